From an optimization exercise on the open Yosys and OpenROAD flow, aimed at small area; shortcuts taken in it are not production practice. RTL that was checked went through simulation tests only; none was proved equivalent to the original. Runs are listed by start time; runs that overlapped did not see each other's results, and the first one shown may already differ from the original design. The series may have gaps, and a smaller design here may also do less where the tests do not look. Function not checked in runs 1 to 6: the RTL went through the layout flow alone. No driver is modelled on the clock port, so clock power and skew are understated where the tree is cut down; a real chip needs a root buffer or a tree. No activity file was given, so power comes from the tool's default toggle rates.

`design/flow/design.v`:
```
`timescale 1ns/1ps
module axi_master (
    input  wire        ACLK,
    input  wire        ARESETN,
    input  wire        start_i,
    output wire [2:0]  awaddr,
    output reg         awvalid,
    input  wire        AWREADY,
    output wire [3:0]  wdata,
    output wire        wlast,
    output reg         wvalid,
    input  wire        WREADY,
    input  wire        BRESP1,
    input  wire        BVALID,
    output wire        bready,
    output reg  [2:0]  araddr,
    output reg         arvalid,
    input  wire        ARREADY,
    input  wire [31:0] RDATA,
    input  wire        RRESP1,
    input  wire        RLAST,
    input  wire        RVALID,
    output reg         error_reg
);
   wire rs = ARESETN & start_i;
   reg aresetn_r, aresetn_rr, aresetn_rrr;
   always @(posedge ACLK) begin
      aresetn_r   <= rs;
      aresetn_rr  <= aresetn_r;
      aresetn_rrr <= aresetn_rr;
   end
   assign bready = aresetn_r;
   reg [2:0] awaddr_r;
   reg [6:0] wcount;       
   reg [2:0] unread;
   reg [3:0] data_gen;
   reg       read_mismatch;
   assign awaddr = awaddr_r;
   assign wdata  = wcount[3:0];
   assign wlast  = &wcount[3:0];
   wire aw_hs = awvalid & AWREADY;
   wire wnext = wvalid & WREADY;
   wire b_hs  = aresetn_r & BVALID;
   wire ar_hs = arvalid & ARREADY;
   wire r_hs  = aresetn_r & RVALID;
   wire [2:0] aw_dist = awaddr_r - araddr;
   wire [2:0] w_dist  = wcount[6:4] - araddr;
   wire aw_throttle = aw_dist < unread;
   wire w_throttle  = w_dist < unread;
   wire ar_throttle = unread == 3'd0;
   always @(posedge ACLK) begin
      if (!aresetn_rrr)
        awvalid <= 1'b0;
      else if (!awvalid)
        awvalid <= !aw_throttle;
      else if (AWREADY && aw_throttle)
        awvalid <= 1'b0;
      if (!aresetn_rrr)
        wvalid <= 1'b0;
      else if (!wvalid)
        wvalid <= !w_throttle;
      else if (WREADY && wlast && w_throttle)
        wvalid <= 1'b0;
   end
   always @(posedge ACLK) begin
      if (!rs) begin
         awaddr_r      <= 3'd0;
         wcount        <= 7'd0;
         araddr        <= 3'd0;
         arvalid       <= 1'b0;
         unread        <= 3'd0;
         data_gen      <= 4'd0;
         read_mismatch <= 1'b0;
         error_reg     <= 1'b0;
      end else begin
         if (aw_hs)
           awaddr_r <= awaddr_r + 3'd1;
         if (wnext)
           wcount <= wcount + 7'd1;
         if (ar_hs) begin
            arvalid <= 1'b0;
            araddr  <= araddr + 3'd1;
         end else if (!ar_throttle)
           arvalid <= 1'b1;
         if (b_hs && !ar_hs)
           unread <= unread + 3'd1;
         else if (ar_hs && !b_hs)
           unread <= unread - 3'd1;
         if (r_hs)
           data_gen <= RLAST ? 4'd0 : data_gen + 4'd1;
         read_mismatch <= r_hs && (RDATA != {28'd0, data_gen});
         if (read_mismatch || (b_hs && BRESP1) || (r_hs && RRESP1))
           error_reg <= 1'b1;
      end
   end
endmodule
`timescale 1ns/1ps
module axi_master_top (
    input  wire        ACLK,
    input  wire        ARESETN,
    input  wire        start_i,
    output wire [8:0]  M_AXI_AWADDR,
    output wire        M_AXI_AWVALID,
    input  wire        M_AXI_AWREADY,
    output wire [31:0] M_AXI_WDATA,
    output wire        M_AXI_WLAST,
    output wire        M_AXI_WVALID,
    input  wire        M_AXI_WREADY,
    input  wire [1:0]  M_AXI_BRESP,
    input  wire        M_AXI_BVALID,
    output wire        M_AXI_BREADY,
    output wire [8:0]  M_AXI_ARADDR,
    output wire        M_AXI_ARVALID,
    input  wire        M_AXI_ARREADY,
    input  wire [31:0] M_AXI_RDATA,
    input  wire [1:0]  M_AXI_RRESP,
    input  wire        M_AXI_RLAST,
    input  wire        M_AXI_RVALID,
    output wire        M_AXI_RREADY,
    output wire        ERROR
);
   wire [2:0] awaddr, araddr;
   wire [3:0] wdata;
   wire       ready;
   assign M_AXI_AWADDR  = {awaddr, 6'd0};
   assign M_AXI_ARADDR  = {araddr, 6'd0};
   assign M_AXI_WDATA   = {28'd0, wdata};
   assign M_AXI_BREADY  = ready;
   assign M_AXI_RREADY  = ready;
   axi_master u_master (
      .ACLK(ACLK),
      .ARESETN(ARESETN),
      .start_i(start_i),
      .awaddr(awaddr),
      .awvalid(M_AXI_AWVALID),
      .AWREADY(M_AXI_AWREADY),
      .wdata(wdata),
      .wlast(M_AXI_WLAST),
      .wvalid(M_AXI_WVALID),
      .WREADY(M_AXI_WREADY),
      .BRESP1(M_AXI_BRESP[1]),
      .BVALID(M_AXI_BVALID),
      .bready(ready),
      .araddr(araddr),
      .arvalid(M_AXI_ARVALID),
      .ARREADY(M_AXI_ARREADY),
      .RDATA(M_AXI_RDATA),
      .RRESP1(M_AXI_RRESP[1]),
      .RLAST(M_AXI_RLAST),
      .RVALID(M_AXI_RVALID),
      .error_reg(ERROR)
   );
endmodule
```
`design/flow/flow/run.sh`:
```
#!/bin/bash
# The standard layout (standard.sh: standard synthesis, floorplan, place,
# CTS, route) with three changes to how the layout is made:
#  - constant outputs share the single tie cell synthesis gives them instead of
#    one tie cell per port (each with an unused second output);
#  - the port buffers are the smallest buffer, sky130_fd_sc_hd__buf_1 (repair
#    may still resize them);
#  - optional CTS arguments from flow/cts_args.txt.
set -euo pipefail
export SKIP_REPAIR_TIE_FANOUT=1
export BUFFER_PORTS_ARGS="-buffer_cell sky130_fd_sc_hd__buf_1"
if [[ -s flow/cts_args.txt ]]; then
  export CTS_ARGS="$(cat flow/cts_args.txt)"
fi
bash standard.sh finish > standard_flow.log 2>&1
```
`design/flow/standard.sh`:
```
#!/bin/bash
# synth_recipe.tcl (not shown) runs the flow's synth.tcl, then flattens the netlist and writes it again
# the make line also repeats each setting of config.mk as NAME=value (left out here)
make -C /OpenROAD-flow-scripts/flow DESIGN_CONFIG=/design/flow/config.mk WORK_HOME=/design/flow/orfs CLKGATE_MAP_FILE= SYNTH_SCRIPT=/design/flow/synth_recipe.tcl "${@:-finish}"
```
`design/flow/config.mk`:
```
export PLATFORM = sky130hd
export DESIGN_NAME = axi_master_top
export DESIGN_NICKNAME = axi_master_top
export VERILOG_FILES = /design/flow/design.v
export SDC_FILE = /design/flow/constraint.sdc
export NUM_CORES = 4
export LEC_CHECK = 0
export CAP_MARGIN = 20
export CORE_MARGIN = 2
export CORE_UTILIZATION = 40
export PLACE_DENSITY = 0.6
export SLEW_MARGIN = 20
```
`design/flow/constraint.sdc`:
```
create_clock -name core_clock -period 5.0 [get_ports {ACLK}]
set_input_delay 1.0000 -clock core_clock [delete_from_list [all_inputs] [get_ports {ACLK}]]
set_output_delay 1.0000 -clock core_clock [all_outputs]
set_load 0.01 [all_outputs]
```
==> summary.txt, run 1 <==
Synth
  – Async SR Flop Fraction: 0%
  – Commonest register cell after synthesis: dfxtp_1
  – #FFs+latches synth: 28
  – Synthesized cell area: between 0.0015 and 0.002 mm^2
  – Syn. warnings: 1
  – Mean Syn Cell Area: 8.593 um^2
  – Post-Synthesis Net Count: about 260
  – EDFF count, synth: 0
  – Yosys cell types: 26
  – Mapped Cells: around 200
  – Sequential area share after synthesis: about a third

Floorplanning
  – Die area: between 0.004 and 0.005 mm^2
  – Num rows: 24
  – CORE AREA: around 0.0043 mm^2
  – Die Wd: around 70 um
  – Die H: 70.20 um
  – # IOs: a little over 100
  – Initial core utilization: between 40% and 50%

Cells and area
  – Biggest register: u_master.wcount
  – Most frequent cells in the layout: 59 x buf_1, 28 x dfxtp_1, 13 x nor2_1, 13 x a21oi_1
  – Final instance area: 0.001765 mm^2
  – P&R area growth vs syn: 0.7136%
  – Largest register FFs: 7
  – Final net count: 280
  – Commonest non-fill, non-tap cell in the layout: buf_1
  – Diodes inserted: 0
  – Largest registers: u_master.wcount (7), u_master.data_gen (4)
  – Layout cell share with drive strength beyond 1: about 2.7%
  – Fin util: 41.11%

Timing
  – Maximum clock frequency: about 440 MHz
  – Final setup viols: 0
  – Worst slew margin: 41.40%
  – Sum of negative setup slack: 0 ps
  – Clock Skew: 5.484 ps
  – Tmin final: 2297 ps
  – Final Hold Viols: 0
  – RSZ-0062 raised after global routing: false
  – Tcrit/Tclk final: 45.95%
  – Measured slew at the worst slew-check pin: a little under 900 ps
  – Final setup margin: 2703 ps
  – Max Transition Viols Final: 0

Routing
  – Drt total wl: roughly 3000 um
  – Via count: between 1,000 and 1,500
  – Wirelength per Cell: roughly 11 um
  – DR iter-0 viols: 26
  – DR vias/cell: roughly 4.8
  – Final ANT Viol Nets: 0
  – Detailed-router iteration count before antenna repair: 4
  – Number of remaining DRC errors: 0

Setup path
  – Crit path required time: about 4000 ps
  – CP arrival: between 1000 and 1500 ps
  – Crit Path Class: flop to output pin
  – Crit path capture type: output pin
  – Crit start category: flop
  – Largest fanout on the critical path: 4

Placement
  – Worst slack, placed: 2451 ps
  – RePlAce Congestion: 0.7481
  – # port buffers: 59
  – Post-DP HPWL: approximately 2300 um
  – Dpl cell area: 0.001694 mm^2

GRT
  – Overall routing resource usage: 12.13%
  – First-pass GRT wire length: approximately 5000 um
  – Vias in the first global route: approximately 1,200
  – Largest net degree at the start of global routing: 41
  – Antenna violations before repair: 0
  – Total grt overflow: 0

Clocking
  – Clk sinks: 28
  – Max clock buf depth: 2
  – Reg clk slew, reported paths: approximately 100 ps
  – Cts hold-fix bufs: 0
  – Worst skew pair latency: roughly 280 ps
  – Post-CTS setup buffers: 0
  – CTS Root Cell: clkbuf_8
  – Cts bufs inserted: 3
  – CTS tree: yes
  – H-tree levels: 1
  – Post-cts resize count: 0

Power and ir drop
  – Pwr dens: 262.3 mW/mm^2
  – P_leak: ~0.61 nW
  – Worst VDD drop: 104.0 uV
  – Pwr Total: roughly 0.46 mW

Run status
  – Status: complete, no violations

Run
  – Max_cap viols: 0

Min path
  – Min-delay worst type: flop to flop
==> final timing paths <==
kind                                        start                            to  slack, ps  depth (start not counted)
setup / recovery  u_master.wcount[0]$_SDFFE_PN0P_                   M_AXI_WLAST       2700                          4
hold / removal        u_master.aresetn_rr$_DFF_P_  u_master.aresetn_rrr$_DFF_P_        340                          0
setup reg to reg  u_master.araddr[0]$_SDFFE_PN0P_   u_master.awvalid$_SDFF_PN0_       3070                          8
hold reg to reg       u_master.aresetn_rr$_DFF_P_  u_master.aresetn_rrr$_DFF_P_        340                          0
==> report_power, final <==
part           total [mW]  internal, mW  switching, mW  leakage [nW]
logic              0.0516        0.0179         0.0337         0.351
clock network       0.179         0.107         0.0721        0.0357
registers           0.232         0.227        0.00474         0.227
==> routing by layer <==
metal  routed length, um  GRT usage [%]  vias to the layer above
met5                   0              0                        -
met4                  27          3.205                        0
met3                 167          2.020                        4
met2                1412          20.74                       29
met1                1324          15.85                      588
li1                    -              -                      675
==> through the flow <==
stage / instances / hold WS, ps
2_1_floorplan: 204 / 309.6
3_3_place_gp: 268 / 313.3
3_5_place_dp: 268 / 312.1
4_1_cts: 272 / 336.9
5_1_grt: 272 / 344.9
6_report: 272 / 335.5
==> synth_stat cells, types with 2 or more instances <==
cell      count  share of area, %
a21boi_0      4               1.7
xor2_1        9               4.5
nand3_1      10               2.9
fa_1          3               3.4
xnor2_1       9               4.5
clkbuf_1      2              0.43
nor2_1       13               2.8
nor4_1        8               2.9
o21ai_0       7               2.0
nor3b_1       2              0.86
inv_1        11               2.4
ha_1         11               7.9
or3_1         3               1.1
nor3_1        6               1.7
nand2_1      10               2.1
a21oi_1      13               3.7
nand4_1       3               1.1
buf_4        45                19
dfxtp_1      28                32
==> layout make-up <==
| cell class | instances | area, um^2 |
|---|---|---|
| Clock buffer | 3 | 41.29 |
| Inverter | 11 | 41.29 |
| Fill cell | 443 | 2529 |
| Multi-Input combinational cell | 118 | 805.8 |
| Clock inverter | 1 | 30.03 |
| Tap cell | 52 | 65.06 |
| Timing Repair Buffer | 59 | 221.5 |
| Sequential cell | 28 | 560.5 |
==> worst max-delay path, cell delays in order, from the launching register on <==
cell and delay (ps):
dfxtp_1 410, ha_1 190, nand3_1 140, inv_1 110
buf_1 160
==> logic make-up (layout without fill, tap and decap cells) <==
family	Yosys count	in the layout	synth area share [%]
and+or+nand+nor	58	58	16.70
AOI/OAI and AO/OA	26	26	8.209
DFF	28	28	31.98
xor gates and xnor gates	18	18	8.994
adders and majority gates	14	14	11.28
other	1	1	0.2139
muxes	1	1	0.5710
buffers and inverters	58	74	22.06
==> run 2: changes to the inputs <==
--- a/design/flow/config.mk
+++ b/design/flow/config.mk
@@ -5,6 +5,7 @@
 export SDC_FILE = /design/flow/constraint.sdc
 export NUM_CORES = 4
 export LEC_CHECK = 0
+export ABC_AREA = 1
 export CAP_MARGIN = 20
 export CORE_MARGIN = 2
 export CORE_UTILIZATION = 40
==> summary.txt, run 2 <==
Floorplanning
  – # IOs: 102 (unchanged)
  – Num rows: 24 (unchanged)
  – Initial core utilization: 42.15% (+1.3 points)
  – CORE AREA: 0.004444 mm^2 (+3.5%)
  – Die Wd: 72.43 um (+3.2%)
  – Die area: 0.005246 mm^2 (+6.5%)
  – Die H: 72.43 um (+3.2%)

Power and ir drop
  – Pwr dens: 250.5 mW/mm^2 (-4.5%)
  – Worst VDD drop: 104.6 uV (+0.63%)
  – P_leak: 0.7568 nW (+23%)

Routing
  – DR vias/cell: 4.442 (-6.8%)
  – Final ANT Viol Nets: 0 (unchanged)
  – Wirelength per Cell: 9.589 um (-11%)
  – Number of remaining DRC errors: 0 (unchanged)
  – Drt total wl: 3059 um (+4.4%)
  – DR iter-0 viols: 26 (unchanged)
  – Via count: 1,417 (+9.3%)
  – Detailed-router iteration count before antenna repair: 4 (unchanged)

Placement
  – # port buffers: 59 (unchanged)
  – RePlAce Congestion: 0.7332 (-2.0%)
  – Post-DP HPWL: 2457 um (+7.8%)
  – Dpl cell area: 0.001810 mm^2 (+6.9%)

Synth
  – Mean Syn Cell Area: 7.492 um^2 (-13%)
  – Async SR Flop Fraction: 0% (unchanged)
  – Synth top cells by count: 45 x buf_4, 37 x nand2_1, 37 x nor2_1, 28 x dfxtp_1, 26 x inv_1
  – Post-Synthesis Net Count: 309 (+17%)
  – Commonest register cell after synthesis: dfxtp_1
  – Synthesized cell area: 0.001873 mm^2 (+6.9%)
  – Most frequent cell after synthesis: buf_4
  – Syn. warnings: 1 (unchanged)
  – Dominant cells by area after synthesis: dfxtp_1 30%, buf_4 18%, nand2_1 7.4%
  – Mapped Cells: 250 (+23%)
  – Sequential area share after synthesis: 29.93% (-2.1 points)
  – Synth area leader: dfxtp_1
  – EDFF count, synth: 0 (unchanged)
  – #FFs+latches synth: 28 (unchanged)
  – Synth top area share: 29.93% (-2.1 points)
  – Yosys cell types: 26 (unchanged)

Setup path
  – Crit path required time: 4000 ps (about the same)
  – Crit start category: flop
  – CP arrival: 1270 ps (-30 ps)
  – Crit path buf inv count: 2 (unchanged)
  – CP max stage cell: dfxtp_1
  – Crit-path leading delay family: flip-flops
  – Crit Path Class: flop to output pin
  – Sequence of cells on the critical path: ha_1 -> nand3_2 -> inv_1 -> buf_1
  – Crit path capture type: output pin
  – CP peak stage delay: 410 ps (about the same)
  – Largest fanout on the critical path: 4 (unchanged)

GRT
  – Overall routing resource usage: 12.56% (+0.43 points)
  – Total grt overflow: 0 (unchanged)
  – First-pass GRT wire length: 5319 um (+6.0%)
  – Antenna violations before repair: 0 (unchanged)
  – Largest net degree at the start of global routing: 41 (unchanged)
  – Vias in the first global route: 1,288 (+10%)

Cells and area
  – Most frequent cells in the layout: 59 x buf_1, 37 x nand2_1, 37 x nor2_1
  – Diodes inserted: 0 (unchanged)
  – P&R area growth vs syn: 0.4674%
  – Biggest register: u_master.wcount
  – Final net count: 327 (+17%)
  – Fin util: 42.34% (+1.2 points)
  – Final instance area: 0.001882 mm^2 (+6.6%)
  – Layout fillers: 481 (+8.6%)
  – Largest register FFs: 7 (unchanged)
  – Commonest non-fill, non-tap cell in the layout: buf_1
  – Layout cell share with drive strength beyond 1: 4.869% (+2.1 points)
  – Largest registers: u_master.wcount (7), u_master.data_gen (4)

Clocking
  – CTS tree: yes
  – Cts hold-fix bufs: 0 (unchanged)
  – Post-CTS setup buffers: 0 (unchanged)
  – Reg clk slew, reported paths: 100 ps (about the same)
  – Max clock buf depth: 2 (unchanged)
  – Worst skew pair latency: 280 ps (about the same)
  – Post-cts resize count: 0 (unchanged)
  – H-tree levels: 1 (unchanged)
  – CTS Root Cell: clkbuf_8
  – Clk sinks: 28 (unchanged)
  – Cts bufs inserted: 3 (unchanged)

Run status
  – Status: complete, no violations

Min path
  – Min-delay worst type: flop to flop

Timing
  – Sum of negative setup slack: 0 ps (unchanged)
  – Clock Skew: 1.804 ps (-3.680 ps)
  – Tmin final: 2274 ps (-23.14 ps)
  – Final setup viols: 0 (unchanged)
  – RSZ-0062 raised after global routing: false
  – Min Hold Slack: 336.5 ps (+1.006 ps)
  – Maximum clock frequency: 439.7 MHz (+1.0%)
  – Max Transition Viols Final: 0 (unchanged)
  – Final Hold Viols: 0 (unchanged)
  – Tcrit/Tclk final: 45.49% (-0.46 points)

Run
  – Max_cap viols: 0 (unchanged)
[run 2: cell count changes in the layout (fill, tap and decap cells not counted), sizes merged, moves of 3 or more]
cell	before	now
nand2	11	40
nor2	13	39
inv	11	27
nor4	8	0
o21ai	7	13
xnor2	9	4
nor3	6	2
a21boi	4	1
nand3	10	7
or3	3	0
[run 2: metal layers]
layer	wire length, um	GRT usage (%)	share of wire [%]
met1	1481	16.23	48
met5	0	0	0
met4	39	4.527	1.3
met3	192	2.639	6.3
met2	1345	20.69	44
[run 2: layout make-up]
cell class / count / area (um^2) / area share [%]
multi-input combinational: 149 / 862.1 / 45.81
sequential: 28 / 560.5 / 29.79
timing repair buffer: 59 / 221.5 / 11.77
inverter: 27 / 101.3 / 5.386
tap: 52 / 65.06 / 3.457
clock buffer: 3 / 41.29 / 2.194
clock inverter: 1 / 30.03 / 1.596
[run 2: through the flow]
| step | std cells | total power, mW | setup slack (ps) |
|---|---|---|---|
| after floorplan | 250 | 0.3008 | 2810 |
| after global placement | 315 | 0.2955 | 2598 |
| after detailed placement | 315 | 0.2963 | 2592 |
| after CTS | 319 | 0.4768 | 2716 |
| after global routing | 319 | 0.4979 | 2572 |
| final | 319 | 0.4714 | 2726 |
[run 2: cell families (layout without fill, tap and decap cells)]
| logic type | Yosys count | after routing | synth area share [%] |
|---|---|---|---|
| simple gates | 90 | 90 | 20.44 |
| buf+inv | 73 | 90 | 24.05 |
| compound gates | 32 | 32 | 9.219 |
| flops | 28 | 28 | 29.93 |
| fa+ha+maj | 14 | 14 | 10.55 |
| xor+xnor | 12 | 12 | 5.611 |
| other cells | 1 | 1 | 0.2002 |
[run 2: worst paths after layout]
kind | cells after the start | to | slack [ps] | from
setup / recovery | 4 | M_AXI_WLAST | 2730 | u_master.wcount[1]$_SDFFE_PN0P_
hold reg to reg | 0 | u_master.aresetn_rrr$_DFF_P_ | 340 | u_master.aresetn_rr$_DFF_P_
hold / removal | 0 | u_master.aresetn_rrr$_DFF_P_ | 340 | u_master.aresetn_rr$_DFF_P_
setup reg to reg | 8 | u_master.wvalid$_SDFF_PN0_ | 3100 | u_master.araddr[0]$_SDFFE_PN0P_
[run 2: power by group]
group	internal [mW]	leakage [nW]	switching, mW
clock network	0.107	0.0357	0.0734
logic	0.0200	0.494	0.0387
registers	0.228	0.227	0.00404
[run 2: worst reg2reg max path, delay by kind of cell, from the launching register on]
family                     cells  cell delay (ps)
adders and majority gates      3              790
DFF                            1              450
xor gates and xnor gates       2              360
AOI/OAI and AO/OA              2              160
buffers and inverters          1               50
==> run 3: changes to the inputs <==
==> design/flow/flow/cts_args.txt (new file) <==
-repair_clock_nets -buf_list sky130_fd_sc_hd__clkbuf_8 -root_buf sky130_fd_sc_hd__clkbuf_8 -dont_use_dummy_load -sink_clustering_enable -sink_clustering_size 40 -sink_clustering_max_diameter 200
--- a/design/flow/config.mk
+++ b/design/flow/config.mk
@@ -5,7 +5,6 @@
 export SDC_FILE = /design/flow/constraint.sdc
 export NUM_CORES = 4
 export LEC_CHECK = 0
-export ABC_AREA = 1
 export CAP_MARGIN = 20
 export CORE_MARGIN = 2
 export CORE_UTILIZATION = 40
==> summary.txt, run 3 <==
Run status
  – Status: complete, no violations

GRT
  – Total grt overflow: 0 (unchanged)
  – Overall routing resource usage: 12.32% (-0.25 points)
  – Vias in the first global route: 1,181 (-8.3%)
  – Largest net degree at the start of global routing: 41 (unchanged)
  – Antenna violations before repair: 0 (unchanged)
  – First-pass GRT wire length: 5037 um (-5.3%)

Synth
  – Synthesized cell area: 0.001753 mm^2 (-6.4%)
  – Mean Syn Cell Area: 8.593 um^2 (+15%)
  – Commonest register cell after synthesis: dfxtp_1
  – Synth Area in Compound Gates: 8.208% (-1.0 points)
  – Most frequent cell after synthesis: buf_4
  – Async SR Flop Fraction: 0% (unchanged)
  – Post-synthesis mux area share: 0.5710% (+0.57 points)
  – Synth top cells by count: 45 x buf_4, 28 x dfxtp_1, 13 x a21oi_1, 13 x nor2_1
  – Yosys cell types: 26 (unchanged)
  – Largest family of logic cells by synthesized area: buffers and inverters
  – Post-Synthesis Net Count: 263 (-15%)
  – Sequential area share after synthesis: 31.98% (+2.1 points)
  – Synth Area in Simple Gates: 16.70% (-3.7 points)
  – Synth top area share: 31.98% (+2.1 points)
  – Post-Synth XOR/XNOR Area: 8.994% (+3.4 points)
  – Dominant cells by area after synthesis: dfxtp_1 32%, buf_4 19%, ha_1 7.9%
  – Synth area leader: dfxtp_1
  – Syn. warnings: 1 (unchanged)
  – Mapped Cells: 204 (-18%)
  – #FFs+latches synth: 28 (unchanged)
  – EDFF count, synth: 0 (unchanged)
  – Synthesized-area fraction occupied by adder cells: 11.28% (+0.72 points)

Clocking
  – Worst skew pair latency: 270 ps (about the same)
  – CTS Root Cell: clkbuf_8
  – Cts bufs inserted: 3 (unchanged)
  – CTS tree: yes
  – Clk sinks: 28 (unchanged)
  – Max clock buf depth: 2 (unchanged)
  – Cts hold-fix bufs: 0 (unchanged)
  – Reg clk slew, reported paths: 100 ps (about the same)
  – Post-CTS setup buffers: 0 (unchanged)
  – Post-cts resize count: 0 (unchanged)
  – H-tree levels: 1 (unchanged)

Placement
  – # port buffers: 59 (unchanged)
  – Placed insts: 268 (-15%)
  – Post-DP HPWL: 2280 um (-7.2%)
  – RePlAce Congestion: 0.7481 (+2.0%)
  – Dpl cell area: 0.001694 mm^2 (-6.4%)

Floorplanning
  – # IOs: 102 (unchanged)
  – Initial core utilization: 40.82% (-1.3 points)
  – Die Wd: 70.20 um (-3.1%)
  – Die area: 0.004928 mm^2 (-6.1%)
  – Num rows: 24 (unchanged)
  – Die H: 70.20 um (-3.1%)
  – CORE AREA: 0.004294 mm^2 (-3.4%)

Timing
  – Measured slew at the worst slew-check pin: 859.2 ps
  – Clock Skew: 14.92 ps (+13.11 ps)
  – Tmin final: 2295 ps (+20.68 ps)
  – Maximum clock frequency: 435.7 MHz (-0.90%)
  – Final Hold Viols: 0 (unchanged)
  – Worst slew margin: 42.58%
  – Tcrit/Tclk final: 45.90% (+0.41 points)
  – Max Transition Viols Final: 0 (unchanged)
  – Final setup viols: 0 (unchanged)
  – Sum of negative setup slack: 0 ps (unchanged)
  – RSZ-0062 raised after global routing: false

Routing
  – Number of remaining DRC errors: 0 (unchanged)
  – DR iter-0 viols: 24 (-7.7%)
  – Drt total wl: 2912 um (-4.8%)
  – Wirelength per Cell: 10.75 um (+12%)
  – Detailed-router iteration count before antenna repair: 3 (-1)
  – Via count: 1,285 (-9.3%)
  – DR vias/cell: 4.742 (+6.7%)
  – Final ANT Viol Nets: 0 (unchanged)

Power and ir drop
  – Worst VDD drop: 102.6 uV (-2.0%)
  – Pwr Total: 0.4038 mW (-14%)
  – Pwr dens: 232.7 mW/mm^2 (-7.1%)
  – P_leak: 0.6003 nW (-21%)

Cells and area
  – Most frequent cells in the layout: 59 x buf_1, 28 x dfxtp_1, 13 x nor2_1, 13 x a21oi_1
  – Largest registers: u_master.wcount (7), u_master.data_gen (4)
  – Layout fillers: 447 (-7.1%)
  – Final instance area: 0.001735 mm^2 (-7.8%)
  – Fin util: 40.41% (-1.9 points)
  – P&R area growth vs syn: -0.9995%
  – Final net count: 280 (-14%)
  – Biggest register: u_master.wcount
  – Non-Filler Instances: 271 (-15%)
  – Largest register FFs: 7 (unchanged)
  – Layout cell share with drive strength beyond 1: 2.283% (-2.6 points)
  – Diodes inserted: 0 (unchanged)
  – Commonest non-fill, non-tap cell in the layout: buf_1

Setup path
  – Register-to-Register Path Depth: 8 (unchanged)
  – Crit start category: flop
  – Crit path required time: 4000 ps (about the same)
  – Largest fanout on the critical path: 4 (unchanged)
  – Crit path capture type: output pin
  – CP arrival: 1290 ps (+20 ps)
  – Crit Path Class: flop to output pin

Run
  – Max_cap viols: 0 (unchanged)

Min path
  – Min-delay worst type: flop to flop
  – Worst hold path depth: 0 (unchanged)
## run 3: worst paths after layout
kind	startpoint	end	slack (ps)
max reg2reg	u_master.araddr[0]$_SDFFE_PN0P_	u_master.awvalid$_SDFF_PN0_	3110
max	u_master.wcount[0]$_SDFFE_PN0P_	M_AXI_WLAST	2710
min reg2reg	u_master.aresetn_rr$_DFF_P_	u_master.aresetn_rrr$_DFF_P_	340
min	u_master.aresetn_rr$_DFF_P_	u_master.aresetn_rrr$_DFF_P_	340
## run 3: cells by family (layout without fill, tap and decap cells)
logic type / after synthesis / in the layout
adders and majority gates: 14 / 14
buffers and inverters: 58 / 73
other: 1 / 1
and+or+nand+nor: 58 / 58
AOI/OAI and AO/OA: 26 / 26
DFF: 28 / 28
xor gates and xnor gates: 18 / 18
muxes: 1 / 1
## run 3: worst max-delay path: stages (launching register included)
cell and delay [ps]:
dfxtp_1 410, ha_1 190, nand3_1 140, inv_1 110
buf_1 160
## run 3: metrics by stage
stage                     worst slack (ps)  hold slack [ps]
after floorplan                       2661            309.6
after global placement                2463            313.3
after detailed placement              2451            312.1
after CTS                             2693            336.9
after global routing                  2566            344.9
final                                 2705            335.4
## run 3: final cells by class
cell class                 count  area, um^2  area share, %
inverter                      11       41.29          2.379
sequential                    28       560.5          32.30
timing repair buffer          59       221.5          12.76
multi-input combinational    118       805.8          46.43
tap                           52       65.06          3.749
clock buffer                   3       41.29          2.379
## run 3: power breakdown
part	leakage, nW	switching, mW	internal (mW)	total, mW
logic	0.351	0.0337	0.0179	0.0516
clock network	0.0216	0.0662	0.0540	0.120
registers	0.227	0.00472	0.227	0.232
total	0.600	0.105	0.299	0.404
## run 3: layer usage
layer,wire (um),up-vias,global-route usage (%)
met5,0,-,0
met4,27,0,4.487
met3,166,2,2.453
met2,1410,24,20.53
met1,1307,584,15.76
li1,-,675,-
==> run 4: changes to the inputs <==
==> design/flow/flow/cts_args.txt (replaced) <==
-repair_clock_nets -buf_list sky130_fd_sc_hd__clkbuf_8 -dont_use_dummy_load -sink_buffer_max_cap_derate 1.0 -sink_clustering_enable -sink_clustering_size 30
==> summary.txt, run 4 <==
Synth
  – Async SR Flop Fraction: 0% (unchanged)
  – Most frequent cell after synthesis: buf_4
  – EDFF count, synth: 0 (unchanged)
  – Syn. warnings: 1 (unchanged)
  – Synth top area share: 31.98% (unchanged)
  – Post-Synthesis Net Count: 263 (unchanged)
  – Mean Syn Cell Area: 8.593 um^2 (unchanged)
  – Synthesized cell area: 0.001753 mm^2 (unchanged)
  – Synth area leader: dfxtp_1
  – Commonest register cell after synthesis: dfxtp_1
  – Synth top cells by count: 45 x buf_4, 28 x dfxtp_1, 13 x a21oi_1, 13 x nor2_1
  – Mapped Cells: 204 (unchanged)
  – #FFs+latches synth: 28 (unchanged)
  – Dominant cells by area after synthesis: dfxtp_1 32%, buf_4 19%, ha_1 7.9%
  – Sequential area share after synthesis: 31.98% (unchanged)
  – Yosys cell types: 26 (unchanged)

Routing
  – Drt total wl: 2912 um (unchanged)
  – Final ANT Viol Nets: 0 (unchanged)
  – DR vias/cell: 4.742 (unchanged)
  – DR iter-0 viols: 24 (unchanged)
  – Detailed-router iteration count before antenna repair: 3 (unchanged)
  – M1 wire length: 1307 um (unchanged)
  – Highest routed layer: met4
  – Number of remaining DRC errors: 0 (unchanged)
  – Via count: 1,285 (unchanged)
  – Wirelength per Cell: 10.75 um (unchanged)
  – WL met2: 1410 um (unchanged)
  – Detail Route met3 WL: 166 um (unchanged)

Setup path
  – Largest fanout on the critical path: 4 (unchanged)
  – Crit start category: flop
  – Worst reg2reg setup slack: 3110 ps (about the same)
  – Crit path required time: 4000 ps (about the same)
  – Crit path capture type: output pin
  – CP arrival: 1290 ps (about the same)
  – Crit Path Class: flop to output pin
  – R2r endpoint: u_master.awvalid$_SDFF_PN0_
  – Register-to-Register Path Depth: 8 (unchanged)
  – Crit path capture: M_AXI_WLAST
  – Crit path from: u_master.wcount[0]$_SDFFE_PN0P_
  – Reg2reg start: u_master.araddr[0]$_SDFFE_PN0P_

Cells and area
  – Fin util: 40.41% (unchanged)
  – Diodes inserted: 0 (unchanged)
  – Layout cell share with drive strength beyond 1: 2.283% (unchanged)
  – Biggest register: u_master.wcount
  – Layout fillers: 447 (unchanged)
  – Largest register FFs: 7 (unchanged)
  – P&R area growth vs syn: -0.9995% (unchanged)
  – Final instance area: 0.001735 mm^2 (unchanged)
  – Final net count: 280 (unchanged)
  – Largest registers: u_master.wcount (7), u_master.data_gen (4)
  – Most frequent cells in the layout: 59 x buf_1, 28 x dfxtp_1, 13 x nor2_1, 13 x a21oi_1
  – Commonest non-fill, non-tap cell in the layout: buf_1

Timing
  – RSZ-0062 raised after global routing: false
  – Measured slew at the worst slew-check pin: 859.2 ps (unchanged)
  – Maximum clock frequency: 435.7 MHz (unchanged)
  – Final setup viols: 0 (unchanged)
  – Worst slew margin: 42.58% (unchanged)
  – Final Hold Viols: 0 (unchanged)
  – Tcrit/Tclk final: 45.90% (unchanged)
  – Sum of negative setup slack: 0 ps (unchanged)
  – Max Transition Viols Final: 0 (unchanged)
  – Min Hold Slack: 335.4 ps (unchanged)
  – Clock Skew: 14.92 ps (unchanged)
  – Tmin final: 2295 ps (unchanged)

Power and ir drop
  – Pwr Total: 0.4038 mW (unchanged)
  – Worst VDD drop: 102.6 uV (unchanged)
  – Pwr dens: 232.7 mW/mm^2 (unchanged)
  – P_leak: 0.6003 nW (unchanged)

Clocking
  – Reg clk slew, reported paths: 100 ps (about the same)
  – Post-cts resize count: 0 (unchanged)
  – CTS tree: yes
  – Worst skew pair latency: 270 ps (about the same)
  – Max clock buf depth: 2 (unchanged)
  – Post-CTS setup buffers: 0 (unchanged)
  – Cts bufs inserted: 3 (unchanged)
  – Cts hold-fix bufs: 0 (unchanged)
  – CTS Root Cell: clkbuf_8
  – H-tree levels: 1 (unchanged)
  – Clk sinks: 28 (unchanged)

GRT
  – Largest net degree at the start of global routing: 41 (unchanged)
  – Overall routing resource usage: 12.32% (unchanged)
  – Antenna violations before repair: 0 (unchanged)
  – Vias in the first global route: 1,181 (unchanged)
  – First-pass GRT wire length: 5037 um (unchanged)
  – Total grt overflow: 0 (unchanged)

Floorplanning
  – Die Wd: 70.20 um (unchanged)
  – CORE AREA: 0.004294 mm^2 (unchanged)
  – Num rows: 24 (unchanged)
  – # IOs: 102 (unchanged)
  – Initial core utilization: 40.82% (unchanged)
  – Die H: 70.20 um (unchanged)
  – Die area: 0.004928 mm^2 (unchanged)

Run
  – Max_cap viols: 0 (unchanged)

Placement
  – # port buffers: 59 (unchanged)
  – RePlAce Congestion: 0.7481 (unchanged)
  – Post-DP HPWL: 2280 um (unchanged)
  – Dpl cell area: 0.001694 mm^2 (unchanged)

Min path
  – Min-delay worst type: flop to flop

Run status
  – Status: complete, no violations
-- run 4: cell counts in the layout (fill, tap and decap cells not counted) --
No cell type changed its count.
-- run 4: critical path, stage by stage (launching register included) --
cell and delay [ps]:
dfxtp_1 410, ha_1 190, nand3_1 140, inv_1 110, buf_1 160
-- run 4: cell type report --
type / instances / area, um^2 / share of cell area [%]
inverters: 11 / 41.29 / 2.379
flip-flops and latches: 28 / 560.5 / 32.30
repair buffers: 59 / 221.5 / 12.76
multi-input cells: 118 / 805.8 / 46.43
well taps: 52 / 65.06 / 3.749
clock buffers: 3 / 41.29 / 2.379
-- run 4: metrics by stage --
stage                     cells  setup WS, ps
after CTS                   271          2693
after global routing        271          2566
final                       271          2705
after detailed placement    268          2451
after global placement      268          2463
after floorplan             204          2661
-- run 4: power by group --
part	internal, mW	switching (mW)	leakage [nW]
clock network	0.0540	0.0662	0.0216
logic	0.0179	0.0337	0.351
registers	0.227	0.00472	0.227
total	0.299	0.105	0.600
-- run 4: cells by family after synthesis --
family / Yosys count / share of synthesized area [%]
compound gates: 26 / 8.209
xor+xnor: 18 / 8.994
fa+ha+maj: 14 / 11.28
buf+inv: 58 / 22.06
flops: 28 / 31.98
mux: 1 / 0.5710
other cells: 1 / 0.2139
simple gates: 58 / 16.70
-- run 4: worst min-delay path by stage --
stage,startpoint,to,slack (ps),cells after the start
final,u_master.aresetn_rr$_DFF_P_,u_master.aresetn_rrr$_DFF_P_,340,0
after global routing,u_master.aresetn_rr$_DFF_P_,u_master.aresetn_rrr$_DFF_P_,340,0
after CTS,u_master.aresetn_rr$_DFF_P_,u_master.aresetn_rrr$_DFF_P_,340,0
after detailed placement,u_master.aresetn_rr$_DFF_P_,u_master.aresetn_rrr$_DFF_P_,310,0
after global placement,u_master.aresetn_rr$_DFF_P_,u_master.aresetn_rrr$_DFF_P_,310,0
after floorplan,u_master.aresetn_rr$_DFF_P_,u_master.aresetn_rrr$_DFF_P_,310,0
-- run 4: routing by layer --
metal	track usage [%]	vias up
li1	-	675
met1	15.76	584
met2	20.53	24
met3	2.453	2
met4	4.487	0
met5	0	-
==> run 5: changes to the inputs <==
==> design/flow/flow/cts_args.txt (replaced) <==
-repair_clock_nets -buf_list sky130_fd_sc_hd__clkbuf_16 -dont_use_dummy_load
==> summary.txt, run 5 <==
Synth
  – Synth top cells by count: 45 x buf_4, 28 x dfxtp_1, 13 x a21oi_1, 13 x nor2_1
  – Async SR Flop Fraction: 0% (unchanged)
  – EDFF count, synth: 0 (unchanged)
  – Post-Synthesis Net Count: 263 (unchanged)
  – Mean Syn Cell Area: 8.593 um^2 (unchanged)
  – Mapped Cells: 204 (unchanged)
  – Most frequent cell after synthesis: buf_4
  – Syn. warnings: 1 (unchanged)
  – Yosys cell types: 26 (unchanged)
  – Commonest register cell after synthesis: dfxtp_1
  – Dominant cells by area after synthesis: dfxtp_1 32%, buf_4 19%, ha_1 7.9%
  – #FFs+latches synth: 28 (unchanged)
  – Sequential area share after synthesis: 31.98% (unchanged)
  – Synth top area share: 31.98% (unchanged)
  – Synthesized cell area: 0.001753 mm^2 (unchanged)
  – Synth area leader: dfxtp_1

Floorplanning
  – Initial core utilization: 40.82% (unchanged)
  – Die H: 70.20 um (unchanged)
  – Die Wd: 70.20 um (unchanged)
  – Num rows: 24 (unchanged)
  – CORE AREA: 0.004294 mm^2 (unchanged)
  – Die area: 0.004928 mm^2 (unchanged)
  – # IOs: 102 (unchanged)

Clocking
  – CTS Root Cell: clkbuf_16
  – CTS tree: yes
  – Worst skew pair latency: 260 ps (about the same)
  – H-tree levels: 1 (unchanged)
  – Clk sinks: 28 (unchanged)
  – Post-cts resize count: 0 (unchanged)
  – Post-CTS setup buffers: 0 (unchanged)
  – Max clock buf depth: 2 (unchanged)
  – Cts hold-fix bufs: 0 (unchanged)
  – Cts bufs inserted: 3 (unchanged)
  – Reg clk slew, reported paths: 70 ps (-30 ps)

Run
  – Max_cap viols: 0 (unchanged)

Routing
  – DR iter-0 viols: 31 (+29%)
  – Wirelength per Cell: 10.87 um (+1.2%)
  – Number of remaining DRC errors: 0 (unchanged)
  – Final ANT Viol Nets: 0 (unchanged)
  – Detailed-router iteration count before antenna repair: 3 (unchanged)
  – DR vias/cell: 4.793 (+1.1%)
  – Via count: 1,299 (+1.1%)
  – Drt total wl: 2947 um (+1.2%)

GRT
  – Vias in the first global route: 1,198 (+1.4%)
  – Largest net degree at the start of global routing: 41 (unchanged)
  – Total grt overflow: 0 (unchanged)
  – Overall routing resource usage: 12.56% (+0.24 points)
  – First-pass GRT wire length: 5140 um (+2.0%)
  – Antenna violations before repair: 0 (unchanged)

Timing
  – Tmin final: 2275 ps (-19.81 ps)
  – Final Hold Viols: 0 (unchanged)
  – Sum of negative setup slack: 0 ps (unchanged)
  – Worst slew margin: 41.84% (-0.74 points)
  – Max Transition Viols Final: 0 (unchanged)
  – Clock Skew: 9.870 ps (-5.048 ps)
  – Final setup margin: 2725 ps (+19.81 ps)
  – Tcrit/Tclk final: 45.50% (-0.40 points)
  – Measured slew at the worst slew-check pin: 870.3 ps (+11.12 ps)
  – RSZ-0062 raised after global routing: false
  – Final setup viols: 0 (unchanged)
  – Maximum clock frequency: 439.5 MHz (+0.87%)

Placement
  – RePlAce Congestion: 0.7481 (unchanged)
  – # port buffers: 59 (unchanged)
  – Post-DP HPWL: 2280 um (unchanged)
  – Dpl cell area: 0.001694 mm^2 (unchanged)
  – Worst slack, placed: 2451 ps (unchanged)

Setup path
  – CP arrival: 2450 ps (+1160 ps)
  – Largest fanout on the critical path: 4 (unchanged)
  – CP peak stage delay: 370 ps (-40 ps)
  – CP max stage cell: fa_1
  – Crit start category: primary input
  – Crit path capture type: flop
  – Crit Path Class: primary input to flop
  – Crit-path leading delay family: adder cells
  – Crit path required time: 5170 ps (+1170 ps)
  – Crit path buf inv count: 2 (unchanged)
  – Sequence of cells on the critical path: buf_1 -> nand2_1 -> ha_1 -> inv_1 -> fa_1 -> xor2_1 -> or3_1 -> a21oi_1

Cells and area
  – Final net count: 280 (unchanged)
  – Largest registers: u_master.wcount (7), u_master.data_gen (4)
  – Layout fillers: 443 (-0.89%)
  – Biggest register: u_master.wcount
  – P&R area growth vs syn: 0.9281%
  – Most frequent cells in the layout: 59 x buf_1, 28 x dfxtp_1, 13 x nor2_1, 13 x a21oi_1
  – Largest register FFs: 7 (unchanged)
  – Diodes inserted: 0 (unchanged)
  – Commonest non-fill, non-tap cell in the layout: buf_1
  – Final instance area: 0.001769 mm^2 (+1.9%)
  – Layout cell share with drive strength beyond 1: 2.283% (unchanged)

Run status
  – Status: complete, no violations

Min path
  – Min-delay worst type: flop to flop

Power and ir drop
  – Pwr Total: 0.4612 mW (+14%)
  – P_leak: 0.6157 nW (+2.6%)
  – Worst VDD drop: 105.1 uV (+2.5%)
  – Pwr dens: 260.7 mW/mm^2 (+12%)
[run 5: cell types whose count changed in the layout (fill, tap and decap cells not counted)]
cell	delta
clkbuf_8	-3
clkbuf_16	+3
[run 5: worst paths after layout]
path	start	endpoint	cells past startpoint	slack, ps
min	u_master.aresetn_rr$_DFF_P_	u_master.aresetn_rrr$_DFF_P_	0	330
max reg2reg	u_master.araddr[0]$_SDFFE_PN0P_	u_master.awvalid$_SDFF_PN0_	8	3110
max	M_AXI_ARREADY	u_master.unread[2]$_SDFFE_PN0P_	8	2720
min reg2reg	u_master.aresetn_rr$_DFF_P_	u_master.aresetn_rrr$_DFF_P_	0	330
[run 5: per-stage QoR]
| stage | std cells | hold slack (ps) | utilization [%] |
|---|---|---|---|
| detailed placement | 268 | 312.1 | 39.45 |
| global route | 271 | 336.1 | 41.20 |
| global placement | 268 | 313.3 | 39.45 |
| CTS | 271 | 329.2 | 41.20 |
| finish | 271 | 328.1 | 41.20 |
| floorplan | 204 | 309.6 | - |
[run 5: layout make-up]
cell class	instances	area, um^2	share of cell area [%]
multi-input cells	118	805.8	45.54
well taps	52	65.06	3.678
flip-flops and latches	28	560.5	31.68
clock buffers	3	75.07	4.243
inverters	11	41.29	2.334
repair buffers	59	221.5	12.52
[run 5: kinds of logic (layout without fill, tap and decap cells)]
family / Yosys count / after routing / share of synthesized area [%]
adder cells (fa/ha/maj): 14 / 14 / 11.28
flip-flops: 28 / 28 / 31.98
AO/OA/AOI/OAI: 26 / 26 / 8.209
other: 1 / 1 / 0.2139
multiplexers: 1 / 1 / 0.5710
buffers and inverters: 58 / 73 / 22.06
XOR/XNOR: 18 / 18 / 8.994
AND/OR/NAND/NOR: 58 / 58 / 16.70
[run 5: per-layer routing]
layer	vias up	wire (um)	GRT usage (%)
met1	592	1303	15.85
li1	677	-	-
met4	0	27	3.205
met3	4	169	3.319
met2	26	1446	21.27
met5	-	0	0
[run 5: where the power goes]
part           switching (mW)  internal [mW]  leakage (nW)
registers             0.00472          0.227         0.227
clock network          0.0713          0.106        0.0370
logic                  0.0338         0.0179         0.351
==> run 6: changes to the inputs <==
==> design/flow/flow/cts_args.txt (replaced) <==
-repair_clock_nets -buf_list sky130_fd_sc_hd__clkbuf_4 sky130_fd_sc_hd__clkbuf_8 -root_buf sky130_fd_sc_hd__clkbuf_4 -dont_use_dummy_load
==> summary.txt, run 6 <==
Placement
  – # port buffers: 59 (unchanged)
  – Placed insts: 268 (unchanged)
  – Post-DP HPWL: 2280 um (unchanged)
  – RePlAce Congestion: 0.7481 (unchanged)

Synth
  – Syn. warnings: 1 (unchanged)
  – Synthesized cell area: 0.001753 mm^2 (unchanged)
  – Dominant cells by area after synthesis: dfxtp_1 32%, buf_4 19%, ha_1 7.9%
  – EDFF count, synth: 0 (unchanged)
  – Sequential area share after synthesis: 31.98% (unchanged)
  – Async SR Flop Fraction: 0% (unchanged)
  – Post-Synthesis Net Count: 263 (unchanged)
  – Most frequent cell after synthesis: buf_4
  – Mean Syn Cell Area: 8.593 um^2 (unchanged)
  – Synth area leader: dfxtp_1
  – Synth top cells by count: 45 x buf_4, 28 x dfxtp_1, 13 x a21oi_1, 13 x nor2_1
  – Synth top area share: 31.98% (unchanged)
  – #FFs+latches synth: 28 (unchanged)
  – Mapped Cells: 204 (unchanged)
  – Yosys cell types: 26 (unchanged)
  – Commonest register cell after synthesis: dfxtp_1

Floorplanning
  – Die H: 70.20 um (unchanged)
  – # IOs: 102 (unchanged)
  – Num rows: 24 (unchanged)
  – Die Wd: 70.20 um (unchanged)
  – Initial core utilization: 40.82% (unchanged)

Run status
  – Status: aborted with a tool error
  – Stopped at: 4_1_cts
  – Error msg: [ERROR STA-0564] clock_tree_synthesis positional arguments not supported.
run 6: cell counts after synthesis:
No cell type changed its count.
run 6: worst max path at each step:
| stage | endpoint | slack [ps] | cells past startpoint |
|---|---|---|---|
| 3_5_place_dp | u_master.unread[2]$_SDFFE_PN0P_ | 2450 | 8 |
| 3_3_place_gp | u_master.unread[2]$_SDFFE_PN0P_ | 2460 | 8 |
| 2_1_floorplan | u_master.unread[2]$_SDFFE_PN0P_ | 2660 | 7 |
run 6: cells by family after synthesis:
group,after synthesis,share of synthesized area [%]
AO/OA/AOI/OAI,26,8.209
XOR/XNOR,18,8.994
adder cells (fa/ha/maj),14,11.28
buffers and inverters,58,22.06
flip-flops,28,31.98
multiplexers,1,0.5710
other,1,0.2139
AND/OR/NAND/NOR,58,16.70
run 6: metrics by stage:
step | hold WS [ps] | setup WS, ps | power (mW) | cell area, um^2 | util (%)
2_1_floorplan | 309.6 | 2661 | 0.2934 | 1753 | -
3_3_place_gp | 313.3 | 2463 | 0.2884 | 1694 | 39.45
3_5_place_dp | 312.1 | 2451 | 0.2893 | 1694 | 39.45
run 6: power groups by stage:
stage,Sequential [mW],Combinational (mW),Clock (mW)
2_1_floorplan,0.237,0.0560,0
3_3_place_gp,0.237,0.0510,0
3_5_place_dp,0.237,0.0519,0
==> run 7: changes to the inputs <==
--- a/design/flow/design.v
+++ b/design/flow/design.v
@@ -31,7 +31,8 @@
    end
    assign bready = aresetn_r;
    reg [2:0] awaddr_r;
-   reg [6:0] wcount;       
+   reg [3:0] wcount;       
+   reg [2:0] w_issue;
    reg [2:0] unread;
    reg [3:0] data_gen;
    reg       read_mismatch;
@@ -44,9 +45,9 @@
    wire ar_hs = arvalid & ARREADY;
    wire r_hs  = aresetn_r & RVALID;
    wire [2:0] aw_dist = awaddr_r - araddr;
-   wire [2:0] w_dist  = wcount[6:4] - araddr;
    wire aw_throttle = aw_dist < unread;
-   wire w_throttle  = w_dist < unread;
+   wire [3:0] w_sum = w_issue + unread;
+   wire w_throttle  = w_sum[3];
    wire ar_throttle = unread == 3'd0;
    always @(posedge ACLK) begin
       if (!aresetn_rrr)
@@ -65,7 +66,8 @@
    always @(posedge ACLK) begin
       if (!rs) begin
          awaddr_r      <= 3'd0;
-         wcount        <= 7'd0;
+         wcount        <= 4'd0;
+         w_issue       <= 3'd0;
          araddr        <= 3'd0;
          arvalid       <= 1'b0;
          unread        <= 3'd0;
@@ -76,7 +78,11 @@
          if (aw_hs)
            awaddr_r <= awaddr_r + 3'd1;
          if (wnext)
-           wcount <= wcount + 7'd1;
+           wcount <= wcount + 4'd1;
+         if (wnext && wlast && !b_hs)
+           w_issue <= w_issue + 3'd1;
+         else if (b_hs && !(wnext && wlast))
+           w_issue <= w_issue - 3'd1;
          if (ar_hs) begin
             arvalid <= 1'b0;
             araddr  <= araddr + 3'd1;
==> design/flow/flow/run.sh (replaced) <==
#!/bin/bash
# The standard layout (standard.sh) with these changes to how it is made:
#  - synthesis: the standard synthesis script, but ABC maps with an area-only
#    script (flow/area.abc) and adders are left to ABC instead of being mapped
#    to half/full-adder cells first (ADDER_MAP_FILE empty);
#  - constant outputs share the single tie cell synthesis gives them instead of
#    one tie cell per port;
#  - the port buffers are the smallest buffer, sky130_fd_sc_hd__buf_1;
#  - CTS does not add dummy loads.
# Each step's output goes to a log file of its own here; ORFS's own logs are
# under orfs/logs.
set -euo pipefail
W=$PWD
export SKIP_REPAIR_TIE_FANOUT=1
export BUFFER_PORTS_ARGS="-buffer_cell sky130_fd_sc_hd__buf_1"
export ADDER_MAP_FILE=
export MY_ABC_SCRIPT=$W/flow/area.abc
export FLOW_SYNTH_TCL=$W/synth_recipe.tcl
export CTS_ARGS="-repair_clock_nets -dont_use_dummy_load"
sed "s#SYNTH_SCRIPT=[^ ]*#SYNTH_SCRIPT=$W/flow/synth.tcl#" standard.sh > standard_synth.sh
bash standard_synth.sh synth > synth.log 2>&1
bash standard.sh finish > layout.log 2>&1
==> design/flow/flow/area.abc (new file) <==
&get -n
&st
&dch
&nf -a
&put
==> design/flow/flow/synth.tcl (new file) <==
# The standard synthesis (synth_recipe.tcl) with one change: ABC maps the
# logic with flow/area.abc, an area-only script, instead of ORFS's speed script.
# Registers are untouched (ABC maps only the combinational logic).
proc abc {args} {
  set i [lsearch -exact $args -script]
  if {$i >= 0} { lset args [expr {$i + 1}] $::env(MY_ABC_SCRIPT) }
  yosys abc {*}$args
}
source $::env(FLOW_SYNTH_TCL)
removed: design/flow/flow/cts_args.txt
==> summary.txt, run 7 <==
Run status
  – Status: complete, no violations

Cells and area
  – Commonest non-fill, non-tap cell in the layout: buf_1
  – Layout cell share with drive strength beyond 1: approximately 1.4%
  – P&R area growth vs syn: 0.9578%
  – Largest registers: u_master.data_gen (4), u_master.wcount (4)
  – Diodes inserted: 0
  – Most frequent cells in the layout: 59 x buf_1, 28 x dfxtp_1, 15 x nand2_1
  – Final net count: 254
  – Final instance area: between 0.0015 and 0.002 mm^2

Synth
  – Dominant cells by area after synthesis: dfxtp_1 36%, buf_4 20%, xnor2_1 5.0%
  – Synthesized cell area: 0.001568 mm^2 (-11%)
  – Most frequent cell after synthesis: buf_4
  – Syn. warnings: 1 (unchanged)
  – EDFF count, synth: 0 (unchanged)
  – Async SR Flop Fraction: 0% (unchanged)
  – Commonest register cell after synthesis: dfxtp_1
  – #FFs+latches synth: 28 (unchanged)
  – Sequential area share after synthesis: 35.75% (+3.8 points)
  – Yosys cell types: 32 (+23%)
  – Post-Synthesis Net Count: 231 (-12%)
  – Synth top cells by count: 41 x buf_4, 28 x dfxtp_1, 15 x nand2_1, 13 x a21oi_1
  – Mapped Cells: 186 (-8.8%)
  – Mean Syn Cell Area: 8.429 um^2 (-1.9%)
  – Synth area leader: dfxtp_1
  – Synth top area share: 35.75% (+3.8 points)

Floorplanning
  – Die area: roughly 0.0044 mm^2
  – CORE AREA: 0.003716 mm^2
  – # IOs: 102 (unchanged)
  – Initial core utilization: 42.19% (+1.4 points)
  – Die Wd: 66.61 um (-5.1%)
  – Die H: 66.61 um (-5.1%)
  – Num rows: 22 (-8.3%)

Power and ir drop
  – Worst VDD drop: roughly 160 uV
  – Pwr dens: approximately 250 mW/mm^2
  – P_leak: 0.5359 nW
  – Pwr Total: approximately 0.4 mW

Placement
  – Worst slack, placed: 2659 ps (+208.0 ps)
  – RePlAce Congestion: 0.7613 (+1.8%)
  – Post-DP HPWL: 2313 um (+1.4%)
  – # port buffers: 59 (unchanged)
  – Dpl cell area: 0.001541 mm^2 (-9.0%)

Routing
  – Detailed-router iteration count before antenna repair: 4
  – Number of remaining DRC errors: 0
  – DR vias/cell: 4.941
  – Via count: between 1,000 and 1,500
  – Wirelength per Cell: about 12 um
  – Final ANT Viol Nets: 0
  – Drt total wl: between 2000 and 3000 um
  – DR iter-0 viols: 33

Setup path
  – Largest fanout on the critical path: 5
  – Crit path capture type: output pin
  – Crit path buf inv count: 2
  – Crit-path leading delay family: flip-flops
  – CP peak stage delay: roughly 420 ps
  – Crit Path Class: flop to output pin
  – Crit start category: flop
  – CP max stage cell: dfxtp_1
  – Sequence of cells on the critical path: nand4_1 -> clkinv_1 -> buf_1
  – Crit path required time: around 4000 ps
  – CP arrival: around 1100 ps

Clocking
  – Post-CTS setup buffers: 0
  – Worst skew pair latency: 270 ps
  – CTS tree: yes
  – Cts bufs inserted: 3
  – Reg clk slew, reported paths: ~90 ps
  – Post-cts resize count: 0
  – H-tree levels: 1
  – CTS Root Cell: clkbuf_8
  – Cts hold-fix bufs: 0
  – Max clock buf depth: 2
  – Clk sinks: 28

Timing
  – Final Hold Viols: 0
  – Max Transition Viols Final: 0
  – Maximum clock frequency: 472.2 MHz
  – RSZ-0062 raised after global routing: false
  – Sum of negative setup slack: 0 ps
  – Final setup margin: slightly below 3000 ps
  – Tmin final: approximately 2100 ps
  – Final setup viols: 0
  – Clock Skew: 3.411 ps
  – Tcrit/Tclk final: a little over two fifths

GRT
  – Total grt overflow: 0
  – Overall routing resource usage: between 10% and 20%
  – Vias in the first global route: roughly 1,100
  – Largest net degree at the start of global routing: 41
  – First-pass GRT wire length: around 5100 um
  – Antenna violations before repair: 0

Run
  – Max_cap viols: 0

Min path
  – Min-delay worst type: flop to flop
run 7: cell types whose count changed after synthesis, sizes merged, moves of 4 or more:
| cell | change |
|---|---|
| ha | -11 |
| inv | -11 |
| and3 | +6 |
| nand3 | -6 |
| xor2 | -6 |
| nor2 | -5 |
| buf | -4 |
| clkinv | +4 |
| nand2 | +4 |
run 7: cell type report:
| class | instances | area [um^2] |
|---|---|---|
| clock buffer | 3 | 41.29 |
| tap | 48 | 60.06 |
| multi-input combinational | 113 | 684.4 |
| fill | 398 | 2133 |
| inverter | 4 | 15.01 |
| timing repair buffer | 59 | 221.5 |
| sequential | 28 | 560.5 |
run 7: cells by family (layout without fill, tap and decap cells):
kind of cell               count (synthesis)  in the layout  synth area share, %
and+or+nand+nor                           59             59                18.83
buffers and inverters                     45             66                20.59
AOI/OAI and AO/OA                         37             37                14.53
DFF                                       28             28                35.75
xor gates and xnor gates                  13             13                8.141
muxes                                      2              2                1.277
adders and majority gates                  1              1               0.6385
other                                      1              1               0.2392
run 7: final timing paths:
path / startpoint / endpoint / slack (ps) / depth (start not counted)
max: u_master.wcount[0]$_SDFFE_PN0N_ / M_AXI_WLAST / 2880 / 3
min: u_master.aresetn_rr$_DFF_P_ / u_master.aresetn_rrr$_DFF_P_ / 330 / 0
max reg2reg: u_master.araddr[0]$_SDFFE_PN0P_ / u_master.awvalid$_SDFF_PN0_ / 3340 / 5
min reg2reg: u_master.aresetn_rr$_DFF_P_ / u_master.aresetn_rrr$_DFF_P_ / 330 / 0
run 7: per-layer routing:
| metal | part of all wire, % | wire, um | global-route usage (%) | up-vias |
|---|---|---|---|---|
| met5 | 0 | 0 | 0 | - |
| met1 | 45 | 1341 | 18.76 | 560 |
| li1 | - | - | - | 666 |
| met4 | 0 | 0 | 3.061 | 0 |
| met3 | 6.0 | 177 | 3.716 | 0 |
| met2 | 49 | 1444 | 25.75 | 34 |
run 7: report_power, final:
group / switching (mW) / internal [mW] / leakage, nW
Combinational: 0.0302 / 0.0150 / 0.287
Clock: 0.0625 / 0.0539 / 0.0216
Sequential: 0.00470 / 0.227 / 0.227
run 7: through the flow:
| stage | util, % | std cells | hold WS, ps |
|---|---|---|---|
| finish | 42.59 | 255 | 327.9 |
| global route | 42.59 | 255 | 345.4 |
| CTS | 42.59 | 255 | 328.9 |
| detailed placement | 41.48 | 252 | 312.1 |
| global placement | 41.48 | 252 | 311.7 |
| floorplan | - | 186 | 309.6 |
==> run 8: changes to the inputs <==
--- a/design/flow/flow/run.sh
+++ b/design/flow/flow/run.sh
@@ -6,7 +6,8 @@
 #  - constant outputs share the single tie cell synthesis gives them instead of
 #    one tie cell per port;
 #  - the port buffers are the smallest buffer, sky130_fd_sc_hd__buf_1;
-#  - CTS does not add dummy loads.
+#  - CTS adds no dummy loads, and its tree is then collapsed into one clock
+#    buffer (flow/one_clock_buffer.tcl), then routing and the rest run as usual.
 # Each step's output goes to a log file of its own here; ORFS's own logs are
 # under orfs/logs.
 set -euo pipefail
@@ -19,4 +20,9 @@
 export CTS_ARGS="-repair_clock_nets -dont_use_dummy_load"
 sed "s#SYNTH_SCRIPT=[^ ]*#SYNTH_SCRIPT=$W/flow/synth.tcl#" standard.sh > standard_synth.sh
 bash standard_synth.sh synth > synth.log 2>&1
-bash standard.sh finish > layout.log 2>&1
+bash standard.sh cts > place_cts.log 2>&1
+R=$W/orfs/results/$FLOW_PLATFORM/axi_master_top/base
+CTS_ODB=$R/4_1_cts.odb CLOCK_BUFFER_CELL=${CLOCK_BUFFER_CELL:-sky130_fd_sc_hd__clkbuf_16} \
+  openroad -no_init -exit flow/one_clock_buffer.tcl > one_clock_buffer.log 2>&1
+cp $R/4_1_cts.odb $R/4_cts.odb
+bash standard.sh finish > route_finish.log 2>&1
==> design/flow/flow/area.abc (replaced) <==
&get -n
&st
&deepsyn -T 60
&st
&dch -f
&nf -a -p -C 32 -A 8
&st
&dch -f
&nf -a -p -C 32 -A 8
&st
&dch -f
&nf -a -p -C 32 -A 8
&put
==> design/flow/flow/one_clock_buffer.tcl (new file) <==
# Collapse the clock tree CTS built (a root buffer driving leaf buffers) into
# a single buffer: the first leaf buffer is kept and driven by the clock port,
# the register clock pins of the other leaves are moved onto its output, the
# root and the other leaves are removed, the kept buffer is set to
# $::env(CLOCK_BUFFER_CELL) and placed at the centre of its sinks, and the
# placement is legalised again. All registers stay one buffer from the port.
read_db $::env(CTS_ODB)
set db [ord::get_db]
set block [ord::get_db_block]
set clknet [[$block findBTerm ACLK] getNet]
proc out_net {inst} {
  foreach it [$inst getITerms] {
    if {[$it isOutputSignal]} { return [$it getNet] }
  }
  return ""
}
set roots [$clknet getITerms]
if {[llength $roots] != 1} {
  puts "one_clock_buffer: the clock port drives [llength $roots] pins; layout left as CTS made it"
  exit 0
}
set root [[lindex $roots 0] getInst]
set rootnet [out_net $root]
set leaves {}
foreach it [$rootnet getITerms] {
  set inst [$it getInst]
  if {$inst == $root} { continue }
  if {![string match "sky130_fd_sc_hd__clkbuf_*" [[$inst getMaster] getName]]} {
    puts "one_clock_buffer: the root buffer drives [$inst getName]; layout left as CTS made it"
    exit 0
  }
  lappend leaves $inst
}
if {[llength $leaves] < 1} {
  puts "one_clock_buffer: no leaf buffers; layout left as CTS made it"
  exit 0
}
set keep [lindex $leaves 0]
set keepnet [out_net $keep]
foreach inst [lrange $leaves 1 end] {
  set leafnet [out_net $inst]
  foreach st [$leafnet getITerms] {
    if {[$st getInst] == $inst} { continue }
    $st disconnect
    $st connect $keepnet
  }
  puts "one_clock_buffer: removed [$inst getName]"
  odb::dbInst_destroy $inst
  odb::dbNet_destroy $leafnet
}
set keepin [$keep findITerm A]
$keepin disconnect
puts "one_clock_buffer: removed [$root getName]"
odb::dbInst_destroy $root
odb::dbNet_destroy $rootnet
$keepin connect $clknet
$keep swapMaster [$db findMaster $::env(CLOCK_BUFFER_CELL)]
set n 0; set sx 0; set sy 0
foreach it [$keepnet getITerms] {
  set inst [$it getInst]
  if {$inst == $keep} { continue }
  set bb [$inst getBBox]
  incr n; incr sx [expr {([$bb xMin] + [$bb xMax]) / 2}]; incr sy [expr {([$bb yMin] + [$bb yMax]) / 2}]
}
puts "one_clock_buffer: [$keep getName] ($::env(CLOCK_BUFFER_CELL)) drives $n clock pins"
$keep setLocation [expr {$sx / $n}] [expr {$sy / $n}]
$keep setPlacementStatus PLACED
detailed_placement
check_placement
write_db $::env(CTS_ODB)
--- a/design/flow/config.mk
+++ b/design/flow/config.mk
@@ -7,6 +7,6 @@
 export LEC_CHECK = 0
 export CAP_MARGIN = 20
 export CORE_MARGIN = 2
-export CORE_UTILIZATION = 40
-export PLACE_DENSITY = 0.6
+export CORE_UTILIZATION = 65
+export PLACE_DENSITY = 0.8
 export SLEW_MARGIN = 20
==> summary.txt, run 8 <==
Run status
  – Status: complete, no violations

Clocking
  – Reg clk slew, reported paths: 100 ps (about the same)
  – Cts hold-fix bufs: 0 (unchanged)
  – Clk sinks: 28 (unchanged)
  – Worst skew pair latency: 160 ps (-110 ps)
  – Post-cts resize count: 0 (unchanged)
  – Post-CTS setup buffers: 0 (unchanged)

Min path
  – Min-delay worst type: flop to flop

Synth
  – Dominant cells by area after synthesis: dfxtp_1 37%, buf_4 20%, xnor2_1 5.8%
  – Async SR Flop Fraction: 0% (unchanged)
  – Commonest register cell after synthesis: dfxtp_1
  – Mapped Cells: 181 (-2.7%)
  – Mean Syn Cell Area: 8.406 um^2 (-0.27%)
  – Sequential area share after synthesis: 36.84% (+1.1 points)
  – Synth top area share: 36.84% (+1.1 points)
  – Synth top cells by count: 41 x buf_4, 28 x dfxtp_1, 15 x a21oi_1, 13 x o21ai_0, 10 x xnor2_1
  – Post-Synthesis Net Count: 226 (-2.2%)
  – Synth area leader: dfxtp_1
  – Most frequent cell after synthesis: buf_4
  – EDFF count, synth: 0 (unchanged)
  – #FFs+latches synth: 28 (unchanged)
  – Syn. warnings: 1 (unchanged)
  – Yosys cell types: 30 (-6.3%)
  – Synthesized cell area: 0.001521 mm^2 (-3.0%)

GRT
  – Total grt overflow: 0 (unchanged)
  – First-pass GRT wire length: 4429 um (-13%)
  – Antenna violations before repair: 0 (unchanged)
  – Overall routing resource usage: 20.64% (+5.7 points)
  – Vias in the first global route: 1,057 (-7.8%)
  – Largest net degree at the start of global routing: 41 (unchanged)

Placement
  – Post-DP HPWL: 2230 um (-3.6%)
  – # port buffers: 59 (unchanged)
  – RePlAce Congestion: 0.7719 (+1.4%)
  – Dpl cell area: 0.001470 mm^2 (-4.6%)

Setup path
  – Sequence of cells on the critical path: buf_1 -> and2_0 -> or3b_1 -> a21oi_1 -> o21ai_0 -> a21oi_1
  – Crit path required time: 5100 ps (+1100 ps)
  – CP peak stage delay: 460 ps (+40 ps)
  – Crit start category: primary input
  – Crit Path Class: primary input to flop
  – Most used cell, CP: a21oi_1
  – Crit path capture type: flop
  – CP max stage cell: or3b_1
  – CP arrival: 2190 ps (+1070 ps)
  – Largest fanout on the critical path: 7 (+2)

Floorplanning
  – # IOs: 102 (unchanged)
  – Initial core utilization: 68.78% (+27 points)
  – Num rows: 17 (-23%)
  – Die Wd: 52.38 um (-21%)
  – CORE AREA: 0.002212 mm^2 (-40%)
  – Die area: 0.002744 mm^2 (-38%)
  – Die H: 52.38 um (-21%)

Power and ir drop
  – P_leak: 0.5096 nW (-4.9%)
  – Pwr dens: 245.2 mW/mm^2 (-1.4%)
  – Pwr Total: 0.3666 mW (-6.8%)
  – Worst VDD drop: 244.8 uV (+51%)

Cells and area
  – Commonest non-fill, non-tap cell in the layout: buf_1
  – Final net count: 247 (-2.8%)
  – Diodes inserted: 0 (unchanged)
  – Area of the multi-input gates: 638.1 um^2 (-6.8%)
  – P&R area growth vs syn: -1.727%
  – Final instance area: 0.001495 mm^2 (-5.5%)
  – Largest registers: u_master.data_gen (4), u_master.wcount (4)
  – Layout fillers: 195 (-51%)
  – Most frequent cells in the layout: 59 x buf_1, 28 x dfxtp_1, 15 x a21oi_1
  – Layout cell share with drive strength beyond 1: 0.5000% (-0.95 points)
  – Storage cell area: 560.5 um^2 (unchanged)

Routing
  – Detailed-router iteration count before antenna repair: 4 (unchanged)
  – Via count: 1,244 (-1.3%)
  – Number of remaining DRC errors: 0 (unchanged)
  – DR vias/cell: 5.456 (+10%)
  – DR iter-0 viols: 20 (-39%)
  – Drt total wl: 2755 um (-7.0%)
  – Wirelength per Cell: 12.08 um (+4.0%)
  – Final ANT Viol Nets: 0 (unchanged)

Timing
  – Clock Skew: 1.835 ps (-1.576 ps)
  – RSZ-0062 raised after global routing: false
  – Final setup viols: 0 (unchanged)
  – Tcrit/Tclk final: 41.77% (-0.59 points)
  – Sum of negative setup slack: 0 ps (unchanged)
  – Tmin final: 2089 ps (-29.35 ps)
  – Maximum clock frequency: 478.8 MHz (+1.4%)
  – Final Hold Viols: 0 (unchanged)
  – Max Transition Viols Final: 0 (unchanged)

Run
  – Max_cap viols: 0 (unchanged)
-- run 8: cell types whose count changed after synthesis, sizes merged, moves of 2 or more --
| cell | before | now |
|---|---|---|
| o21ai | 9 | 13 |
| a21oi | 13 | 15 |
| nand2 | 15 | 9 |
| xor2 | 3 | 1 |
| nor3 | 9 | 7 |
-- run 8: critical path, delay by kind of cell --
family	cells	cell delay (ps)
AOI/OAI and AO/OA	3	400
buffers and inverters	1	80
and+or+nand+nor	2	700
-- run 8: cells by family (layout without fill, tap and decap cells) --
group                    count (synthesis)  in the layout  share of synthesized area (%)
AO/OA/AOI/OAI                           38             38                          14.14
XOR/XNOR                                11             11                          6.332
adder cells (fa/ha/maj)                  2              2                          1.316
buffers and inverters                   45             64                          21.22
flip-flops                              28             28                          36.84
multiplexers                             1              1                         0.6579
other                                    1              1                         0.2465
AND/OR/NAND/NOR                         55             55                          19.24
-- run 8: path summary, 6_finish.rpt --
path	from	to	slack, ps	cells past startpoint
worst min-delay path	u_master.aresetn_rr$_DFF_P_	u_master.aresetn_rrr$_DFF_P_	340	0
worst max-delay path	M_AXI_ARREADY	u_master.unread[2]$_SDFFE_PN0P_	2910	6
worst max register to register	u_master.aresetn_r$_DFF_P_	u_master.unread[2]$_SDFFE_PN0P_	3360	5
worst min register to register	u_master.aresetn_rr$_DFF_P_	u_master.aresetn_rrr$_DFF_P_	340	0
-- run 8: area by class of cell --
| class | count | share of cell area (%) |
|---|---|---|
| inverter | 4 | 1.004 |
| multi-input combinational | 108 | 42.68 |
| clock buffer | 1 | 1.674 |
| sequential | 28 | 37.49 |
| tap | 28 | 2.343 |
| timing repair buffer | 59 | 14.81 |
-- run 8: stage by stage --
step	util [%]	hold WS [ps]	setup slack, ps	cells
after floorplan	-	309.6	2956	181
after global placement	66.46	311.1	2783	227
after detailed placement	66.46	320.4	2758	227
after CTS	67.48	394.3	2870	230
after global routing	67.59	358.3	2812	228
final	67.59	344.1	2911	228
-- run 8: per-layer routing --
metal	wire length (um)	track usage, %
met2	1389	37.08
met3	153	2.857
met4	26	4.701
met5	0	0
met1	1185	25.85
-- run 8: power by group --
group / leakage, nW / switching (mW) / internal (mW)
Sequential: 0.227 / 0.00431 / 0.227
Clock: 0.0123 / 0.0526 / 0.0369
Combinational: 0.270 / 0.0301 / 0.0155
==> run 9: changes to the inputs <==
--- a/design/flow/config.mk
+++ b/design/flow/config.mk
@@ -7,6 +7,6 @@
 export LEC_CHECK = 0
 export CAP_MARGIN = 20
 export CORE_MARGIN = 2
-export CORE_UTILIZATION = 65
-export PLACE_DENSITY = 0.8
+export CORE_UTILIZATION = 40
+export PLACE_DENSITY = 0.6
 export SLEW_MARGIN = 20
==> summary.txt, run 9 <==
Floorplanning
  – Die H: 65.68 um (+25%)
  – CORE AREA: 0.003661 mm^2 (+65%)
  – Num rows: 22 (+5)
  – Initial core utilization: 41.56% (-27 points)
  – Die area: 0.004313 mm^2 (+57%)
  – Die Wd: 65.68 um (+25%)
  – # IOs: 102 (unchanged)

Clocking
  – Worst skew pair latency: 160 ps (about the same)
  – Clk sinks: 28 (unchanged)
  – Post-CTS setup buffers: 0 (unchanged)
  – Post-cts resize count: 0 (unchanged)
  – Cts hold-fix bufs: 0 (unchanged)
  – Reg clk slew, reported paths: 100 ps (about the same)

Timing
  – Maximum clock frequency: 476.4 MHz (-0.50%)
  – Final Hold Viols: 0 (unchanged)
  – Clock Skew: 2.725 ps (+0.8897 ps)
  – Max Transition Viols Final: 0 (unchanged)
  – Tcrit/Tclk final: 41.98% (+0.21 points)
  – Sum of negative setup slack: 0 ps (unchanged)
  – Tmin final: 2099 ps (+10.58 ps)
  – Final setup viols: 0 (unchanged)
  – RSZ-0062 raised after global routing: false

GRT
  – Antenna violations before repair: 0 (unchanged)
  – Vias in the first global route: 1,061 (+0.38%)
  – Largest net degree at the start of global routing: 41 (unchanged)
  – Overall routing resource usage: 13.88% (-6.8 points)
  – First-pass GRT wire length: 4774 um (+7.8%)
  – Total grt overflow: 0 (unchanged)

Synth
  – Synthesized cell area: 0.001521 mm^2 (unchanged)
  – Yosys cell types: 30 (unchanged)
  – Sequential area share after synthesis: 36.84% (unchanged)
  – Syn. warnings: 1 (unchanged)
  – Largest family of logic cells by synthesized area: buffers and inverters
  – Post-Synthesis Net Count: 226 (unchanged)
  – Post-Synth XOR/XNOR Area: 6.332% (unchanged)
  – Synthesized-area fraction occupied by adder cells: 1.316% (unchanged)
  – Synth top area share: 36.84% (unchanged)
  – Mapped Cells: 181 (unchanged)
  – Synth Area in Simple Gates: 19.24% (unchanged)
  – Synth area leader: dfxtp_1
  – Synth top cells by count: 41 x buf_4, 28 x dfxtp_1, 15 x a21oi_1, 13 x o21ai_0, 10 x xnor2_1
  – #FFs+latches synth: 28 (unchanged)
  – EDFF count, synth: 0 (unchanged)
  – Dominant cells by area after synthesis: dfxtp_1 37%, buf_4 20%, xnor2_1 5.8%
  – Mean Syn Cell Area: 8.406 um^2 (unchanged)
  – Commonest register cell after synthesis: dfxtp_1
  – Async SR Flop Fraction: 0% (unchanged)
  – Post-synthesis mux area share: 0.6579% (unchanged)
  – Synth Area in Compound Gates: 14.14% (unchanged)
  – Most frequent cell after synthesis: buf_4

Setup path
  – Most used cell, CP: a21oi_1
  – Crit path from: M_AXI_ARREADY
  – CP peak stage delay: 460 ps (about the same)
  – Crit path required time: 5100 ps (about the same)
  – R2r endpoint: u_master.unread[2]$_SDFFE_PN0P_
  – Worst reg2reg setup slack: 3290 ps (-70 ps)
  – Crit-path leading delay family: simple AND/OR/NAND/NOR gates
  – Crit start category: primary input
  – Sequence of cells on the critical path: buf_1 -> and2_0 -> or3b_1 -> a21oi_1 -> o21ai_0 -> a21oi_1
  – Crit path buf inv count: 1 (unchanged)
  – Crit path capture type: flop
  – Crit Path Class: primary input to flop
  – Reg2reg start: u_master.aresetn_r$_DFF_P_
  – CP arrival: 2200 ps (about the same)
  – Register-to-Register Path Depth: 5 (unchanged)
  – CP max stage cell: or3b_1
  – Largest fanout on the critical path: 7 (unchanged)

Routing
  – DR vias/cell: 4.871 (-11%)
  – Final ANT Viol Nets: 0 (unchanged)
  – Number of remaining DRC errors: 0 (unchanged)
  – Wirelength per Cell: 11.48 um (-5.0%)
  – DR iter-0 viols: 30 (+50%)
  – Via count: 1,208 (-2.9%)
  – Drt total wl: 2847 um (+3.3%)
  – Detailed-router iteration count before antenna repair: 4 (unchanged)

Power and ir drop
  – Pwr Total: 0.3676 mW (+0.30%)
  – Reg power frac: 63.0% (-0.2 points)
  – Clock network fraction of total power: 24.5% (about the same)
  – P_leak: 0.5096 nW (unchanged)
  – Worst VDD drop: 153.7 uV (-37%)
  – Switching pwr: 0.08803 mW (+1.2%)
  – Logic pwr share: 12.5% (about the same)
  – Sw Share: 23.94% (+0.22 points)
  – Internal Power: 0.2796 mW (about the same)
  – Pwr dens: 241.8 mW/mm^2 (-1.4%)

Min path
  – Worst hold path depth: 0 (unchanged)
  – Min-delay worst type: flop to flop
  – Worst hold start: u_master.aresetn_rr$_DFF_P_
  – Sink of the worst hold path: u_master.aresetn_rrr$_DFF_P_

Run
  – Max_cap viols: 0 (unchanged)

Cells and area
  – Storage cell area: 560.5 um^2 (unchanged)
  – Commonest non-fill, non-tap cell in the layout: buf_1
  – Largest registers: u_master.data_gen (4), u_master.wcount (4)
  – Layout fillers: 390 (+100%)
  – Final net count: 247 (unchanged)
  – Most frequent cells in the layout: 59 x buf_1, 28 x dfxtp_1, 15 x a21oi_1
  – Area of the multi-input gates: 638.1 um^2 (unchanged)
  – Diodes inserted: 0 (unchanged)
  – Fin util: 41.52% (-26 points)
  – P&R area growth vs syn: -0.08209%
  – Layout cell share with drive strength beyond 1: 0.5000% (unchanged)
  – Non-Filler Instances: 248 (+8.8%)

Placement
  – # port buffers: 59 (unchanged)
  – RePlAce Congestion: 0.7909 (+2.5%)
  – Placed insts: 247 (+8.8%)
  – Post-DP HPWL: 2224 um (-0.29%)

Run status
  – Status: complete, no violations
## run 9: cell counts after synthesis
Identical to the previous run, type by type.
## run 9: metal layers
| layer | share of wire, % | GRT usage, % | up-vias |
|---|---|---|---|
| met5 | 0 | 0 | - |
| met4 | 0.77 | 3.646 | 0 |
| met3 | 5.6 | 2.740 | 2 |
| met2 | 45 | 20.96 | 27 |
| met1 | 49 | 20.06 | 541 |
| li1 | - | - | 638 |
## run 9: worst max path at each step
stage	end	slack [ps]	depth (start not counted)
floorplan	u_master.unread[2]$_SDFFE_PN0P_	2960	5
global placement	u_master.unread[2]$_SDFFE_PN0P_	2740	6
detailed placement	u_master.unread[2]$_SDFFE_PN0P_	2750	6
CTS	M_AXI_WLAST	2890	2
global route	u_master.unread[2]$_SDFFE_PN0P_	2760	6
finish	u_master.unread[2]$_SDFFE_PN0P_	2900	6
## run 9: cells by family after synthesis
kind of cell               after synthesis
AOI/OAI and AO/OA                       38
xor gates and xnor gates                11
adders and majority gates                2
buffers and inverters                   45
DFF                                     28
muxes                                    1
other                                    1
and+or+nand+nor                         55
## run 9: cell type report
| type | instances | area share (%) |
|---|---|---|
| Timing Repair Buffer | 59 | 14.57 |
| Tap cell | 48 | 3.951 |
| Clock buffer | 1 | 1.646 |
| Sequential cell | 28 | 36.87 |
| Inverter | 4 | 0.9877 |
| Multi-Input combinational cell | 108 | 41.98 |
## run 9: power by group through the flow
stage / Combinational [mW] / Sequential, mW / Clock [mW]
after global placement: 0.0455 / 0.237 / 0
after floorplan: 0.0505 / 0.237 / 0
after CTS: 0.0458 / 0.232 / 0.122
final: 0.0460 / 0.232 / 0.0899
after detailed placement: 0.0456 / 0.237 / 0
after global routing: 0.0520 / 0.233 / 0.103
## run 9: per-stage QoR
step                worst slack (ps)  instance area, um^2  hold WS, ps
floorplan                       2956                 1521        309.6
global placement                2744                 1495        310.5
detailed placement              2753                 1495        314.3
CTS                             2886                 1536        335.1
global route                    2761                 1520        349.1
finish                          2901                 1520        336.2
==> run 10: changes to the inputs <==
--- a/design/flow/design.v
+++ b/design/flow/design.v
@@ -41,9 +41,9 @@
    assign wlast  = &wcount[3:0];
    wire aw_hs = awvalid & AWREADY;
    wire wnext = wvalid & WREADY;
-   wire b_hs  = aresetn_r & BVALID;
+   wire b_hs  = BVALID;
    wire ar_hs = arvalid & ARREADY;
-   wire r_hs  = aresetn_r & RVALID;
+   wire r_hs  = RVALID;
    wire [2:0] aw_dist = awaddr_r - araddr;
    wire aw_throttle = aw_dist < unread;
    wire [3:0] w_sum = w_issue + unread;
@@ -63,6 +63,8 @@
       else if (WREADY && wlast && w_throttle)
         wvalid <= 1'b0;
    end
+   always @(posedge ACLK)
+      read_mismatch <= r_hs && (RDATA != {28'd0, data_gen});
    always @(posedge ACLK) begin
       if (!rs) begin
          awaddr_r      <= 3'd0;
@@ -72,7 +74,6 @@
          arvalid       <= 1'b0;
          unread        <= 3'd0;
          data_gen      <= 4'd0;
-         read_mismatch <= 1'b0;
          error_reg     <= 1'b0;
       end else begin
          if (aw_hs)
@@ -93,8 +94,7 @@
          else if (ar_hs && !b_hs)
            unread <= unread - 3'd1;
          if (r_hs)
-           data_gen <= RLAST ? 4'd0 : data_gen + 4'd1;
-         read_mismatch <= r_hs && (RDATA != {28'd0, data_gen});
+           data_gen <= data_gen + 4'd1;
          if (read_mismatch || (b_hs && BRESP1) || (r_hs && RRESP1))
            error_reg <= 1'b1;
       end
==> design/flow/flow/area.abc (replaced) <==
&get -n
&st
&b
&dc2
&dch -f
&nf -a -p -k
&st
&st
&dc2
&b
&dch
&nf -a -p
&st
&put
rewrite -z
refactor -z
&get -n
&syn2
&fraig -x
&dch -f
&nf -a
&st
&put
resub -K 8
&get -n
&fraig -x
&dch -f
&nf -p -R 1000
&put
==> summary.txt, run 10 <==
Run status
  – Status: complete, no violations

Cells and area
  – Commonest non-fill, non-tap cell in the layout: buf_1
  – Most frequent cells in the layout: 58 x buf_1, 28 x dfxtp_1, 21 x a21oi_1
  – Largest registers: u_master.data_gen (4), u_master.wcount (4)
  – Diodes inserted: 0 (unchanged)
  – Final net count: 243 (-1.6%)
  – P&R area growth vs syn: -0.3388%
  – Layout cell share with drive strength beyond 1: 0.5102% (+0.010 points)

Timing
  – Min Hold Slack: 338.7 ps (+2.547 ps)
  – Final setup viols: 0 (unchanged)
  – Tmin final: 1971 ps (-128.4 ps)
  – RSZ-0062 raised after global routing: false
  – Maximum clock frequency: 507.4 MHz (+6.5%)
  – Final Hold Viols: 0 (unchanged)
  – Max Transition Viols Final: 0 (unchanged)
  – Sum of negative setup slack: 0 ps (unchanged)
  – Clock Skew: 2.468 ps (-0.2568 ps)
  – Tcrit/Tclk final: 39.42% (-2.6 points)

Synth
  – Commonest register cell after synthesis: dfxtp_1
  – Post-Synthesis Net Count: 223 (-1.3%)
  – Mean Syn Cell Area: 8.301 um^2 (-1.2%)
  – Yosys cell types: 28 (-6.7%)
  – EDFF count, synth: 0 (unchanged)
  – Async SR Flop Fraction: 0% (unchanged)
  – Synth top cells by count: 41 x buf_4, 28 x dfxtp_1, 21 x a21oi_1, 16 x o21ai_0, 10 x nor2_1
  – Most frequent cell after synthesis: buf_4
  – Mapped Cells: 178 (-1.7%)
  – #FFs+latches synth: 28 (unchanged)
  – Synthesized cell area: 0.001478 mm^2 (-2.9%)
  – Syn. warnings: 1 (unchanged)
  – Sequential area share after synthesis: 37.93% (+1.1 points)
  – Synth top area share: 37.93% (+1.1 points)
  – Synth area leader: dfxtp_1
  – Dominant cells by area after synthesis: dfxtp_1 38%, buf_4 21%, a21oi_1 7.1%

Run
  – Max_cap viols: 0 (unchanged)

Routing
  – Via count: 1,168 (-3.3%)
  – Final ANT Viol Nets: 0 (unchanged)
  – Detailed-router iteration count before antenna repair: 4 (unchanged)
  – Wirelength per Cell: 10.87 um (-5.3%)
  – Drt total wl: 2653 um (-6.8%)
  – Number of remaining DRC errors: 0 (unchanged)
  – DR iter-0 viols: 52 (+73%)
  – DR vias/cell: 4.787 (-1.7%)

Clocking
  – Cts hold-fix bufs: 0 (unchanged)
  – Post-cts resize count: 0 (unchanged)
  – Reg clk slew, reported paths: 100 ps (about the same)
  – Clk sinks: 28 (unchanged)
  – Worst skew pair latency: 160 ps (about the same)
  – Post-CTS setup buffers: 0 (unchanged)

Setup path
  – CP arrival: 2010 ps (-190 ps)
  – Crit start category: primary input
  – Crit path from: ARESETN
  – Reg2reg start: u_master.araddr[1]$_SDFFE_PN0P_
  – Crit path required time: 5040 ps (-60 ps)
  – Crit path capture type: flop
  – Crit Path Class: primary input to flop
  – Largest fanout on the critical path: 15 (+8)

Floorplanning
  – CORE AREA: 0.003606 mm^2 (-1.5%)
  – Num rows: 22 (unchanged)
  – # IOs: 102 (unchanged)
  – Die Wd: 64.78 um (-1.4%)
  – Die H: 64.78 um (-1.4%)
  – Initial core utilization: 40.98% (-0.58 points)
  – Die area: 0.004196 mm^2 (-2.7%)

GRT
  – Antenna violations before repair: 0 (unchanged)
  – Total grt overflow: 0 (unchanged)
  – Overall routing resource usage: 12.43% (-1.5 points)
  – Largest net degree at the start of global routing: 41 (unchanged)
  – Vias in the first global route: 952 (-10%)
  – First-pass GRT wire length: 4229 um (-11%)

Power and ir drop
  – P_leak: 0.5471 nW (+7.4%)
  – Switching pwr: 0.09350 mW (+6.2%)
  – Logic pwr share: 13.1% (+0.6 points)
  – Internal Power: 0.2834 mW (+1.3%)
  – Reg power frac: 62.5% (-0.5 points)
  – Pwr dens: 255.9 mW/mm^2 (+5.8%)
  – Sw Share: 24.81% (+0.86 points)
  – Clock network fraction of total power: 24.4% (about the same)
  – Worst VDD drop: 151.9 uV (-1.2%)

Min path
  – Min-delay worst type: flop to flop
  – Worst hold start: u_master.aresetn_rr$_DFF_P_

Placement
  – # port buffers: 58 (-1.7%)
  – Post-DP HPWL: 2035 um (-8.5%)
  – RePlAce Congestion: 0.7264 (-8.2%)
-- run 10: cell types whose count changed in the layout (fill, tap and decap cells not counted), sizes merged, moves of 2 or more --
cell    before  now
xnor2       10    3
a21oi       15   21
o21ai       13   16
and2         5    3
clkinv       4    6
maj3         2    0
nand3        5    3
nand4        3    1
nor2         8   10
o211a        0    2
xor2         1    3
-- run 10: path summary, 6_finish.rpt --
kind	end	slack (ps)	depth (start not counted)
hold / removal	u_master.aresetn_rrr$_DFF_P_	340	0
setup reg to reg	u_master.awvalid$_SDFF_PN0_	3490	6
setup / recovery	u_master.unread[0]$_SDFFE_PN0P_	3030	5
hold reg to reg	u_master.aresetn_rrr$_DFF_P_	340	0
-- run 10: cell families (layout without fill, tap and decap cells) --
family / after synthesis / in the layout / share of synthesized area (%)
AOI/OAI and AO/OA: 49 / 49 / 19.56
xor gates and xnor gates: 6 / 6 / 3.557
buffers and inverters: 47 / 65 / 22.35
DFF: 28 / 28 / 37.93
other: 1 / 1 / 0.2538
and+or+nand+nor: 47 / 47 / 16.34
-- run 10: cell type report --
| cell class | instances | area [um^2] |
|---|---|---|
| Tap cell | 48 | 60.06 |
| Timing Repair Buffer | 58 | 217.7 |
| Fill cell | 361 | 2133 |
| Multi-Input combinational cell | 103 | 586.8 |
| Sequential cell | 28 | 560.5 |
| Inverter | 6 | 22.52 |
| Clock buffer | 1 | 25.02 |
-- run 10: through the flow --
step / setup slack [ps] / power [mW] / area [um^2] / cells / utilization, %
after detailed placement: 2814 / 0.2900 / 1448 / 243 / 40.15
final: 3029 / 0.3769 / 1473 / 244 / 40.84
after global routing: 2883 / 0.3970 / 1473 / 244 / 40.84
after global placement: 2780 / 0.2900 / 1448 / 243 / 40.15
after CTS: 2946 / 0.4071 / 1489 / 246 / 41.29
after floorplan: 3115 / 0.2942 / 1478 / 178 / -
-- run 10: worst max-delay path, stage by stage --
cell,delay [ps]
buf_1,70
nand2_1,270
clkinv_1,430
o21ai_0,190
a21oi_1,50
-- run 10: metal layers --
| metal | GRT usage [%] | part of all wire (%) | vias to the layer above |
|---|---|---|---|
| li1 | - | - | 629 |
| met3 | 2.778 | 7.2 | 2 |
| met4 | 2.394 | 0.53 | 0 |
| met5 | 0 | 0 | - |
| met1 | 18.53 | 49 | 503 |
| met2 | 18.30 | 43 | 34 |
-- run 10: power by group through the flow --
stage / logic [mW] / registers [mW] / clock network [mW]
global route: 0.0564 / 0.237 / 0.104
CTS: 0.0495 / 0.236 / 0.122
floorplan: 0.0535 / 0.241 / 0
global placement: 0.0492 / 0.241 / 0
finish: 0.0494 / 0.236 / 0.0918
detailed placement: 0.0492 / 0.241 / 0
==> run 11: changes to the inputs <==
--- a/design/flow/flow/run.sh
+++ b/design/flow/flow/run.sh
@@ -22,7 +22,7 @@
 bash standard_synth.sh synth > synth.log 2>&1
 bash standard.sh cts > place_cts.log 2>&1
 R=$W/orfs/results/$FLOW_PLATFORM/axi_master_top/base
-CTS_ODB=$R/4_1_cts.odb CLOCK_BUFFER_CELL=${CLOCK_BUFFER_CELL:-sky130_fd_sc_hd__clkbuf_16} \
+CTS_ODB=$R/4_1_cts.odb CLOCK_BUFFER_CELL=${CLOCK_BUFFER_CELL:-sky130_fd_sc_hd__buf_12} \
   openroad -no_init -exit flow/one_clock_buffer.tcl > one_clock_buffer.log 2>&1
 cp $R/4_1_cts.odb $R/4_cts.odb
 bash standard.sh finish > route_finish.log 2>&1
==> summary.txt, run 11 <==
Timing
  – Clock Skew: 2.153 ps (-0.3152 ps)
  – Tcrit/Tclk final: 39.94% (+0.52 points)
  – Final Hold Viols: 0 (unchanged)
  – Max Transition Viols Final: 0 (unchanged)
  – Maximum clock frequency: 500.7 MHz (-1.3%)
  – Final setup viols: 0 (unchanged)
  – RSZ-0062 raised after global routing: false
  – Tmin final: 1997 ps (+26.25 ps)
  – Sum of negative setup slack: 0 ps (unchanged)

Clocking
  – Reg clk slew, reported paths: 110 ps (about the same)
  – Clk sinks: 28 (unchanged)
  – Cts hold-fix bufs: 0 (unchanged)
  – Post-cts resize count: 0 (unchanged)
  – Worst skew pair latency: 140 ps (-20 ps)
  – Post-CTS setup buffers: 0 (unchanged)

Synth
  – Synth top area share: 37.93% (unchanged)
  – #FFs+latches synth: 28 (unchanged)
  – Post-Synthesis Net Count: 223 (unchanged)
  – Dominant cells by area after synthesis: dfxtp_1 38%, buf_4 21%, a21oi_1 7.1%
  – Commonest register cell after synthesis: dfxtp_1
  – Async SR Flop Fraction: 0% (unchanged)
  – Mean Syn Cell Area: 8.301 um^2 (unchanged)
  – Yosys cell types: 28 (unchanged)
  – Synth area leader: dfxtp_1
  – Mapped Cells: 178 (unchanged)
  – Synthesized cell area: 0.001478 mm^2 (unchanged)
  – EDFF count, synth: 0 (unchanged)
  – Sequential area share after synthesis: 37.93% (unchanged)
  – Syn. warnings: 1 (unchanged)
  – Synth top cells by count: 41 x buf_4, 28 x dfxtp_1, 21 x a21oi_1, 16 x o21ai_0, 10 x nor2_1
  – Most frequent cell after synthesis: buf_4

Floorplanning
  – CORE AREA: 0.003606 mm^2 (unchanged)
  – Die Wd: 64.78 um (unchanged)
  – Die H: 64.78 um (unchanged)
  – Initial core utilization: 40.98% (unchanged)
  – Die area: 0.004196 mm^2 (unchanged)
  – Num rows: 22 (unchanged)
  – # IOs: 102 (unchanged)

Setup path
  – CP peak stage delay: 430 ps (about the same)
  – Crit path capture type: flop
  – Crit Path Class: primary input to flop
  – Crit start category: primary input
  – Sequence of cells on the critical path: buf_1 -> nand2_1 -> clkinv_1 -> o21ai_0 -> a21oi_1
  – CP max stage cell: clkinv_1
  – Largest fanout on the critical path: 15 (unchanged)
  – Crit path required time: 5020 ps (-20 ps)
  – CP arrival: 2020 ps (about the same)

Cells and area
  – Most frequent cells in the layout: 58 x buf_1, 28 x dfxtp_1, 21 x a21oi_1
  – Layout cell share with drive strength beyond 1: 0.5102% (unchanged)
  – Fin util: 40.70% (-0.14 points)
  – Diodes inserted: 0 (unchanged)
  – Commonest non-fill, non-tap cell in the layout: buf_1
  – P&R area growth vs syn: -0.6772%
  – Non-Filler Instances: 244 (unchanged)
  – Final net count: 243 (unchanged)
  – Largest registers: u_master.data_gen (4), u_master.wcount (4)

Run status
  – Status: complete, no violations

Routing
  – Via count: 1,167 (-0.086%)
  – Final ANT Viol Nets: 0 (unchanged)
  – Drt total wl: 2644 um (-0.34%)
  – Number of remaining DRC errors: 0 (unchanged)
  – Wirelength per Cell: 10.84 um (-0.34%)
  – DR vias/cell: 4.783 (about the same)
  – DR iter-0 viols: 52 (unchanged)
  – Detailed-router iteration count before antenna repair: 4 (unchanged)

Power and ir drop
  – Logic pwr share: 13.2% (about the same)
  – Internal Power: 0.2790 mW (-1.6%)
  – Worst VDD drop: 137.0 uV (-9.8%)
  – Sw Share: 25.35% (+0.54 points)
  – Switching pwr: 0.09472 mW (+1.3%)
  – Clock network fraction of total power: 23.7% (-0.7 points)
  – Reg power frac: 63.1% (+0.6 points)
  – P_leak: 0.5441 nW (-0.53%)
  – Pwr dens: 254.6 mW/mm^2 (-0.51%)

GRT
  – First-pass GRT wire length: 4229 um (unchanged)
  – Largest net degree at the start of global routing: 41 (unchanged)
  – Overall routing resource usage: 12.43% (unchanged)
  – Total grt overflow: 0 (unchanged)
  – Antenna violations before repair: 0 (unchanged)
  – Vias in the first global route: 952 (unchanged)

Min path
  – Min-delay worst type: flop to flop

Placement
  – RePlAce Congestion: 0.7264 (unchanged)
  – Post-DP HPWL: 2035 um (unchanged)
  – Placed insts: 243 (unchanged)
  – # port buffers: 58 (unchanged)

Run
  – Max_cap viols: 0 (unchanged)
-- run 11: area by class of cell --
type / count / area, um^2
sequential: 28 / 560.5
timing repair buffer: 58 / 217.7
inverter: 6 / 22.52
fill: 362 / 2138
tap: 48 / 60.06
multi-input combinational: 103 / 586.8
clock buffer: 1 / 20.02
-- run 11: cells by family after synthesis --
logic type	count (synthesis)	share of synthesized area [%]
compound gates	49	19.56
xor+xnor	6	3.557
buf+inv	47	22.35
flops	28	37.93
other cells	1	0.2538
simple gates	47	16.34
-- run 11: worst max-delay path, delay by kind of cell --
family	cells	cell delay (ps)
simple gates	1	270
compound gates	2	240
buf+inv	2	500
-- run 11: worst paths after layout --
kind	from	end	slack (ps)	cells after the start
max reg2reg	u_master.araddr[1]$_SDFFE_PN0P_	u_master.awvalid$_SDFF_PN0_	3490	6
max	ARESETN	u_master.unread[0]$_SDFFE_PN0P_	3000	5
min reg2reg	u_master.aresetn_rr$_DFF_P_	u_master.aresetn_rrr$_DFF_P_	340	0
min	u_master.aresetn_rr$_DFF_P_	u_master.aresetn_rrr$_DFF_P_	340	0
-- run 11: per-layer routing --
| layer | up-vias | track usage [%] | part of all wire (%) |
|---|---|---|---|
| met5 | - | 0 | 0 |
| met4 | 0 | 2.394 | 0.64 |
| met3 | 2 | 2.778 | 7.0 |
| met2 | 32 | 18.30 | 43 |
| met1 | 501 | 18.53 | 49 |
| li1 | 632 | - | - |
-- run 11: stage by stage --
step | power (mW) | hold WS, ps | worst slack (ps) | instance area, um^2
3_3_place_gp | 0.2900 | 311.5 | 2780 | 1448
4_1_cts | 0.4071 | 335.5 | 2946 | 1489
3_5_place_dp | 0.2900 | 314.3 | 2814 | 1448
6_report | 0.3737 | 337.8 | 3003 | 1468
5_1_grt | 0.3924 | 351.7 | 2860 | 1468
2_1_floorplan | 0.2942 | 309.6 | 3115 | 1478
-- run 11: power by group through the flow --
stage	logic (mW)	clock network, mW	registers [mW]
floorplan	0.0535	0	0.241
global placement	0.0492	0	0.241
detailed placement	0.0492	0	0.241
CTS	0.0495	0.122	0.236
global route	0.0564	0.0990	0.237
finish	0.0494	0.0886	0.236
==> run 12: changes to the inputs <==
--- a/design/flow/design.v
+++ b/design/flow/design.v
@@ -3,10 +3,10 @@
     input  wire        ACLK,
     input  wire        ARESETN,
     input  wire        start_i,
-    output wire [2:0]  awaddr,
+    output reg  [2:0]  awaddr,
     output reg         awvalid,
     input  wire        AWREADY,
-    output wire [3:0]  wdata,
+    output reg  [3:0]  wdata,
     output wire        wlast,
     output reg         wvalid,
     input  wire        WREADY,
@@ -30,25 +30,22 @@
       aresetn_rrr <= aresetn_rr;
    end
    assign bready = aresetn_r;
-   reg [2:0] awaddr_r;
-   reg [3:0] wcount;       
    reg [2:0] w_issue;
    reg [2:0] unread;
    reg [3:0] data_gen;
    reg       read_mismatch;
-   assign awaddr = awaddr_r;
-   assign wdata  = wcount[3:0];
-   assign wlast  = &wcount[3:0];
+   assign wlast = &wdata;
    wire aw_hs = awvalid & AWREADY;
    wire wnext = wvalid & WREADY;
-   wire b_hs  = BVALID;
+   wire wdone = wnext & wlast;
+   wire b_hs  = aresetn_r & BVALID;
    wire ar_hs = arvalid & ARREADY;
-   wire r_hs  = RVALID;
-   wire [2:0] aw_dist = awaddr_r - araddr;
-   wire aw_throttle = aw_dist < unread;
+   wire r_hs  = aresetn_r & RVALID;
+   wire [2:0] aw_dist = awaddr - araddr;
+   wire       aw_throttle = aw_dist < unread;
    wire [3:0] w_sum = w_issue + unread;
-   wire w_throttle  = w_sum[3];
-   wire ar_throttle = unread == 3'd0;
+   wire       w_throttle = w_sum[3];
+   wire       ar_throttle = unread == 3'd0;
    always @(posedge ACLK) begin
       if (!aresetn_rrr)
         awvalid <= 1'b0;
@@ -60,29 +57,28 @@
         wvalid <= 1'b0;
       else if (!wvalid)
         wvalid <= !w_throttle;
-      else if (WREADY && wlast && w_throttle)
+      else if (wdone && w_throttle)
         wvalid <= 1'b0;
    end
-   always @(posedge ACLK)
-      read_mismatch <= r_hs && (RDATA != {28'd0, data_gen});
    always @(posedge ACLK) begin
       if (!rs) begin
-         awaddr_r      <= 3'd0;
-         wcount        <= 4'd0;
-         w_issue       <= 3'd0;
-         araddr        <= 3'd0;
-         arvalid       <= 1'b0;
-         unread        <= 3'd0;
-         data_gen      <= 4'd0;
-         error_reg     <= 1'b0;
+         awaddr    <= 3'd0;
+         wdata     <= 4'd0;
+         w_issue   <= 3'd0;
+         araddr    <= 3'd0;
+         arvalid   <= 1'b0;
+         unread    <= 3'd0;
+         data_gen  <= 4'd0;
+         read_mismatch <= 1'b0;
+         error_reg <= 1'b0;
       end else begin
          if (aw_hs)
-           awaddr_r <= awaddr_r + 3'd1;
+           awaddr <= awaddr + 3'd1;
          if (wnext)
-           wcount <= wcount + 4'd1;
-         if (wnext && wlast && !b_hs)
+           wdata <= wdata + 4'd1;
+         if (wdone && !b_hs)
            w_issue <= w_issue + 3'd1;
-         else if (b_hs && !(wnext && wlast))
+         else if (b_hs && !wdone)
            w_issue <= w_issue - 3'd1;
          if (ar_hs) begin
             arvalid <= 1'b0;
@@ -94,7 +90,8 @@
          else if (ar_hs && !b_hs)
            unread <= unread - 3'd1;
          if (r_hs)
-           data_gen <= data_gen + 4'd1;
+           data_gen <= RLAST ? 4'd0 : data_gen + 4'd1;
+         read_mismatch <= r_hs && (RDATA != {28'd0, data_gen});
          if (read_mismatch || (b_hs && BRESP1) || (r_hs && RRESP1))
            error_reg <= 1'b1;
       end
--- a/design/flow/flow/run.sh
+++ b/design/flow/flow/run.sh
@@ -7,7 +7,8 @@
 #    one tie cell per port;
 #  - the port buffers are the smallest buffer, sky130_fd_sc_hd__buf_1;
 #  - CTS adds no dummy loads, and its tree is then collapsed into one clock
-#    buffer (flow/one_clock_buffer.tcl), then routing and the rest run as usual.
+#    buffer, a sky130_fd_sc_hd__buf_12 (flow/one_clock_buffer.tcl), then
+#    routing and the rest run as usual.
 # Each step's output goes to a log file of its own here; ORFS's own logs are
 # under orfs/logs.
 set -euo pipefail
==> design/flow/flow/area.abc (replaced) <==
&get -n
&st
&put
drw
drf
&get -n
&synch2
&dch
&nf -p -R 1000 -C 32 -F 8
&st
&put
resub -K 8
&get -n
&dch -f
&nf -p -R 1000 -C 32 -F 8
&put
==> summary.txt, run 12 <==
Synth
  – #FFs+latches synth: 28 (unchanged)
  – Async SR Flop Fraction: 0% (unchanged)
  – Synthesized cell area: 0.001505 mm^2 (+1.9%)
  – Synth top cells by count: 41 x buf_4, 28 x dfxtp_1, 21 x a21oi_1, 12 x o21ai_0, 9 x xnor2_1
  – Synth area leader: dfxtp_1
  – Post-Synthesis Net Count: 223 (unchanged)
  – Dominant cells by area after synthesis: dfxtp_1 37%, buf_4 20%, a21oi_1 7.0%
  – Sequential area share after synthesis: 37.24% (-0.69 points)
  – Syn. warnings: 1 (unchanged)
  – EDFF count, synth: 0 (unchanged)
  – Mapped Cells: 178 (unchanged)
  – Most frequent cell after synthesis: buf_4
  – Mean Syn Cell Area: 8.456 um^2 (+1.9%)
  – Yosys cell types: 29 (+3.6%)
  – Synth top area share: 37.24% (-0.69 points)
  – Commonest register cell after synthesis: dfxtp_1

Setup path
  – Crit Path Class: primary input to flop
  – Crit path capture type: flop
  – Crit start category: primary input
  – Largest fanout on the critical path: 5 (-10)
  – CP arrival: 2470 ps (+450 ps)
  – Crit path required time: 5080 ps (+60 ps)

GRT
  – Vias in the first global route: 1,101 (+16%)
  – First-pass GRT wire length: 4761 um (+13%)
  – Overall routing resource usage: 13.62% (+1.2 points)
  – Total grt overflow: 0 (unchanged)
  – Antenna violations before repair: 0 (unchanged)
  – Largest net degree at the start of global routing: 41 (unchanged)

Routing
  – Wirelength per Cell: 11.51 um (+6.2%)
  – Detailed-router iteration count before antenna repair: 4 (unchanged)
  – DR vias/cell: 4.869 (+1.8%)
  – Drt total wl: 2819 um (+6.6%)
  – Final ANT Viol Nets: 0 (unchanged)
  – Via count: 1,193 (+2.2%)
  – Number of remaining DRC errors: 0 (unchanged)
  – DR iter-0 viols: 39 (-25%)

Cells and area
  – Largest registers: u_master.data_gen (4), u_master.wdata (4)
  – P&R area growth vs syn: -0.4155%
  – Diodes inserted: 0 (unchanged)
  – Final instance area: 0.001499 mm^2 (+2.1%)
  – Non-Filler Instances: 245 (+0.41%)
  – Final net count: 244 (+0.41%)
  – Commonest non-fill, non-tap cell in the layout: buf_1
  – Most frequent cells in the layout: 59 x buf_1, 28 x dfxtp_1, 21 x a21oi_1
  – Layout cell share with drive strength beyond 1: 0.5076% (-0.0026 points)

Placement
  – Placed insts: 244 (+0.41%)
  – RePlAce Congestion: 0.7419 (+2.1%)
  – # port buffers: 59 (+1.7%)
  – Dpl cell area: 0.001479 mm^2 (+2.2%)
  – Post-DP HPWL: 2189 um (+7.6%)

Timing
  – Tcrit/Tclk final: 47.79% (+7.8 points)
  – Max Transition Viols Final: 0 (unchanged)
  – RSZ-0062 raised after global routing: false
  – Maximum clock frequency: 418.5 MHz (-16%)
  – Final setup viols: 0 (unchanged)
  – Sum of negative setup slack: 0 ps (unchanged)
  – Tmin final: 2389 ps (+392.3 ps)
  – Clock Skew: 4.933 ps (+2.780 ps)
  – Final Hold Viols: 0 (unchanged)

Power and ir drop
  – Worst VDD drop: 146.6 uV (+7.0%)
  – Pwr Total: 0.3650 mW (-2.3%)
  – P_leak: 0.5099 nW (-6.3%)
  – Pwr dens: 243.5 mW/mm^2 (-4.4%)

Floorplanning
  – # IOs: 102 (unchanged)
  – CORE AREA: 0.003633 mm^2 (+0.76%)
  – Die Wd: 65.35 um (+0.87%)
  – Num rows: 22 (unchanged)
  – Die H: 65.35 um (+0.87%)
  – Die area: 0.004270 mm^2 (+1.8%)
  – Initial core utilization: 41.43% (+0.45 points)

Clocking
  – Post-CTS setup buffers: 0 (unchanged)
  – Cts hold-fix bufs: 0 (unchanged)
  – Worst skew pair latency: 140 ps (about the same)
  – Reg clk slew, reported paths: 110 ps (about the same)
  – Post-cts resize count: 0 (unchanged)
  – Clk sinks: 28 (unchanged)

Run
  – Max_cap viols: 0 (unchanged)

Min path
  – Min-delay worst type: flop to flop

Run status
  – Status: complete, no violations
==> run 12: changes by cell type after synthesis, sizes merged, moves of 3 or more <==
cell,delta
nand3,+4
o21ai,-4
xnor2,+6
nor2,-5
nand2,-4
and2,-3
and3,+3
==> run 12: kinds of logic (layout without fill, tap and decap cells) <==
family / count (synthesis) / in the layout / synth area share [%]
compound gates: 45 / 45 / 17.21
xor+xnor: 10 / 10 / 5.819
fa+ha+maj: 1 / 1 / 0.6650
buf+inv: 46 / 65 / 21.70
flops: 28 / 28 / 37.24
other cells: 1 / 1 / 0.2491
simple gates: 47 / 47 / 17.12
==> run 12: area by class of cell <==
class / instances / area [um^2]
tap: 48 / 60.06
timing repair buffer: 59 / 221.5
inverter: 5 / 18.77
sequential: 28 / 560.5
multi-input combinational: 104 / 618.1
fill: 387 / 2135
clock buffer: 1 / 20.02
==> run 12: worst max-delay path: stages <==
cell and delay [ps]:
buf_1 90, and4_1 230, and3_1 250, or3_1 370, nor2b_1 160, a21oi_1 160, o21ai_0 90, a21oi_1 120
==> run 12: worst paths after layout <==
path | slack (ps) | cells past startpoint | endpoint | from
worst min register to register | 340 | 0 | u_master.aresetn_rrr$_DFF_P_ | u_master.aresetn_rr$_DFF_P_
worst min-delay path | 340 | 0 | u_master.aresetn_rrr$_DFF_P_ | u_master.aresetn_rr$_DFF_P_
worst max register to register | 3170 | 7 | u_master.w_issue[2]$_SDFFE_PN0P_ | u_master.wvalid$_SDFF_PN0_
worst max-delay path | 2610 | 8 | u_master.w_issue[2]$_SDFFE_PN0P_ | M_AXI_WREADY
==> run 12: layer usage <==
layer	vias to the layer above	share of wire, %	GRT usage (%)
li1	639	-	-
met1	522	49	17.09
met2	30	44	24.74
met3	2	6.0	2.226
met4	0	0.60	2.344
met5	-	0	0
==> run 12: through the flow <==
stage | setup slack [ps] | util (%) | hold slack, ps
finish | 2611 | 41.25 | 342.9
detailed placement | 2466 | 40.70 | 315.0
global route | 2392 | 41.25 | 353.6
CTS | 2757 | 41.84 | 344.4
floorplan | 2694 | - | 309.6
global placement | 2509 | 40.70 | 314.2
==> run 12: power breakdown <==
group / switching (mW) / internal, mW
clock: 0.0562 / 0.0327
combinational: 0.0296 / 0.0147
sequential: 0.00469 / 0.227

## re-timing with driven ports
How much do the figures lean on ideal ports? The routed layouts below were timed once more, with nothing changed but the port constraints.
Step 1, drivers: a clkbuf_16 drives ACLK and a buf_2 each remaining input, both assumed.
Step 2, shift: input delay + t, output delay - t, t = (earliest + latest rising clock arrival at the registers) / 2. This alone moves slack from input paths to output paths.
a / b / c = ideal / step 1 / step 2; a / b = the first two.
| run | shift t [ns] | setup slack, ns | pins driven straight from the clock port |
|---|---|---|---|
| run 1 | 0.296 | 2.703 / 2.680 / 2.456 | 1 |
| run 2 | 0.300 | 2.726 / 2.701 / 2.588 | 1 |
| run 3 | 0.293 | 2.705 / 2.678 / 2.448 | 1 |
| run 4 | 0.293 | 2.705 / 2.678 / 2.448 | 1 |
| run 5 | 0.285 | 2.725 / 2.702 / 2.448 | 1 |
| run 7 | 0.287 | 2.882 / 2.858 / 2.691 | 1 |
| run 8 | 0.185 | 2.911 / 2.917 / 2.731 | 1 |
| run 9 | 0.188 | 2.901 / 2.912 / 2.724 | 1 |
| run 10 | 0.192 | 3.029 / 3.022 / 2.848 | 1 |
| run 11 | 0.171 | 3.003 / 3.017 / 2.846 | 1 |
| run 12 | 0.168 | 2.611 / 2.616 / 2.447 | 1 |
After both steps setup and hold are still met in every run listed. The setup slack of run 5, which loses most, moves by -0.023 ns with the drivers and by -0.277 ns with both steps.
